Source: an optimization exercise on an open RTL-to-GDS flow (aim: small area). Production flows keep margins and buffers that such runs may drop.
In this exercise RTL edits were held to simulation tests only and were not proved equivalent to the original.
Order is by start time. A run may have started before the one above it ended, and the first run may already hold edits.
Some runs may be left out. An edit can pass the tests and still lose a function that they never use.
Power and IR drop assume default switching activity.

## flow/config.mk

```make
export PLATFORM = sky130hd
export DESIGN_NAME = breakout_wall
export DESIGN_NICKNAME = breakout_wall
export VERILOG_FILES = /design/flow/design.v
export SDC_FILE = /design/flow/constraint.sdc
export NUM_CORES = 4
export LEC_CHECK = 0
export CAP_MARGIN = 20
export CORE_MARGIN = 2
export CORE_UTILIZATION = 45
export SLEW_MARGIN = 20
```

## flow/constraint.sdc

```tcl
create_clock -name core_clock -period 10.0 [get_ports {clk}]
set_input_delay 2.0000 -clock core_clock [delete_from_list [all_inputs] [get_ports {clk}]]
set_output_delay 2.0000 -clock core_clock [all_outputs]
set_load 0.01 [all_outputs]
```

## flow/design.v

```verilog
module block #(parameter xloc=120,
	      parameter	yloc=100,
	      parameter	xsize_div_2 = 20,
	      parameter	ysize_div_2 = 10)
   (
    input	     clk,  
    input	     pixpulse,  
    input	     rst,
    input [9:0]	     hcount,  
    input [9:0]	     vcount,  
    input	     empty,  
    input	     move,  
    input	     unbreak,   
    output	     draw_block,  
    output reg	     broken  
    );
   reg [ysize_div_2*2:0]			 occupied_lft;
   reg [ysize_div_2*2:0]			 occupied_rgt;
   reg [xsize_div_2*2:0]			 occupied_bot;
   reg [xsize_div_2*2:0]			 occupied_top;
   wire				 blk_lft, blk_rgt;
   wire				 blk_up, blk_dn;
   assign draw_block = (hcount <= xloc+xsize_div_2) & (hcount >= xloc-xsize_div_2) & 
			(vcount <= yloc+ysize_div_2) & (vcount >= yloc-ysize_div_2) ?  ~broken : 0;
   always @(posedge clk or posedge rst)
     begin
	if (rst) begin
	   occupied_lft <= 0;
	   occupied_rgt <= 0;
	   occupied_bot <= 0;
	   occupied_top <= 0;
	end else if (pixpulse) begin   
	   if (vcount >= yloc-(ysize_div_2+1) && vcount <= yloc+(ysize_div_2+1)) 
	     if (hcount == xloc+(xsize_div_2+1))
	       occupied_rgt[(yloc-vcount+(ysize_div_2+1))] <= ~empty;   
	     else if (hcount == xloc-(xsize_div_2+1))
	       occupied_lft[(yloc-vcount+(ysize_div_2+1))] <= ~empty;
	   if (hcount >= xloc-(xsize_div_2+1) && hcount <= xloc+(xsize_div_2+1)) 
	     if (vcount == yloc+(ysize_div_2+1))
	       occupied_bot[(xloc-hcount+(xsize_div_2+1))] <= ~empty;   
	     else if (vcount == yloc-(ysize_div_2+1))
	       occupied_top[(xloc-hcount+(xsize_div_2+1))] <= ~empty;
	end
     end	      
   assign blk_lft = |occupied_lft;   
   assign blk_rgt = |occupied_rgt;   
   assign blk_up = |occupied_top;   
   assign blk_dn = |occupied_bot;   
   always @(posedge clk or posedge rst)
     begin
	if (rst) begin
	   broken <= 0;
	end else if (pixpulse) begin
	   if (unbreak) begin
	      broken <= 0;
	   end
	   if (move) begin
	      if (blk_lft | blk_dn | blk_up | blk_rgt) begin
		 broken <= 1;
	      end
	   end 
	end 
     end
endmodule 
module paddle #(parameter xloc_start=320,
	      parameter	yloc_start=400,
	      parameter	xsize_div_2 = 5,
	      parameter	ysize_div_2 = 2)
   (
    input	     clk,  
    input	     pixpulse,  
    input	     rst,
    input [9:0]	     hcount,  
    input [9:0]	     vcount,  
    input	     empty,  
    input	     move,  
    input [3:0]	     move_dir,  
    output	     draw_paddle,  
    output reg [9:0] xloc,  
    output reg [9:0] yloc  
    );
   reg [ysize_div_2*2:0]			 occupied_lft;
   reg [ysize_div_2*2:0]			 occupied_rgt;
   reg [xsize_div_2*2:0]			 occupied_bot;
   reg [xsize_div_2*2:0]			 occupied_top;
   wire				 blk_lft, blk_rgt;
   wire				 blk_up, blk_dn;
   assign draw_paddle = (hcount <= xloc+xsize_div_2) & (hcount >= xloc-xsize_div_2) & 
			(vcount <= yloc+ysize_div_2) & (vcount >= yloc-ysize_div_2) ?  1 : 0;
   always @(posedge clk or posedge rst)
     begin
	if (rst) begin
	   occupied_lft <= 0;
	   occupied_rgt <= 0;
	   occupied_bot <= 0;
	   occupied_top <= 0;
	end else if (pixpulse) begin   
	   if (vcount >= yloc-(ysize_div_2+1) && vcount <= yloc+(ysize_div_2+1)) 
	     if (hcount == xloc+(xsize_div_2+1))
	       occupied_rgt[(yloc-vcount+(ysize_div_2+1))] <= ~empty;   
	     else if (hcount == xloc-(xsize_div_2+1))
	       occupied_lft[(yloc-vcount+(ysize_div_2+1))] <= ~empty;
	   if (hcount >= xloc-(xsize_div_2+1) && hcount <= xloc+(xsize_div_2+1)) 
	     if (vcount == yloc+(ysize_div_2+1))
	       occupied_bot[(xloc-hcount+(xsize_div_2+1))] <= ~empty;   
	     else if (vcount == yloc-(ysize_div_2+1))
	       occupied_top[(xloc-hcount+(xsize_div_2+1))] <= ~empty;
	end
     end	      
   assign blk_lft = |occupied_lft;   
   assign blk_rgt = |occupied_rgt;   
   assign blk_up = |occupied_top;   
   assign blk_dn = |occupied_bot;   
   always @(posedge clk or posedge rst)
     begin
	if (rst) begin
	   xloc <= xloc_start;
	   yloc <= yloc_start;
	end else if (pixpulse) begin
	   if (move) begin
	      case (move_dir)
		4'b0001: begin   
		   if (~blk_lft) begin
		      xloc <= xloc - 1;
		   end
		end
		4'b0010: begin   
		   if (~blk_dn) begin
		      yloc <= yloc + 1;
		   end
		end
		4'b0100: begin   
		   if (~blk_rgt) begin
		      xloc <= xloc + 1;
		   end
		end
		4'b1000: begin   
		   if (~blk_up) begin
		      yloc <= yloc - 1;
		   end
		end
	      endcase 
	   end 
	end 
     end
endmodule  
module breakout_wall
  (
   input	 clk,  
   input	 pixpulse,  
   input	 rst,
   input [9:0]	 hcount,  
   input [9:0]	 vcount,  
   input	 empty,  
   input	 move,  
   input [3:0]	 move_dir,  
   input	 unbreak,  
   output	 draw_paddle,  
   output [9:0]	 paddle_x,  
   output [9:0]	 paddle_y,
   output	 draw_blocks,  
   output [23:0] broken  
   );
   localparam NX = 6;
   localparam NY = 4;
   localparam X0 = 200;   
   localparam Y0 = 60;    
   localparam XP = 42;    
   localparam YP = 22;    
   wire [NX*NY-1:0] draw_b;
   genvar	    r, c;
   generate
      for (r = 0; r < NY; r = r + 1) begin : row
	 for (c = 0; c < NX; c = c + 1) begin : col
	    block #(.xloc(X0 + c*XP), .yloc(Y0 + r*YP)) ublk
	      (.clk(clk), .pixpulse(pixpulse), .rst(rst),
	       .hcount(hcount), .vcount(vcount), .empty(empty),
	       .move(move), .unbreak(unbreak),
	       .draw_block(draw_b[r*NX+c]), .broken(broken[r*NX+c]));
	 end
      end
   endgenerate
   assign draw_blocks = |draw_b;
   paddle upad
     (.clk(clk), .pixpulse(pixpulse), .rst(rst),
      .hcount(hcount), .vcount(vcount), .empty(empty),
      .move(move), .move_dir(move_dir),
      .draw_paddle(draw_paddle), .xloc(paddle_x), .yloc(paddle_y));
endmodule
```

## flow/run.sh

```bash
#!/bin/bash
# synth_recipe.tcl (not shown) runs the flow's synth.tcl, then flattens the netlist and writes it again
# the make line also repeats each setting of config.mk as NAME=value (left out here)
make -C /OpenROAD-flow-scripts/flow DESIGN_CONFIG=/design/flow/config.mk WORK_HOME=/design/flow/orfs CLKGATE_MAP_FILE= SYNTH_SCRIPT=/design/flow/synth_recipe.tcl finish
```

==> results of run 1 <==
## metrics by stage
step                std cells  utilization [%]  hold slack (ps)  worst slack [ps]  instance area, um2
floorplan               16220                -            448.7            -34470              153700
global placement        20140            47.07            460.6             744.0              159900
detailed placement      20140            47.08            465.9             714.0              160000
CTS                     20750            50.46            481.1              1357              171500
global route            20750            50.48            493.8              1020              171500
finish                  20770            50.49            476.0              1140              171600
## worst register-to-register path, stage by stage (launching register included)
cell	delay, ps
dfrtp_1	680
inv_1	340
fa_1	570
nor2b_1	130
o21ai_0	110
a21oi_1	500
nand4_1	410
nor4_1	800
nand3_1	170
ha_1	440
and3_1	180
nand3_1	120
nor3_1	230
nand3_1	110
o2bb2ai_1	460
nand4_1	220
nor4_1	300
o2111ai_1	240
a2111o_1	570
nor4_1	350
mux2i_1	230
## where the power goes
| part | switching [mW] | internal, mW |
|---|---|---|
| Clock | 5.39 | 7.56 |
| Combinational | 1.84 | 0.517 |
| Sequential | 0.0607 | 12.4 |
| Total | 7.29 | 20.4 |
## per-layer routing
layer	wire length [um]	global-route usage, %	share of wire, %	vias up
met5	123	0	0.022	-
met4	31440	16.00	5.7	16
met3	46540	6.103	8.4	1163
met2	238200	46.06	43	5164
met1	237600	44.05	43	63440
li1	-	-	-	57930
## cells in the final DEF (no fill, tap or decap), types with 50 or more instances in the layout
master	n
dfrtp_1	3047
o21ai_0	1787
nand2_1	1555
inv_1	1192
mux2i_1	1120
nor4_1	919
o31ai_1	898
nor2_1	756
nand3_1	412
buf_4	375
a21oi_1	362
nand4_1	353
clkbuf_16	344
nor3_1	299
xnor2_1	223
a21o_1	219
or3_1	218
ha_1	213
a31oi_1	163
nand2b_1	91
clkbuf_8	86
xor2_1	82
and3_1	81
nor4_2	75
or4_1	67
clkbuf_1	66
clkdlybuf4s50_1	63
nor3_2	62
clkinv_2	62
or2_2	59
and2_1	55
nor2b_1	50
## final timing paths
path | start | end | slack, ps | depth (start not counted)
min reg2reg | row[1].col[5].ublk.occupied_top[10] | row[1].col[5].ublk.occupied_top[10] | 480 | 1
max reg2reg | upad.yloc[1] | upad.occupied_lft[3] | 2800 | 20
max in group asynchronous | rst | row[2].col[2].ublk.occupied_bot[17] | 6140 | 4
min | row[1].col[5].ublk.occupied_top[10] | row[1].col[5].ublk.occupied_top[10] | 480 | 1
max | hcount[6] | draw_blocks | 1140 | 13
min in group asynchronous | rst | row[2].col[4].ublk.occupied_bot[20] | 1540 | 2
## cell families after synthesis
kind of cell	synth area share [%]
adders and majority gates	1.786
DFF	49.69
muxes	7.433
xor gates and xnor gates	1.872
and+or+nand+nor	17.70
AOI/OAI and AO/OA	15.72
buffers and inverters	5.799
## area by class of cell
class                           count  area [um2]  area share, %
Sequential cell                  3052       76380          44.52
Multi-Input combinational cell  10870       69280          40.38
Clock buffer                      496       10040          5.852
Tap cell                         4536        5675          3.308
Inverter                         1199        4504          2.626
Timing Repair Buffer              484        4195          2.445
Clock inverter                    115        1444         0.8416
Antenna cell                       15       37.54        0.02188
## registers in the layout (all words and copies together) (netlist names)
signal / flops
upad.occupied_top: 11
upad.xloc: 10
upad.occupied_bot: 11
upad.yloc: 10
row.col.ublk.occupied_rgt: 504
row.col.ublk.occupied_bot: 984
upad.occupied_lft: 5
row.col.ublk.occupied_top: 984
upad.occupied_rgt: 5
row.col.ublk.occupied_lft: 504
row.col.ublk.broken: 24
==> impl_metrics.env, run 1 <==
export IMPL_outcome="no timing/DRC/antenna violations"
export IMPL_endpoint_kind="output port"
export IMPL_cp_common_cell="nor2_1"
export IMPL_fin_crit_sh_pct=88.60
export IMPL_die_x_um=588.4
export IMPL_async_reset_ff_share_pct=100.0
export IMPL_num_rows=214
export IMPL_syn_to_final_growth_pct=11.61
export IMPL_io_pins=76
export IMPL_root_buffer="clkbuf_16"
export IMPL_clk_path_buf_depth=4
export IMPL_dp_hpwl_mm=383.5
export IMPL_syn_nets=16470
export IMPL_wire_per_inst_um=26.68
export IMPL_arrival_ps=6860
export IMPL_yosys_cell_count_top_type="dfrtp_1"
export IMPL_core_um2=339800
export IMPL_max_cap_viol_count=0
export IMPL_ir_drop_mv=0.1401
export IMPL_ys_dominant_reg_cell="dfrtp_1"
export IMPL_drc_errors=0
export IMPL_synth_edf_count=0
export IMPL_synthCells=16220
export IMPL_vias_per_cell=6.150
export IMPL_clk_pin_slew_ps=60
export IMPL_vias=127700
export IMPL_grt_pass1_vias=121300
export IMPL_critical_path_class="in -> out"
export IMPL_seq_area_frac_synth_pct=49.69
export IMPL_start_kind="input pin"
export IMPL_power_total_mw=27.73
export IMPL_setup_tns_final_ps=0
export IMPL_synth_area_leaders="dfrtp_1 (50%), mux2i_1 (7.3%), o21ai_0 (5.8%), o31ai_1 (4.4%), nor4_1 (3.9%)"
export IMPL_die_area_um2=346300
export IMPL_syn_avg_cell_area_um2=9.475
export IMPL_dr_pass1_iters=8
export IMPL_worst_path_max_fanout=20
export IMPL_max_slew_worst_pin_slew_ps=1307
export IMPL_cts_hold_buf=0
export IMPL_worst_path_max_delay_cell="clkdlybuf4s50_1"
export IMPL_gp_congestion=1.015
export IMPL_drv_slew=0
export IMPL_grtUsageTotal_pct=31.35
export IMPL_grt_start_max_net_pins=225
export IMPL_period_needed_ps=8860
export IMPL_setup_viol=0
export IMPL_rsz0062_at_grt="no"
export IMPL_ant_nets=0
export IMPL_power_density_nw_per_um2=161.6
export IMPL_h_tree_depth=5
export IMPL_path_cells="clkdlybuf4s50_1, buf_4, nor2_1, buf_4, o21ai_1, nor2_1, o21ai_0, o22ai_1, nor2_1, o221ai_1, o2111ai_1, nand3_1, clkdlybuf4s50_1"
export IMPL_relSlewSlack_pct=12.14
export IMPL_finalNetCount=16190
export IMPL_drtIter0Drc=15420
export IMPL_fmax_mhz=112.9
export IMPL_synth_ff_latch_count=3052
export IMPL_synth_top_area_share_pct=49.61
export IMPL_crit_buf_inv=4
export IMPL_crit_required_ps=8000
export IMPL_grt_pass1_wl_mm=822.4
export IMPL_syn_area_um2=153700
export IMPL_fin_skew_ps=66.23
export IMPL_path_delay_family="buffers and inverters"
export IMPL_cts_sink_count=3052
export IMPL_hp_class="reg -> reg"
export IMPL_initial_core_util_pct=45.24
export IMPL_placement_io_buffers=75
export IMPL_ys_types=117
export IMPL_post_cts_resized=0
export IMPL_antenna_found_initial=34
export IMPL_yosys_top_cells_count="dfrtp_1 (3047), o21ai_0 (1787), nand2_1 (1567)"
export IMPL_ys_warnings_count=25
export IMPL_cts_tree="built"
export IMPL_grt_ovfl_total=0
export IMPL_hold_violations=0
export IMPL_synth_top_area_cell="dfrtp_1"
export IMPL_clock_latency_ps=990
export IMPL_die_h_um=588.4
export IMPL_cts_setup_buffers=0
export IMPL_cts_made_buffers=338
export IMPL_drive_gt1_share_pct=8.350
export IMPL_fillCellCount=31320
export IMPL_cp_slowest_stage_delay_ps=780
export IMPL_p_leak_nw=77.50
export IMPL_routed_wl_mm=553.9
==> inputs of run 2 (changes only) <==
==> flow/design.v (replaced) <==
module block_wall
  (
   input	 clk,
   input	 pixpulse,
   input	 rst,
   input [9:0]	 hcount,
   input [9:0]	 vcount,
   input	 empty,
   input	 move,
   input	 unbreak,
   output	 draw_blocks,
   output reg [23:0] broken
   );
   wire [31:0]	 hlo, vlo, hhi, vhi;
   genvar	 k;
   generate
      for (k = 0; k < 32; k = k + 1) begin : pre
	 assign hlo[k] = (hcount[4:0] == k) | rst;
	 assign vlo[k] = (vcount[4:0] == k) | rst;
	 assign hhi[k] = (hcount[9:5] == k) | rst;
	 assign vhi[k] = (vcount[9:5] == k) | rst;
      end
   endgenerate
   wire		 go = pixpulse & ~rst;
   wire		 set = go & ~empty;
   wire [1229:0] H;
   wire [587:0]	 V;
   wire [29:0]	 orH;    
   wire [27:0]	 orV;    
   wire [5:0]	 hl_nb, hl_nc;    
   genvar	 h, c, i, r, l, j;
   generate
      for (h = 0; h < 5; h = h + 1) begin : hl
	 localparam Y = 49 + 22*h;
	 wire rs = vhi[Y/32] & vlo[Y%32];
	 assign hl_nb[h] = ~(rs & set);
	 assign hl_nc[h] = ~((rs & pixpulse) | rst);
      end
      for (c = 0; c < 6; c = c + 1) begin : hc
	 for (i = 0; i < 41; i = i + 1) begin : hb
	    localparam X = 181 + 42*c + i;
	    wire na = ~(hhi[X/32] & hlo[X%32]);
	    for (h = 0; h < 5; h = h + 1) begin : hl
	       ring_flag uf (.clk(clk), .na(na), .nb(hl_nb[h]), .nc(hl_nc[h]),
			     .q(H[(h*6+c)*41+i]));
	    end
	 end
      end
      for (h = 0; h < 5; h = h + 1) begin : ho
	 for (c = 0; c < 6; c = c + 1) begin : hc
	    assign orH[h*6+c] = |H[(h*6+c)*41 +: 41];
	 end
      end
      for (l = 0; l < 7; l = l + 1) begin : vl
	 localparam X = 179 + 42*l;
	 wire cs = hhi[X/32] & hlo[X%32];
	 wire nb = ~(cs & set);
	 wire nc = ~((cs & pixpulse) | rst);
	 for (r = 0; r < 4; r = r + 1) begin : vr
	    for (j = 0; j < 21; j = j + 1) begin : vb
	       localparam Y = 51 + 22*r + j;
	       if (l >= 1 && j == 20) begin : sh
		  assign V[(r*7+l)*21+j] = H[((r+1)*6+l-1)*41+40];
	       end else begin : st
		  wire na = ~(vhi[Y/32] & vlo[Y%32]);
		  ring_flag uf (.clk(clk), .na(na), .nb(nb), .nc(nc),
				.q(V[(r*7+l)*21+j]));
	       end
	    end
	    assign orV[r*7+l] = |V[(r*7+l)*21 +: 21];
	 end
      end
      for (r = 0; r < 4; r = r + 1) begin : br
	 for (c = 0; c < 6; c = c + 1) begin : bc
	    wire hit = orH[r*6+c] | orH[(r+1)*6+c] | orV[r*7+c] | orV[r*7+c+1];
	    always @(posedge clk or posedge rst)
	      if (rst)
		broken[r*6+c] <= 1'b0;
	      else if (pixpulse & ((move & hit) | unbreak))
		broken[r*6+c] <= move & hit;
	 end
      end
   endgenerate
   wire [5:0]	 incol;
   wire [3:0]	 inrow;
   generate
      for (c = 0; c < 6; c = c + 1) begin : dc
	 assign incol[c] = (hcount >= 180 + 42*c) & (hcount <= 220 + 42*c);
      end
      for (r = 0; r < 4; r = r + 1) begin : dr
	 assign inrow[r] = (vcount >= 50 + 22*r) & (vcount <= 70 + 22*r);
      end
   endgenerate
   wire [23:0]	 covered;
   generate
      for (r = 0; r < 4; r = r + 1) begin : cr
	 for (c = 0; c < 6; c = c + 1) begin : cc
	    assign covered[r*6+c] = inrow[r] & incol[c] & ~broken[r*6+c];
	 end
      end
   endgenerate
   assign draw_blocks = |covered;
endmodule
module ring_flag
  (
   input      clk,
   input      na,
   input      nb,
   input      nc,
   output reg q
   );
   always @(posedge clk)
     q <= ~((na | nb) & ~((na | nc) & q));
endmodule
module paddle #(parameter xloc_start=320,
		parameter yloc_start=400)
   (
    input	     clk,
    input	     pixpulse,
    input	     rst,
    input [9:0]	     hcount,
    input [9:0]	     vcount,
    input	     empty,
    input	     move,
    input [3:0]	     move_dir,  
    output	     draw_paddle,
    output reg [9:0] xloc,
    output reg [9:0] yloc
    );
   wire [4:0]	     occupied_lft;
   wire [4:0]	     occupied_rgt;
   wire [10:0]	     occupied_bot;
   wire [10:0]	     occupied_top;
   wire [10:0]	     dh = {1'b0, hcount} - {1'b0, xloc};
   wire [10:0]	     dv = {1'b0, vcount} - {1'b0, yloc};
   wire		     x_ge5 = (xloc >= 10'd5);
   wire		     x_ge6 = (xloc >= 10'd6);
   wire		     y_ge2 = (yloc >= 10'd2);
   wire		     y_ge3 = (yloc >= 10'd3);
   wire [10:0]	     dh_p5 = dh + 11'd5;
   wire [10:0]	     dv_p2 = dv + 11'd2;
   wire		     dh_in5 = (dh_p5 <= 11'd10);
   wire		     dv_in2 = (dv_p2 <= 11'd4);
   assign draw_paddle = x_ge5 & y_ge2 & dh_in5 & dv_in2;
   wire		     go = pixpulse & ~rst;
   wire		     set = go & ~empty;
   wire		     at_rgt = (dh == 11'd6);
   wire		     at_lft = (dh == 11'h7fa);   
   wire		     nb_rgt = ~(at_rgt & set);
   wire		     nc_rgt = ~((at_rgt & pixpulse) | rst);
   wire		     nb_lft = ~(at_lft & set);
   wire		     nc_lft = ~((at_lft & pixpulse) | rst);
   wire		     at_bot = (dv == 11'd3);
   wire		     at_top = (dv == 11'h7fd);   
   wire		     nb_bot = ~(at_bot & set);
   wire		     nc_bot = ~((at_bot & pixpulse) | rst);
   wire		     nb_top = ~(at_top & set);
   wire		     nc_top = ~((at_top & pixpulse) | rst);
   genvar	     n;
   generate
      for (n = 0; n < 5; n = n + 1) begin : sf
	 localparam [10:0] DV = 3 - n;
	 wire na = ~((y_ge3 & (dv == DV)) | rst);
	 ring_flag ur (.clk(clk), .na(na), .nb(nb_rgt), .nc(nc_rgt), .q(occupied_rgt[n]));
	 ring_flag ul (.clk(clk), .na(na), .nb(nb_lft), .nc(nc_lft), .q(occupied_lft[n]));
      end
      for (n = 0; n < 11; n = n + 1) begin : tf
	 localparam [10:0] DH = 6 - n;
	 wire na = ~((x_ge6 & (dh == DH)) | rst);
	 ring_flag ub (.clk(clk), .na(na), .nb(nb_bot), .nc(nc_bot), .q(occupied_bot[n]));
	 ring_flag ut (.clk(clk), .na(na), .nb(nb_top), .nc(nc_top), .q(occupied_top[n]));
      end
   endgenerate
   wire blk_lft = |occupied_lft;
   wire blk_rgt = |occupied_rgt;
   wire blk_up = |occupied_top;
   wire blk_dn = |occupied_bot;
   always @(posedge clk or posedge rst)
     begin
	if (rst) begin
	   xloc <= xloc_start;
	   yloc <= yloc_start;
	end else if (pixpulse & move) begin
	   case (move_dir)
	     4'b0001: if (~blk_lft) xloc <= xloc - 1'b1;
	     4'b0010: if (~blk_dn)  yloc <= yloc + 1'b1;
	     4'b0100: if (~blk_rgt) xloc <= xloc + 1'b1;
	     4'b1000: if (~blk_up)  yloc <= yloc - 1'b1;
	     default: ;
	   endcase
	end
     end
endmodule
module breakout_wall
  (
   input	 clk,  
   input	 pixpulse,  
   input	 rst,
   input [9:0]	 hcount,  
   input [9:0]	 vcount,  
   input	 empty,  
   input	 move,  
   input [3:0]	 move_dir,  
   input	 unbreak,  
   output	 draw_paddle,  
   output [9:0]	 paddle_x,  
   output [9:0]	 paddle_y,
   output	 draw_blocks,  
   output [23:0] broken  
   );
   block_wall uwall
     (.clk(clk), .pixpulse(pixpulse), .rst(rst),
      .hcount(hcount), .vcount(vcount), .empty(empty),
      .move(move), .unbreak(unbreak),
      .draw_blocks(draw_blocks), .broken(broken));
   paddle upad
     (.clk(clk), .pixpulse(pixpulse), .rst(rst),
      .hcount(hcount), .vcount(vcount), .empty(empty),
      .move(move), .move_dir(move_dir),
      .draw_paddle(draw_paddle), .xloc(paddle_x), .yloc(paddle_y));
endmodule
--- a/flow/config.mk
+++ b/flow/config.mk
@@ -8,4 +8,8 @@
 export CAP_MARGIN = 20
 export CORE_MARGIN = 2
 export CORE_UTILIZATION = 45
+export CTS_BUF_LIST = sky130_fd_sc_hd__clkbuf_4 sky130_fd_sc_hd__clkbuf_8
+export CTS_CLUSTER_SIZE = 20
 export SLEW_MARGIN = 20
+export SYNTH_HIERARCHICAL = 1
+export SYNTH_MINIMUM_KEEP_SIZE = 0
==> run 2 against run 1 <==
  * Still clean on timing, DRC and antenna
  * Worst setup slack improved by 250 ps
  * Register-to-register slack improved by 3400 ps
  * Area after synthesis fell by 57%
  * Clock power fell by 45%
  * Critical path type unchanged
  * Critical endpoint is now draw_paddle
  * Highest routed layer unchanged
==> impl_metrics.env, run 2 <==
export IMPL_holdPathStages=2
export IMPL_ys_warnings_count=9
export IMPL_critical_path_class="in -> out"
export IMPL_final_seq_area_um2=37660
export IMPL_design_area_um2=76820
export IMPL_hp_start="uwall.vl[2].vr[1].vb[2].st.uf.q"
export IMPL_swShare_pct=28.37
export IMPL_crit_required_ps=8000
export IMPL_reg2reg_to="upad.tf[2].ut.q"
export IMPL_pwr_share_seq_pct=45.8
export IMPL_syn_nets=7369
export IMPL_vias_per_cell=5.985
export IMPL_max_cap_viol_count=0
export IMPL_hp_class="reg -> reg"
export IMPL_clk_pin_slew_ps=60
export IMPL_place_ws_ps=1448
export IMPL_post_cts_resized=0
export IMPL_power_density_nw_per_um2=231.3
export IMPL_post_route_util_pct=52.77
export IMPL_worst_slack_ps=1394
export IMPL_ys_dominant_reg_cell="dfxtp_1"
export IMPL_synth_ff_latch_count=1870
export IMPL_grt_ovfl_total=0
export IMPL_grt_pass1_vias=54370
export IMPL_drv_slew=0
export IMPL_setup_tns_final_ps=0
export IMPL_multi_input_area_um2=28340
export IMPL_clock_latency_ps=1020
export IMPL_p_switching_mw=5.041
export IMPL_cts_sink_count=1870
export IMPL_syn_to_final_growth_pct=16.38
export IMPL_fin_crit_sh_pct=86.06
export IMPL_max_slew_worst_pin_slew_ps=1279
export IMPL_cts_made_buffers=318
export IMPL_combPwrFrac_pct=14.4
export IMPL_syn_avg_cell_area_um2=9.049
export IMPL_internal_power_mw=12.73
export IMPL_initial_core_util_pct=45.34
export IMPL_finalNetCount=7793
export IMPL_start_kind="input pin"
export IMPL_synthCells=7294
export IMPL_hold_violations=0
export IMPL_arrival_ps=6610
export IMPL_antenna_found_initial=12
export IMPL_gp_congestion=0.8712
export IMPL_seq_area_frac_synth_pct=57.06
export IMPL_setup_viol=0
export IMPL_die_area_um2=149800
export IMPL_rsz0062_at_grt="no"
export IMPL_worst_path_max_fanout=16
export IMPL_synth_area_leaders="dfxtp_1 (55%), o21ai_1 (28%), nor4_1 (3.9%), nand2_1 (2.4%), dfrtp_1 (1.5%)"
export IMPL_placement_io_buffers=75
export IMPL_drtIter0Drc=5401
export IMPL_outcome="no timing/DRC/antenna violations"
export IMPL_ant_nets=0
export IMPL_root_buffer="clkbuf_8"
export IMPL_relSlewSlack_pct=14.55
export IMPL_ys_types=90
export IMPL_dr_pass1_iters=6
export IMPL_syn_area_um2=66010
export IMPL_mostFrequentLayoutCells="o21ai_1 (3680), dfxtp_1 (1826), nand2_1 (418)"
export IMPL_cts_hold_buf=0
export IMPL_vias=58990
export IMPL_wire_per_inst_um=22.29
export IMPL_cts_setup_buffers=0
export IMPL_fillCellCount=13460
export IMPL_routed_wl_mm=219.7
export IMPL_clockPowerShare_pct=39.8
export IMPL_period_needed_ps=8606
export IMPL_placed_cell_area_um2=70100
export IMPL_h_tree_depth=5
export IMPL_grt_start_max_net_pins=198
export IMPL_final_common_cell="o21ai_1"
export IMPL_reg2reg_from="upad.yloc[0]"
export IMPL_ff2ff_path_depth=12
export IMPL_drive_gt1_share_pct=9.099
export IMPL_regMostFlops="uwall.hc.hb.hl.uf.q"
export IMPL_num_rows=140
export IMPL_yosys_top_cells_count="o21ai_1 (3689), dfxtp_1 (1826), nand2_1 (419)"
export IMPL_fmax_mhz=116.2
export IMPL_endpoint_kind="output port"
export IMPL_synth_top_area_cell="dfxtp_1"
export IMPL_clk_path_buf_depth=4
export IMPL_core_um2=145600
export IMPL_io_pins=76
export IMPL_die_h_um=387.0
export IMPL_grtUsageTotal_pct=28.66
export IMPL_synth_edf_count=0
export IMPL_min_to="uwall.vl[2].vr[1].vb[2].st.uf.q"
export IMPL_r2r_setup_slack_ps=6200
export IMPL_p_leak_nw=27.15
export IMPL_largest_reg_flops=1230
export IMPL_die_x_um=387.0
export IMPL_ir_drop_mv=0.1487
export IMPL_async_reset_ff_share_pct=2.353
export IMPL_drc_errors=0
export IMPL_dp_hpwl_mm=140.1
export IMPL_synth_top_area_share_pct=55.38
export IMPL_grt_pass1_wl_mm=334.4
export IMPL_yosys_cell_count_top_type="o21ai_1"
export IMPL_cts_tree="built"
export IMPL_fin_skew_ps=62.44
[run 2: cell count changes in the layout (fill, tap and decap cells not counted), moves of 895 or more]
cell     change
dfrtp_1   -3008
dfxtp_1   +1826
inv_1     -1150
mux2i_1   -1120
nand2_1   -1137
o21ai_0   -1749
o21ai_1   +3648
o31ai_1    -895
[run 2: worst max-delay path by stage]
stage                   start                      endpoint  cells after the start
global placement    hcount[0]                   draw_paddle                     13
global route        hcount[0]                   draw_paddle                     13
CTS                 hcount[0]                   draw_paddle                     13
finish              hcount[0]                   draw_paddle                     13
floorplan           vcount[2]  uwall.hc[0].hb[0].hl[3].uf.q                      7
detailed placement  hcount[0]                   draw_paddle                     13
[run 2: power groups by stage]
stage,combinational (mW),clock [mW],sequential (mW)
after floorplan,1.59,0,8.21
after global placement,2.48,0,8.28
after detailed placement,2.52,0,8.29
after CTS,2.53,7.18,8.14
after global routing,2.78,7.55,8.18
final,2.56,7.06,8.14
[run 2: critical path, stage by stage]
cell             delay (ps)
clkdlybuf4s50_1         830
inv_1                   180
ha_1                    270
fa_1                    430
nand2b_1                200
a21oi_1                 170
xnor2_1                 150
or3_1                   460
nor4_1                  380
mux2_1                  360
o21a_1                  170
nor4_1                  390
clkdlybuf4s50_1         630
[run 2: Yosys stat by module, one instance, submodules excluded, excerpt]
module,cell area (um2),flops+latches,cells inside
block_wall,7752,24,1371
paddle,3421,20,445
ring_flag,30.03,1,3
[run 2: final cells by class]
cell class | instances | share of cell area (%)
Timing Repair Buffer | 178 | 2.233
Antenna cell | 4 | 0.01303
Tap cell | 1917 | 3.122
Sequential cell | 1870 | 49.03
Multi-Input combinational cell | 5307 | 36.89
Clock inverter | 32 | 0.3600
Inverter | 43 | 0.2101
Clock buffer | 505 | 8.144
[run 2: logic make-up after synthesis]
kind of cell | synth area share (%)
AO/OA/AOI/OAI | 30.52
XOR/XNOR | 0.4739
buffers and inverters | 0.7222
multiplexers | 0.05686
adder cells (fa/ha/maj) | 0.9137
AND/OR/NAND/NOR | 10.25
flip-flops | 57.06
[run 2: per-stage QoR]
stage | total power, mW | cells | hold WS (ps)
finish | 17.77 | 9856 | 462.8
CTS | 17.85 | 9845 | 465.0
floorplan | 9.804 | 7294 | 433.6
global placement | 10.76 | 9308 | 444.4
detailed placement | 10.81 | 9308 | 451.7
global route | 18.51 | 9853 | 484.3
[run 2: routing by layer]
| layer | wire, um | vias to the layer above | GRT usage, % |
|---|---|---|---|
| li1 | - | 29000 | - |
| met4 | 7597 | 10 | 10.80 |
| met3 | 18340 | 407 | 6.410 |
| met5 | 64 | - | 0 |
| met1 | 98600 | 27640 | 39.75 |
| met2 | 95090 | 1925 | 43.48 |
==> inputs of run 3 (changes only) <==
--- a/flow/design.v
+++ b/flow/design.v
@@ -137,21 +137,25 @@
    wire		     x_ge6 = (xloc >= 10'd6);
    wire		     y_ge2 = (yloc >= 10'd2);
    wire		     y_ge3 = (yloc >= 10'd3);
-   wire [10:0]	     dh_p5 = dh + 11'd5;
-   wire [10:0]	     dv_p2 = dv + 11'd2;
-   wire		     dh_in5 = (dh_p5 <= 11'd10);
-   wire		     dv_in2 = (dv_p2 <= 11'd4);
+   wire		     hz = (dh[10:4] == 7'h00);    
+   wire		     ho = (dh[10:4] == 7'h7f);    
+   wire [3:0]	     dl = dh[3:0];
+   wire		     vz = (dv[10:2] == 9'h000);   
+   wire		     vo = (dv[10:2] == 9'h1ff);   
+   wire [1:0]	     vl = dv[1:0];
+   wire		     dh_in5 = (hz & (dl <= 4'd5)) | (ho & (dl >= 4'd11));
+   wire		     dv_in2 = (vz & (vl <= 2'd2)) | (vo & (vl >= 2'd2));
    assign draw_paddle = x_ge5 & y_ge2 & dh_in5 & dv_in2;
    wire		     go = pixpulse & ~rst;
    wire		     set = go & ~empty;
-   wire		     at_rgt = (dh == 11'd6);
-   wire		     at_lft = (dh == 11'h7fa);   
+   wire		     at_rgt = hz & (dl == 4'd6);
+   wire		     at_lft = ho & (dl == 4'd10);   
    wire		     nb_rgt = ~(at_rgt & set);
    wire		     nc_rgt = ~((at_rgt & pixpulse) | rst);
    wire		     nb_lft = ~(at_lft & set);
    wire		     nc_lft = ~((at_lft & pixpulse) | rst);
-   wire		     at_bot = (dv == 11'd3);
-   wire		     at_top = (dv == 11'h7fd);   
+   wire		     at_bot = vz & (vl == 2'd3);
+   wire		     at_top = vo & (vl == 2'd1);    
    wire		     nb_bot = ~(at_bot & set);
    wire		     nc_bot = ~((at_bot & pixpulse) | rst);
    wire		     nb_top = ~(at_top & set);
@@ -159,14 +163,14 @@
    genvar	     n;
    generate
       for (n = 0; n < 5; n = n + 1) begin : sf
-	 localparam [10:0] DV = 3 - n;
-	 wire na = ~((y_ge3 & (dv == DV)) | rst);
+	 wire at = (n <= 3) ? (vz & (vl == 3 - n)) : (vo & (vl == 2'd3));
+	 wire na = ~((y_ge3 & at) | rst);
 	 ring_flag ur (.clk(clk), .na(na), .nb(nb_rgt), .nc(nc_rgt), .q(occupied_rgt[n]));
 	 ring_flag ul (.clk(clk), .na(na), .nb(nb_lft), .nc(nc_lft), .q(occupied_lft[n]));
       end
       for (n = 0; n < 11; n = n + 1) begin : tf
-	 localparam [10:0] DH = 6 - n;
-	 wire na = ~((x_ge6 & (dh == DH)) | rst);
+	 wire at = (n <= 6) ? (hz & (dl == 6 - n)) : (ho & (dl == 22 - n));
+	 wire na = ~((x_ge6 & at) | rst);
 	 ring_flag ub (.clk(clk), .na(na), .nb(nb_bot), .nc(nc_bot), .q(occupied_bot[n]));
 	 ring_flag ut (.clk(clk), .na(na), .nb(nb_top), .nc(nc_top), .q(occupied_top[n]));
       end
@@ -175,19 +179,20 @@
    wire blk_rgt = |occupied_rgt;
    wire blk_up = |occupied_top;
    wire blk_dn = |occupied_bot;
+   wire		     go_lft = (move_dir == 4'b0001) & ~blk_lft;
+   wire		     go_dn  = (move_dir == 4'b0010) & ~blk_dn;
+   wire		     go_rgt = (move_dir == 4'b0100) & ~blk_rgt;
+   wire		     go_up  = (move_dir == 4'b1000) & ~blk_up;
+   wire [9:0]	     xnext = xloc + {{9{~move_dir[2]}}, 1'b1};
+   wire [9:0]	     ynext = yloc + {{9{move_dir[3]}}, 1'b1};
    always @(posedge clk or posedge rst)
      begin
 	if (rst) begin
 	   xloc <= xloc_start;
 	   yloc <= yloc_start;
 	end else if (pixpulse & move) begin
-	   case (move_dir)
-	     4'b0001: if (~blk_lft) xloc <= xloc - 1'b1;
-	     4'b0010: if (~blk_dn)  yloc <= yloc + 1'b1;
-	     4'b0100: if (~blk_rgt) xloc <= xloc + 1'b1;
-	     4'b1000: if (~blk_up)  yloc <= yloc - 1'b1;
-	     default: ;
-	   endcase
+	   if (go_lft | go_rgt) xloc <= xnext;
+	   if (go_dn | go_up) yloc <= ynext;
 	end
      end
 endmodule
--- a/flow/config.mk
+++ b/flow/config.mk
@@ -7,7 +7,7 @@
 export LEC_CHECK = 0
 export CAP_MARGIN = 20
 export CORE_MARGIN = 2
-export CORE_UTILIZATION = 45
+export CORE_UTILIZATION = 65
 export CTS_BUF_LIST = sky130_fd_sc_hd__clkbuf_4 sky130_fd_sc_hd__clkbuf_8
 export CTS_CLUSTER_SIZE = 20
 export SLEW_MARGIN = 20
==> run 3 against run 2 <==
  * Flip-flop and latch count unchanged
  * Hold slack about the same
  * Critical path depth decreased by 1
  * Fmax increased by 3.4%
  * Synthesized cell count decreased by 0.25%
  * Still clean on timing, DRC and antenna
==> impl_metrics.env, run 3 <==
export IMPL_syn_avg_cell_area_um2=9.063
export IMPL_die_x_um=322.5
export IMPL_yosys_top_cells_count="o21ai_1 (3666), dfxtp_1 (1826), nor4_1 (420)"
export IMPL_mostFrequentLayoutCells="o21ai_1 (3662), dfxtp_1 (1826), nor4_1 (418)"
export IMPL_relSlewSlack_pct=15.11
export IMPL_num_rows=116
export IMPL_post_cts_resized=0
export IMPL_regMostFlops="uwall.hc.hb.hl.uf.q"
export IMPL_clock_latency_ps=980
export IMPL_grt_ovfl_total=0
export IMPL_synth_top_area_share_pct=55.43
export IMPL_drive_gt1_share_pct=8.736
export IMPL_setup_viol=0
export IMPL_vias=60260
export IMPL_syn_to_final_growth_pct=14.40
export IMPL_root_buffer="clkbuf_8"
export IMPL_placement_io_buffers=75
export IMPL_fin_crit_sh_pct=83.24
export IMPL_final_common_cell="o21ai_1"
export IMPL_antenna_found_initial=5
export IMPL_finalNetCount=7735
export IMPL_io_pins=76
export IMPL_drv_slew=0
export IMPL_setup_tns_final_ps=0
export IMPL_clk_path_buf_depth=4
export IMPL_whs_ps=462.7
export IMPL_largest_reg_flops=1230
export IMPL_crit_buf_inv=3
export IMPL_arrival_ps=6320
export IMPL_grt_pass1_wl_mm=319.6
export IMPL_core_um2=100300
export IMPL_grt_start_max_net_pins=210
export IMPL_vias_per_cell=6.531
export IMPL_ys_dominant_reg_cell="dfxtp_1"
export IMPL_cts_setup_buffers=0
export IMPL_fmax_mhz=120.1
export IMPL_synth_ff_latch_count=1870
export IMPL_clk_pin_slew_ps=60
export IMPL_ir_drop_mv=0.1658
export IMPL_h_tree_depth=5
export IMPL_cts_hold_buf=0
export IMPL_period_needed_ps=8324
export IMPL_ys_warnings_count=9
export IMPL_drtIter0Drc=6453
export IMPL_cts_tree="built"
export IMPL_worst_path_max_delay_cell="clkdlybuf4s50_1"
export IMPL_gp_congestion=0.9230
export IMPL_outcome="no timing/DRC/antenna violations"
export IMPL_grtUsageTotal_pct=39.54
export IMPL_synth_area_leaders="dfxtp_1 (55%), o21ai_1 (28%), nor4_1 (4.0%), nand2_1 (2.2%), dfrtp_1 (1.5%)"
export IMPL_dp_hpwl_mm=131.8
export IMPL_hold_violations=0
export IMPL_async_reset_ff_share_pct=2.353
export IMPL_path_cells="clkdlybuf4s50_1, inv_1, ha_1, fa_1, nand2b_1, a2111oi_4, a311oi_2, nor4b_2, nand3_1, or4b_1, o2bb2a_4, clkdlybuf4s50_1"
export IMPL_fillCellCount=7483
export IMPL_synthCells=7276
export IMPL_seq_area_frac_synth_pct=57.11
export IMPL_rsz0062_at_grt="no"
export IMPL_hp_class="reg -> reg"
export IMPL_syn_area_um2=65950
export IMPL_routed_wl_mm=209.1
export IMPL_synth_edf_count=0
export IMPL_worst_path_max_fanout=18
export IMPL_cts_made_buffers=298
export IMPL_wire_per_inst_um=22.66
export IMPL_syn_nets=7346
export IMPL_endpoint_kind="output port"
export IMPL_grt_pass1_vias=55100
export IMPL_max_slew_worst_pin_slew_ps=1264
export IMPL_drc_errors=0
export IMPL_p_leak_nw=26.71
export IMPL_fin_skew_ps=69.77
export IMPL_power_density_nw_per_um2=230.0
export IMPL_ant_nets=0
export IMPL_max_cap_viol_count=0
export IMPL_cp_common_cell="clkdlybuf4s50_1"
export IMPL_cp_slowest_stage_delay_ps=980
export IMPL_die_h_um=322.5
export IMPL_synth_top_area_cell="dfxtp_1"
export IMPL_crit_required_ps=8000
export IMPL_yosys_cell_count_top_type="o21ai_1"
export IMPL_initial_core_util_pct=65.75
export IMPL_cts_sink_count=1870
export IMPL_ys_types=85
export IMPL_critical_path_class="in -> out"
export IMPL_die_area_um2=104000
export IMPL_dr_pass1_iters=6
export IMPL_path_delay_family="buffers and inverters"
export IMPL_start_kind="input pin"
==> run 3: final timing paths <==
path	start	depth (start not counted)	slack, ps	end
max in group asynchronous	rst	3	7760	uwall.broken[14]
max	hcount[0]	12	1680	draw_paddle
min	uwall.vl[2].vr[2].vb[4].st.uf.q	2	460	uwall.vl[2].vr[2].vb[4].st.uf.q
max reg2reg	uwall.hc[4].hb[8].hl[1].uf.q	6	6010	uwall.broken[4]
min reg2reg	uwall.vl[2].vr[2].vb[4].st.uf.q	2	460	uwall.vl[2].vr[2].vb[4].st.uf.q
min in group asynchronous	rst	2	1110	uwall.broken[17]
==> run 3: kinds of logic after synthesis <==
kind of cell,after synthesis,synth area share [%]
AOI/OAI and AO/OA,3927,30.55
xor gates and xnor gates,24,0.3188
adders and majority gates,40,0.8045
buffers and inverters,121,0.7532
DFF,1870,57.11
muxes,8,0.1385
and+or+nand+nor,1286,10.32
==> run 3: Yosys stat by module (local to each module, per instance), excerpt <==
module | times used | flip-flops and latches | cell area [um2]
ring_flag | 1826 | 1 | 30.03
block_wall | 1 | 24 | 7914
paddle | 1 | 20 | 3199
==> run 3: final cells by class <==
type | instances | area (um2) | share of cell area (%)
flip-flops and latches | 1870 | 37660 | 49.92
multi-input cells | 5285 | 28320 | 37.54
clock buffers | 465 | 5762 | 7.637
well taps | 1357 | 1698 | 2.251
repair buffers | 166 | 1550 | 2.055
clock inverters | 34 | 270.3 | 0.3582
inverters | 44 | 166.4 | 0.2206
diodes | 6 | 15.01 | 0.01990
==> run 3: per-layer routing <==
| metal | vias to the layer above | GRT usage, % | part of all wire, % |
|---|---|---|---|
| met5 | - | 0 | 0.0086 |
| li1 | 28870 | - | - |
| met2 | 2618 | 60.49 | 44 |
| met3 | 580 | 8.056 | 9.1 |
| met1 | 28200 | 52.10 | 41 |
| met4 | 2 | 23.06 | 5.7 |
==> run 3: through the flow <==
step / utilization (%) / power [mW] / std cells / setup slack, ps / instance area (um2)
after floorplan: - / 9.842 / 7276 / 1124 / 65970
after global placement: 69.12 / 10.76 / 8720 / 1681 / 69330
after detailed placement: 69.15 / 10.82 / 8721 / 1707 / 69350
after CTS: 75.17 / 17.31 / 9220 / 1702 / 75380
after global routing: 75.21 / 17.96 / 9223 / 1447 / 75430
final: 75.22 / 17.35 / 9227 / 1676 / 75440
==> run 3: worst reg2reg max path, cell delays in order (launching register included) <==
cell	delay, ps
dfxtp_1	310
nor4_1	530
nand4_1	300
nor3_1	1060
nand3_1	600
nor4_1	820
o21ai_0	190
==> run 3: where the power goes <==
part	total [mW]	internal [mW]	switching, mW	leakage [nW]
Combinational	2.59	0.849	1.75	8.17
Sequential	8.16	7.87	0.286	15.3
Clock	6.59	3.70	2.90	3.22
==> inputs of run 4 (changes only) <==
--- a/flow/config.mk
+++ b/flow/config.mk
@@ -8,7 +8,8 @@
 export CAP_MARGIN = 20
 export CORE_MARGIN = 2
 export CORE_UTILIZATION = 65
-export CTS_BUF_LIST = sky130_fd_sc_hd__clkbuf_4 sky130_fd_sc_hd__clkbuf_8
+export CTS_BUF_LIST = sky130_fd_sc_hd__clkbuf_8
+export CTS_CLUSTER_DIAMETER = 50
 export CTS_CLUSTER_SIZE = 20
 export SLEW_MARGIN = 20
 export SYNTH_HIERARCHICAL = 1
==> run 4 against run 3 <==
  * Still clean on timing, DRC and antenna
  * Critical path depth unchanged
  * Design area down 3.8%
  * Die area stayed put
  * Register-to-register slack worse by 170 ps
  * Total power fell by 12%
  * Utilization decreased by 2.8 points
  * Flip-flop and latch count stayed put
  * Area after synthesis did not move
  * Critical endpoint unchanged
  * Largest power group unchanged
==> impl_metrics.env, run 4 <==
export IMPL_outcome="no timing/DRC/antenna violations"
export IMPL_dp_hpwl_mm=131.8
export IMPL_wire_per_inst_um=22.76
export IMPL_drive_gt1_share_pct=5.610
export IMPL_start_kind="input pin"
export IMPL_routed_wl_mm=204.2
export IMPL_dr_pass1_iters=7
export IMPL_synth_ff_latch_count=1870
export IMPL_power_density_nw_per_um2=210.1
export IMPL_syn_area_um2=65950
export IMPL_synth_top_area_share_pct=55.43
export IMPL_worst_path_max_fanout=18
export IMPL_cts_hold_buf=0
export IMPL_relSlewSlack_pct=15.03
export IMPL_grt_ovfl_total=0
export IMPL_cp_common_cell="clkdlybuf4s50_1"
export IMPL_mostFrequentLayoutCells="o21ai_1 (3662), dfxtp_1 (1826), nor4_1 (419)"
export IMPL_die_h_um=322.5
export IMPL_clockPowerShare_pct=29.6
export IMPL_multi_input_area_um2=28320
export IMPL_synth_top_area_cell="dfxtp_1"
export IMPL_grtUsageTotal_pct=38.59
export IMPL_worst_path_max_delay_cell="clkdlybuf4s50_1"
export IMPL_rsz0062_at_grt="no"
export IMPL_clk_pin_slew_ps=80
export IMPL_cts_made_buffers=139
export IMPL_post_route_util_pct=72.39
export IMPL_finalNetCount=7576
export IMPL_drv_slew=0
export IMPL_period_needed_ps=8347
export IMPL_p_leak_nw=25.12
export IMPL_io_pins=76
export IMPL_antenna_found_initial=6
export IMPL_cts_sink_count=1870
export IMPL_worst_slack_ps=1653
export IMPL_ir_drop_mv=0.1598
export IMPL_vias_per_cell=6.561
export IMPL_final_common_cell="o21ai_1"
export IMPL_p_switching_mw=4.640
export IMPL_cts_tree="built"
export IMPL_drtIter0Drc=6232
export IMPL_drc_errors=0
export IMPL_die_x_um=322.5
export IMPL_yosys_top_cells_count="o21ai_1 (3666), dfxtp_1 (1826), nor4_1 (420)"
export IMPL_max_cap_viol_count=0
export IMPL_syn_nets=7346
export IMPL_setup_tns_final_ps=0
export IMPL_largest_reg_flops=1230
export IMPL_async_reset_ff_share_pct=2.353
export IMPL_pwr_share_seq_pct=53.4
export IMPL_clock_latency_ps=910
export IMPL_swShare_pct=30.43
export IMPL_post_cts_resized=0
export IMPL_regMostFlops="uwall.hc.hb.hl.uf.q"
export IMPL_root_buffer="clkbuf_8"
export IMPL_cts_setup_buffers=0
export IMPL_initial_core_util_pct=65.75
export IMPL_max_slew_worst_pin_slew_ps=1263
export IMPL_hold_violations=0
export IMPL_placement_io_buffers=75
export IMPL_final_seq_area_um2=37660
export IMPL_synth_area_leaders="dfxtp_1 (55%), o21ai_1 (28%), nor4_1 (4.0%), nand2_1 (2.2%), dfrtp_1 (1.5%)"
export IMPL_hp_class="reg -> reg"
export IMPL_endpoint_kind="output port"
export IMPL_syn_avg_cell_area_um2=9.063
export IMPL_seq_area_frac_synth_pct=57.11
export IMPL_place_ws_ps=1707
export IMPL_path_cells="clkdlybuf4s50_1, inv_1, ha_1, fa_1, nand2b_1, a2111oi_4, a311oi_2, nor4b_2, nand3_1, or4b_1, o2bb2a_4, clkdlybuf4s50_1"
export IMPL_grt_pass1_wl_mm=311.5
export IMPL_fillCellCount=7814
export IMPL_fmax_mhz=119.8
export IMPL_synth_edf_count=0
export IMPL_power_total_mw=15.25
export IMPL_core_um2=100300
export IMPL_gp_congestion=0.9230
export IMPL_clk_path_buf_depth=3
export IMPL_syn_to_final_growth_pct=10.09
export IMPL_setup_viol=0
export IMPL_crit_required_ps=8000
export IMPL_fin_skew_ps=43.04
export IMPL_combPwrFrac_pct=17.0
export IMPL_yosys_cell_count_top_type="o21ai_1"
export IMPL_num_rows=116
export IMPL_ys_dominant_reg_cell="dfxtp_1"
export IMPL_grt_start_max_net_pins=210
export IMPL_fin_crit_sh_pct=83.47
export IMPL_ys_types=85
export IMPL_grt_pass1_vias=53070
export IMPL_vias=58870
export IMPL_critical_path_class="in -> out"
export IMPL_ys_warnings_count=9
export IMPL_cp_slowest_stage_delay_ps=970
export IMPL_ant_nets=0
export IMPL_h_tree_depth=4
export IMPL_die_area_um2=104000
export IMPL_internal_power_mw=10.61
export IMPL_arrival_ps=6350
export IMPL_synthCells=7276
[run 4: worst max-delay path: cells and delay by family]
kind	cells	cell delay, ps
buf+inv	3	1650
simple gates	4	1220
compound gates	3	740
fa+ha+maj	2	720
[run 4: cell families after synthesis]
logic type	count (synthesis)	synth area share, %
multiplexers	8	0.1385
AO/OA/AOI/OAI	3927	30.55
flip-flops	1870	57.11
XOR/XNOR	24	0.3188
AND/OR/NAND/NOR	1286	10.32
adder cells (fa/ha/maj)	40	0.8045
buffers and inverters	121	0.7532
[run 4: worst paths after layout]
path                                                  startpoint                                to  slack [ps]  cells past startpoint
worst max-delay path                                   hcount[0]                       draw_paddle        1650                     12
worst min-delay path            uwall.vl[6].vr[2].vb[10].st.uf.q  uwall.vl[6].vr[2].vb[10].st.uf.q         470                      2
worst max register to register      uwall.hc[4].hb[8].hl[1].uf.q                   uwall.broken[4]        5840                      6
worst min register to register  uwall.vl[6].vr[2].vb[10].st.uf.q  uwall.vl[6].vr[2].vb[10].st.uf.q         470                      2
max in group asynchronous                                    rst                  uwall.broken[22]        7730                      3
min in group asynchronous                                    rst                  uwall.broken[17]        1200                      2
[run 4: per-stage QoR]
stage,hold slack (ps),cell area (um2),cells
global placement,442.7,69330,8720
global route,491.4,72590,8970
detailed placement,451.9,69350,8721
finish,473.2,72600,8972
CTS,475.2,72530,8967
floorplan,433.7,65970,7276
[run 4: power groups by stage]
stage          Clock, mW  Sequential (mW)  Combinational, mW
6_report            4.52             8.15               2.59
5_1_grt             4.82             8.19               2.79
4_1_cts             4.55             8.14               2.53
3_5_place_dp           0             8.31               2.52
3_3_place_gp           0             8.29               2.47
2_1_floorplan          0             8.24               1.61
[run 4: layout make-up]
type | count | area share (%)
antenna | 4 | 0.01379
clock buffer | 156 | 2.957
clock inverter | 90 | 1.425
inverter | 44 | 0.2292
timing repair buffer | 166 | 2.146
multi-input combinational | 5285 | 39.01
sequential | 1870 | 51.88
tap | 1357 | 2.339
[run 4: modules after synthesis (local to each module, per instance), a selection]
module      copies in the design  cells inside
block_wall                     1          1384
paddle                         1           414
ring_flag                   1826             3
[run 4: layer usage]
layer | up-vias | global-route usage (%) | wire (um)
li1 | 28450 | - | -
met1 | 27480 | 51.63 | 83640
met2 | 2400 | 59.44 | 90380
met3 | 528 | 7.183 | 18560
met4 | 6 | 20.80 | 11600
met5 | - | 0 | 31
==> inputs of run 5 (changes only) <==
--- a/flow/design.v
+++ b/flow/design.v
@@ -27,21 +27,24 @@
    wire [587:0]	 V;
    wire [29:0]	 orH;    
    wire [27:0]	 orV;    
-   wire [5:0]	 hl_nb, hl_nc;    
+   wire [79:0]	 hnb, hnc;    
+   wire [55:0]	 vnb, vnc;    
    genvar	 h, c, i, r, l, j;
    generate
       for (h = 0; h < 5; h = h + 1) begin : hl
 	 localparam Y = 49 + 22*h;
 	 wire rs = vhi[Y/32] & vlo[Y%32];
-	 assign hl_nb[h] = ~(rs & set);
-	 assign hl_nc[h] = ~((rs & pixpulse) | rst);
+	 for (k = 5; k <= 13; k = k + 1) begin : hk
+	    assign hnb[h*16+k] = ~(rs & hhi[k] & set);
+	    assign hnc[h*16+k] = ~((rs & hhi[k] & pixpulse) | rst);
+	 end
       end
       for (c = 0; c < 6; c = c + 1) begin : hc
 	 for (i = 0; i < 41; i = i + 1) begin : hb
 	    localparam X = 181 + 42*c + i;
-	    wire na = ~(hhi[X/32] & hlo[X%32]);
+	    wire na = ~hlo[X%32];
 	    for (h = 0; h < 5; h = h + 1) begin : hl
-	       ring_flag uf (.clk(clk), .na(na), .nb(hl_nb[h]), .nc(hl_nc[h]),
+	       ring_flag uf (.clk(clk), .na(na), .nb(hnb[h*16+X/32]), .nc(hnc[h*16+X/32]),
 			     .q(H[(h*6+c)*41+i]));
 	    end
 	 end
@@ -54,16 +57,18 @@
       for (l = 0; l < 7; l = l + 1) begin : vl
 	 localparam X = 179 + 42*l;
 	 wire cs = hhi[X/32] & hlo[X%32];
-	 wire nb = ~(cs & set);
-	 wire nc = ~((cs & pixpulse) | rst);
+	 for (k = 1; k <= 4; k = k + 1) begin : vk
+	    assign vnb[l*8+k] = ~(cs & vhi[k] & set);
+	    assign vnc[l*8+k] = ~((cs & vhi[k] & pixpulse) | rst);
+	 end
 	 for (r = 0; r < 4; r = r + 1) begin : vr
 	    for (j = 0; j < 21; j = j + 1) begin : vb
 	       localparam Y = 51 + 22*r + j;
 	       if (l >= 1 && j == 20) begin : sh
 		  assign V[(r*7+l)*21+j] = H[((r+1)*6+l-1)*41+40];
 	       end else begin : st
-		  wire na = ~(vhi[Y/32] & vlo[Y%32]);
-		  ring_flag uf (.clk(clk), .na(na), .nb(nb), .nc(nc),
+		  wire na = ~vlo[Y%32];
+		  ring_flag uf (.clk(clk), .na(na), .nb(vnb[l*8+Y/32]), .nc(vnc[l*8+Y/32]),
 				.q(V[(r*7+l)*21+j]));
 	       end
 	    end
==> flow/flow/run.sh (new file) <==
#!/bin/bash
# The standard layout (standard.sh), with two changes passed to ORFS:
# the clock tree is built from clkbuf_4 leaf clusters without dummy loads,
# and the ports are buffered with the smallest buffer, buf_1.
set -e
export CTS_ARGS="-sink_clustering_enable -repair_clock_nets -sink_clustering_size 10 -sink_clustering_max_diameter 35 -buf_list sky130_fd_sc_hd__clkbuf_4 -dont_use_dummy_load"
export BUFFER_PORTS_ARGS="-buffer_cell sky130_fd_sc_hd__buf_1"
bash standard.sh > standard.log 2>&1
==> flow/standard.sh (new file) <==
#!/bin/bash
# synth_recipe.tcl (not shown) runs the flow's synth.tcl, then flattens the netlist and writes it again
# the make line also repeats each setting of config.mk as NAME=value (left out here)
make -C /OpenROAD-flow-scripts/flow DESIGN_CONFIG=/design/flow/config.mk WORK_HOME=/design/flow/orfs CLKGATE_MAP_FILE= SYNTH_SCRIPT=/design/flow/synth_recipe.tcl "${@:-finish}"
--- a/flow/config.mk
+++ b/flow/config.mk
@@ -8,9 +8,9 @@
 export CAP_MARGIN = 20
 export CORE_MARGIN = 2
 export CORE_UTILIZATION = 65
-export CTS_BUF_LIST = sky130_fd_sc_hd__clkbuf_8
-export CTS_CLUSTER_DIAMETER = 50
-export CTS_CLUSTER_SIZE = 20
+export CTS_BUF_LIST = sky130_fd_sc_hd__clkbuf_4
+export CTS_CLUSTER_DIAMETER = 35
+export CTS_CLUSTER_SIZE = 10
 export SLEW_MARGIN = 20
 export SYNTH_HIERARCHICAL = 1
 export SYNTH_MINIMUM_KEEP_SIZE = 0
removed: flow/run.sh
==> run 5 against run 4 <==
  * Largest power group unchanged
  * Critical endpoint unchanged
  * Sequential power down 5.9%
  * Wire length up 3.5%
  * Synthesized cell count down 3.4%
  * Cell count down 2.6%
==> impl_metrics.env, run 5 <==
export IMPL_power_density_nw_per_um2=180.8
export IMPL_multi_input_area_um2=27910
export IMPL_synth_compound_area_share_pct=31.46
export IMPL_clk_path_buf_depth=3
export IMPL_mostFrequentLayoutCells="o21ai_1 (3663), dfxtp_1 (1826), nor4_1 (419)"
export IMPL_hold_violations=0
export IMPL_dp_hpwl_mm=126.7
export IMPL_dr_pass1_iters=6
export IMPL_critical_path_class="in -> out"
export IMPL_synth_ff_latch_count=1870
export IMPL_ys_dominant_reg_cell="dfxtp_1"
export IMPL_ff2ff_path_depth=11
export IMPL_largest_reg_flops=1230
export IMPL_die_h_um=320.4
export IMPL_drtIter0Drc=7184
export IMPL_grt_pass1_vias=53050
export IMPL_hp_class="reg -> reg"
export IMPL_endpoint_kind="output port"
export IMPL_wire_per_inst_um=24.18
export IMPL_cts_made_buffers=234
export IMPL_ant_nets=0
export IMPL_outcome="no timing/DRC/antenna violations"
export IMPL_num_rows=116
export IMPL_worst_slack_ps=2674
export IMPL_h_tree_depth=4
export IMPL_fmax_mhz=136.5
export IMPL_placement_io_buffers=75
export IMPL_post_cts_resized=0
export IMPL_syn_nets=7096
export IMPL_initial_core_util_pct=65.26
export IMPL_ys_warnings_count=9
export IMPL_syn_to_final_growth_pct=8.751
export IMPL_synthCells=7026
export IMPL_die_x_um=320.4
export IMPL_worst_path_max_fanout=16
export IMPL_synth_top_area_cell="dfxtp_1"
export IMPL_placed_cell_area_um2=68790
export IMPL_reg2reg_from="upad.xloc[0]"
export IMPL_regMostFlops="uwall.hc.hb.hl.uf.q"
export IMPL_cts_tree="built"
export IMPL_rsz0062_at_grt="no"
export IMPL_p_leak_nw=25.20
export IMPL_cts_setup_buffers=0
export IMPL_max_cap_viol_count=0
export IMPL_r2r_setup_slack_ps=6170
export IMPL_setup_viol=0
export IMPL_syn_avg_cell_area_um2=9.261
export IMPL_ys_types=91
export IMPL_grt_start_max_net_pins=77
export IMPL_ir_drop_mv=0.1558
export IMPL_fin_crit_sh_pct=73.26
export IMPL_fin_skew_ps=82.58
export IMPL_core_um2=99710
export IMPL_antenna_found_initial=8
export IMPL_period_needed_ps=7326
export IMPL_finalNetCount=7509
export IMPL_min_to="upad.sf[2].ur.q"
export IMPL_arrival_ps=5330
export IMPL_start_kind="input pin"
export IMPL_synth_area_mux_share_pct=0.1096
export IMPL_drv_slew=0
export IMPL_reg2reg_to="upad.sf[2].ul.q"
export IMPL_worst_path_max_delay_cell="buf_1"
export IMPL_vias=58800
export IMPL_whs_ps=470.6
export IMPL_cp_common_cell="buf_1"
export IMPL_synthAdderAreaFrac_pct=0.8153
export IMPL_crit_required_ps=8000
export IMPL_grt_pass1_wl_mm=318.9
export IMPL_synth_simple_gate_area_share_pct=8.599
export IMPL_fillCellCount=8131
export IMPL_gp_congestion=0.8952
export IMPL_io_pins=76
export IMPL_final_seq_area_um2=37660
export IMPL_drc_errors=0
export IMPL_yosys_cell_count_top_type="o21ai_1"
export IMPL_vias_per_cell=6.726
export IMPL_max_slew_worst_pin_slew_ps=1284
export IMPL_relSlewSlack_pct=13.96
export IMPL_root_buffer="clkbuf_4"
export IMPL_synth_area_leaders="dfxtp_1 (56%), o21ai_1 (28%), nor4_1 (4.0%), dfrtp_1 (1.5%), a21oi_1 (1.2%)"
export IMPL_routed_wl_mm=211.3
export IMPL_synth_top_family_by_area="compound AO/OA/AOI/OAI gates"
export IMPL_holdPathStages=2
export IMPL_cts_sink_count=1870
export IMPL_synth_top_area_share_pct=56.18
export IMPL_async_reset_ff_share_pct=2.353
export IMPL_synth_xor_area_share_pct=0.3903
export IMPL_design_area_um2=70770
export IMPL_seq_area_frac_synth_pct=57.88
export IMPL_setup_tns_final_ps=0
export IMPL_die_area_um2=102700
export IMPL_clock_latency_ps=1220
export IMPL_cp_slowest_stage_delay_ps=520
export IMPL_path_cells="buf_1, inv_1, fa_1, and2b_4, or4b_1, a211oi_2, a31oi_1, nor4_4, o211a_1, o221a_1, buf_1"
export IMPL_place_ws_ps=2697
export IMPL_final_common_cell="o21ai_1"
export IMPL_yosys_top_cells_count="o21ai_1 (3666), dfxtp_1 (1826), nor4_1 (419)"
export IMPL_grtUsageTotal_pct=40.29
export IMPL_grt_ovfl_total=0
export IMPL_hp_start="upad.sf[2].ur.q"
export IMPL_syn_area_um2=65070
export IMPL_synth_edf_count=0
export IMPL_clk_pin_slew_ps=80
export IMPL_cts_hold_buf=0
export IMPL_drive_gt1_share_pct=7.772
-- run 5: per-module statistics from Yosys, one instance, submodules excluded, excerpt --
module	cell area, um2	times used	flip-flops and latches
block_wall	7207	1	24
ring_flag	30.03	1826	1
paddle	3032	1	20
-- run 5: worst max path at each step --
| stage | from | endpoint |
|---|---|---|
| after floorplan | hcount[0] | uwall.vl[6].vr[3].vb[1].st.uf.q |
| after global placement | hcount[0] | draw_paddle |
| after global routing | hcount[1] | draw_paddle |
| after detailed placement | hcount[0] | draw_paddle |
| final | hcount[1] | draw_paddle |
| after CTS | hcount[0] | draw_paddle |
-- run 5: routing by layer --
metal	global-route usage, %	vias up	part of all wire (%)
met2	61.37	2692	44
met1	55.57	27560	42
met5	0	-	0.021
li1	-	28040	-
met3	7.760	492	9.7
met4	18.63	8	4.5
-- run 5: cell type report --
cell class | instances | area share, %
diodes | 6 | 0.02122
clock buffers | 234 | 2.482
flip-flops and latches | 1870 | 53.22
multi-input cells | 5048 | 39.44
inverters | 44 | 0.2334
repair buffers | 241 | 2.304
well taps | 1298 | 2.295
-- run 5: critical path: cells and delay by family --
kind | cells | cell delay, ps
compound gates | 4 | 750
fa+ha+maj | 1 | 510
buf+inv | 3 | 840
simple gates | 3 | 1230
-- run 5: power breakdown --
part	internal (mW)	switching (mW)	total [mW]	leakage [nW]
clock network	1.06	2.33	3.39	1.08
logic	0.466	1.27	1.73	8.87
registers	7.53	0.137	7.67	15.3
total	9.06	3.73	12.8	25.2
-- run 5: cells by family (layout without fill, tap and decap cells) --
logic type | count (synthesis) | after routing
flip-flops | 1870 | 1870
adder cells (fa/ha/maj) | 40 | 40
AND/OR/NAND/NOR | 963 | 963
XOR/XNOR | 29 | 29
other | 0 | 6
buffers and inverters | 108 | 519
multiplexers | 7 | 7
AO/OA/AOI/OAI | 4009 | 4009
-- run 5: stage by stage --
step	power, mW	std cells	util [%]
after floorplan	8.818	7026	-
after detailed placement	9.510	8495	68.99
after global routing	13.27	8737	70.96
after global placement	9.488	8494	68.94
after CTS	12.76	8729	70.75
final	12.79	8741	70.97
==> inputs of run 6 (changes only) <==
--- a/flow/design.v
+++ b/flow/design.v
@@ -15,37 +15,41 @@
    genvar	 k;
    generate
       for (k = 0; k < 32; k = k + 1) begin : pre
-	 assign hlo[k] = (hcount[4:0] == k) | rst;
-	 assign vlo[k] = (vcount[4:0] == k) | rst;
-	 assign hhi[k] = (hcount[9:5] == k) | rst;
-	 assign vhi[k] = (vcount[9:5] == k) | rst;
-      end
-   endgenerate
-   wire		 go = pixpulse & ~rst;
-   wire		 set = go & ~empty;
-   wire [1229:0] H;
+	 assign hlo[k] = (hcount[4:0] == k);
+	 assign vlo[k] = (vcount[4:0] == k);
+	 assign hhi[k] = (hcount[9:5] == k);
+	 assign vhi[k] = (vcount[9:5] == k);
+      end
+   endgenerate
+   wire		 set = pixpulse & ~empty;
+   reg [1229:0]	 H;
+   wire [1229:0] Hd;
+   wire [587:0]	 Vd;
+   reg [587:0]	 Vr;
    wire [587:0]	 V;
    wire [29:0]	 orH;    
    wire [27:0]	 orV;    
-   wire [79:0]	 hnb, hnc;    
-   wire [55:0]	 vnb, vnc;    
+   wire [5:0]	 hl_nb, hl_nc;    
    genvar	 h, c, i, r, l, j;
    generate
       for (h = 0; h < 5; h = h + 1) begin : hl
 	 localparam Y = 49 + 22*h;
 	 wire rs = vhi[Y/32] & vlo[Y%32];
-	 for (k = 5; k <= 13; k = k + 1) begin : hk
-	    assign hnb[h*16+k] = ~(rs & hhi[k] & set);
-	    assign hnc[h*16+k] = ~((rs & hhi[k] & pixpulse) | rst);
-	 end
+	 assign hl_nb[h] = ~(rs & set);
+	 assign hl_nc[h] = ~(rs & pixpulse);
       end
       for (c = 0; c < 6; c = c + 1) begin : hc
 	 for (i = 0; i < 41; i = i + 1) begin : hb
 	    localparam X = 181 + 42*c + i;
-	    wire na = ~hlo[X%32];
+	    wire na = ~(hhi[X/32] & hlo[X%32]);
 	    for (h = 0; h < 5; h = h + 1) begin : hl
-	       ring_flag uf (.clk(clk), .na(na), .nb(hnb[h*16+X/32]), .nc(hnc[h*16+X/32]),
-			     .q(H[(h*6+c)*41+i]));
+	       ring_next un (.na(na), .nb(hl_nb[h]), .nc(hl_nc[h]),
+			     .q(H[(h*6+c)*41+i]), .d(Hd[(h*6+c)*41+i]));
+	       always @(posedge clk or posedge rst)
+		 if (rst)
+		   H[(h*6+c)*41+i] <= 1'b0;
+		 else
+		   H[(h*6+c)*41+i] <= Hd[(h*6+c)*41+i];
 	    end
 	 end
       end
@@ -57,19 +61,23 @@
       for (l = 0; l < 7; l = l + 1) begin : vl
 	 localparam X = 179 + 42*l;
 	 wire cs = hhi[X/32] & hlo[X%32];
-	 for (k = 1; k <= 4; k = k + 1) begin : vk
-	    assign vnb[l*8+k] = ~(cs & vhi[k] & set);
-	    assign vnc[l*8+k] = ~((cs & vhi[k] & pixpulse) | rst);
-	 end
+	 wire nb = ~(cs & set);
+	 wire nc = ~(cs & pixpulse);
 	 for (r = 0; r < 4; r = r + 1) begin : vr
 	    for (j = 0; j < 21; j = j + 1) begin : vb
 	       localparam Y = 51 + 22*r + j;
 	       if (l >= 1 && j == 20) begin : sh
 		  assign V[(r*7+l)*21+j] = H[((r+1)*6+l-1)*41+40];
 	       end else begin : st
-		  wire na = ~vlo[Y%32];
-		  ring_flag uf (.clk(clk), .na(na), .nb(vnb[l*8+Y/32]), .nc(vnc[l*8+Y/32]),
-				.q(V[(r*7+l)*21+j]));
+		  wire na = ~(vhi[Y/32] & vlo[Y%32]);
+		  ring_next un (.na(na), .nb(nb), .nc(nc),
+				.q(Vr[(r*7+l)*21+j]), .d(Vd[(r*7+l)*21+j]));
+		  always @(posedge clk or posedge rst)
+		    if (rst)
+		      Vr[(r*7+l)*21+j] <= 1'b0;
+		    else
+		      Vr[(r*7+l)*21+j] <= Vd[(r*7+l)*21+j];
+		  assign V[(r*7+l)*21+j] = Vr[(r*7+l)*21+j];
 	       end
 	    end
 	    assign orV[r*7+l] = |V[(r*7+l)*21 +: 21];
@@ -106,16 +114,15 @@
    endgenerate
    assign draw_blocks = |covered;
 endmodule
-module ring_flag
+module ring_next
   (
-   input      clk,
-   input      na,
-   input      nb,
-   input      nc,
-   output reg q
+   input  na,
+   input  nb,
+   input  nc,
+   input  q,
+   output d
    );
-   always @(posedge clk)
-     q <= ~((na | nb) & ~((na | nc) & q));
+   assign d = ~((na | nb) & ~((na | nc) & q));
 endmodule
 module paddle #(parameter xloc_start=320,
 		parameter yloc_start=400)
@@ -132,10 +139,12 @@
     output reg [9:0] xloc,
     output reg [9:0] yloc
     );
-   wire [4:0]	     occupied_lft;
-   wire [4:0]	     occupied_rgt;
-   wire [10:0]	     occupied_bot;
-   wire [10:0]	     occupied_top;
+   reg [4:0]	     occupied_lft;
+   reg [4:0]	     occupied_rgt;
+   reg [10:0]	     occupied_bot;
+   reg [10:0]	     occupied_top;
+   wire [4:0]	     next_lft, next_rgt;
+   wire [10:0]	     next_bot, next_top;
    wire [10:0]	     dh = {1'b0, hcount} - {1'b0, xloc};
    wire [10:0]	     dv = {1'b0, vcount} - {1'b0, yloc};
    wire		     x_ge5 = (xloc >= 10'd5);
@@ -151,35 +160,46 @@
    wire		     dh_in5 = (hz & (dl <= 4'd5)) | (ho & (dl >= 4'd11));
    wire		     dv_in2 = (vz & (vl <= 2'd2)) | (vo & (vl >= 2'd2));
    assign draw_paddle = x_ge5 & y_ge2 & dh_in5 & dv_in2;
-   wire		     go = pixpulse & ~rst;
-   wire		     set = go & ~empty;
+   wire		     set = pixpulse & ~empty;
    wire		     at_rgt = hz & (dl == 4'd6);
    wire		     at_lft = ho & (dl == 4'd10);   
    wire		     nb_rgt = ~(at_rgt & set);
-   wire		     nc_rgt = ~((at_rgt & pixpulse) | rst);
+   wire		     nc_rgt = ~(at_rgt & pixpulse);
    wire		     nb_lft = ~(at_lft & set);
-   wire		     nc_lft = ~((at_lft & pixpulse) | rst);
+   wire		     nc_lft = ~(at_lft & pixpulse);
    wire		     at_bot = vz & (vl == 2'd3);
    wire		     at_top = vo & (vl == 2'd1);    
    wire		     nb_bot = ~(at_bot & set);
-   wire		     nc_bot = ~((at_bot & pixpulse) | rst);
+   wire		     nc_bot = ~(at_bot & pixpulse);
    wire		     nb_top = ~(at_top & set);
-   wire		     nc_top = ~((at_top & pixpulse) | rst);
+   wire		     nc_top = ~(at_top & pixpulse);
    genvar	     n;
    generate
       for (n = 0; n < 5; n = n + 1) begin : sf
 	 wire at = (n <= 3) ? (vz & (vl == 3 - n)) : (vo & (vl == 2'd3));
-	 wire na = ~((y_ge3 & at) | rst);
-	 ring_flag ur (.clk(clk), .na(na), .nb(nb_rgt), .nc(nc_rgt), .q(occupied_rgt[n]));
-	 ring_flag ul (.clk(clk), .na(na), .nb(nb_lft), .nc(nc_lft), .q(occupied_lft[n]));
+	 wire na = ~(y_ge3 & at);
+	 ring_next ur (.na(na), .nb(nb_rgt), .nc(nc_rgt), .q(occupied_rgt[n]), .d(next_rgt[n]));
+	 ring_next ul (.na(na), .nb(nb_lft), .nc(nc_lft), .q(occupied_lft[n]), .d(next_lft[n]));
       end
       for (n = 0; n < 11; n = n + 1) begin : tf
 	 wire at = (n <= 6) ? (hz & (dl == 6 - n)) : (ho & (dl == 22 - n));
-	 wire na = ~((x_ge6 & at) | rst);
-	 ring_flag ub (.clk(clk), .na(na), .nb(nb_bot), .nc(nc_bot), .q(occupied_bot[n]));
-	 ring_flag ut (.clk(clk), .na(na), .nb(nb_top), .nc(nc_top), .q(occupied_top[n]));
-      end
-   endgenerate
+	 wire na = ~(x_ge6 & at);
+	 ring_next ub (.na(na), .nb(nb_bot), .nc(nc_bot), .q(occupied_bot[n]), .d(next_bot[n]));
+	 ring_next ut (.na(na), .nb(nb_top), .nc(nc_top), .q(occupied_top[n]), .d(next_top[n]));
+      end
+   endgenerate
+   always @(posedge clk or posedge rst)
+     if (rst) begin
+	occupied_lft <= 0;
+	occupied_rgt <= 0;
+	occupied_bot <= 0;
+	occupied_top <= 0;
+     end else begin
+	occupied_lft <= next_lft;
+	occupied_rgt <= next_rgt;
+	occupied_bot <= next_bot;
+	occupied_top <= next_top;
+     end
    wire blk_lft = |occupied_lft;
    wire blk_rgt = |occupied_rgt;
    wire blk_up = |occupied_top;
==> run 6 against run 5 <==
  * Synthesized cell count increased by 2.6%
  * Design area increased by 13%
  * Area after synthesis increased by 15%
  * Via count increased by 5.8%
  * Wire length increased by 10%
  * Non-clock buffer count decreased by 71
  * Sequential share of layout area increased by 5.2 points
  * Clock power increased by 11%
  * Critical path depth increased by 1
  * Hold slack improved by 28 ps
  * Flip-flop and latch count unchanged
  * Global-route usage about the same
  * Critical endpoint unchanged
==> impl_metrics.env, run 6 <==
export IMPL_outcome="no timing/DRC/antenna violations"
export IMPL_cts_hold_buf=0
export IMPL_setup_tns_final_ps=0
export IMPL_syn_avg_cell_area_um2=10.35
export IMPL_crit_required_ps=8000
export IMPL_ant_nets=0
export IMPL_fin_skew_ps=123.9
export IMPL_rsz0062_at_grt="no"
export IMPL_relSlewSlack_pct=14.63
export IMPL_dp_cells=8810
export IMPL_combPwrFrac_pct=8.6
export IMPL_dr_pass1_iters=6
export IMPL_p_leak_nw=34.02
export IMPL_fillCellCount=8927
export IMPL_ir_drop_mv=0.1573
export IMPL_worst_path_max_fanout=15
export IMPL_cp_slowest_stage_delay_ps=650
export IMPL_cts_sink_count=1870
export IMPL_vias=62180
export IMPL_setup_viol=0
export IMPL_drtIter0Drc=7098
export IMPL_cts_tree="built"
export IMPL_synth_area_leaders="dfrtp_1 (63%), o21ai_1 (25%), nor4_1 (3.5%), nand2_1 (1.8%), nand4_1 (0.91%)"
export IMPL_initial_core_util_pct=65.40
export IMPL_grt_pass1_vias=58890
export IMPL_drc_errors=0
export IMPL_fmax_mhz=134.0
export IMPL_critical_path_class="in -> out"
export IMPL_period_needed_ps=7461
export IMPL_clk_path_buf_depth=4
export IMPL_ys_types=82
export IMPL_internal_power_mw=9.263
export IMPL_clockPowerShare_pct=30.0
export IMPL_hold_violations=0
export IMPL_clk_pin_slew_ps=70
export IMPL_seq_area_frac_synth_pct=62.76
export IMPL_finalNetCount=7662
export IMPL_cts_made_buffers=284
export IMPL_wire_per_inst_um=25.56
export IMPL_dp_hpwl_mm=147.3
export IMPL_placement_io_buffers=75
export IMPL_arrival_ps=5460
export IMPL_regMostFlops="uwall.H"
export IMPL_die_h_um=342.7
export IMPL_grtUsageTotal_pct=40.32
export IMPL_cp_common_cell="buf_1"
export IMPL_io_pins=76
export IMPL_syn_nets=7278
export IMPL_gp_congestion=0.9493
export IMPL_die_area_um2=117500
export IMPL_core_um2=114000
export IMPL_grt_ovfl_total=0
export IMPL_fin_crit_sh_pct=74.61
export IMPL_instances_no_fill=9112
export IMPL_whs_ps=498.2
export IMPL_cts_setup_buffers=0
export IMPL_h_tree_depth=5
export IMPL_swShare_pct=25.92
export IMPL_clock_latency_ps=1300
export IMPL_mostFrequentLayoutCells="o21ai_1 (3654), dfrtp_1 (1865), nor4_1 (417)"
export IMPL_yosys_top_cells_count="o21ai_1 (3654), dfrtp_1 (1865), nor4_1 (422)"
export IMPL_synth_top_area_cell="dfrtp_1"
export IMPL_syn_to_final_growth_pct=7.367
export IMPL_synthCells=7208
export IMPL_routed_wl_mm=232.9
export IMPL_async_reset_ff_share_pct=100.0
export IMPL_max_slew_worst_pin_slew_ps=1271
export IMPL_drive_gt1_share_pct=6.192
export IMPL_endpoint_kind="output port"
export IMPL_post_route_util_pct=70.22
export IMPL_final_common_cell="o21ai_1"
export IMPL_largest_reg_flops=1230
export IMPL_synth_edf_count=0
export IMPL_power_density_nw_per_um2=156.2
export IMPL_grt_pass1_wl_mm=359.1
export IMPL_root_buffer="clkbuf_4"
export IMPL_post_cts_resized=0
export IMPL_path_cells="buf_1, inv_1, ha_1, fa_1, nand2b_1, a211oi_1, o22ai_1, mux2i_1, nand4_1, or4_1, a221oi_2, buf_1"
export IMPL_synth_ff_latch_count=1870
export IMPL_antenna_found_initial=13
export IMPL_drv_slew=0
export IMPL_hp_class="reg -> reg"
export IMPL_ys_warnings_count=8
export IMPL_crit_buf_inv=3
export IMPL_vias_per_cell=6.824
export IMPL_path_delay_family="buffers and inverters"
export IMPL_grt_start_max_net_pins=202
export IMPL_pwr_share_seq_pct=61.4
export IMPL_start_kind="input pin"
export IMPL_synth_top_area_share_pct=62.58
export IMPL_p_switching_mw=3.241
export IMPL_power_total_mw=12.50
export IMPL_die_x_um=342.7
export IMPL_worst_path_max_delay_cell="buf_1"
export IMPL_yosys_cell_count_top_type="o21ai_1"
export IMPL_max_cap_viol_count=0
export IMPL_ys_dominant_reg_cell="dfrtp_1"
export IMPL_syn_area_um2=74580
export IMPL_num_rows=124
## run 6: changes by cell type after synthesis, sizes merged, moves of 18 or more
cell    before   now
dfxtp     1826     0
nand2      111   365
dfrtp       39  1865
nor2        81   111
buf         28    10
clkbuf      36    62
nand3       47   101
a21oi      161    29
o21ai     3712  3687
## run 6: cell type report
cell class	count	area [um2]	area share, %
multi-input combinational	5218	27780	34.69
timing repair buffer	170	1260	1.574
clock buffer	284	2132	2.663
antenna	10	25.02	0.03125
sequential	1870	46800	58.45
tap	1512	1892	2.363
inverter	48	183.9	0.2297
## run 6: path summary, 6_finish.rpt
check                              from          endpoint  slack, ps  depth (start not counted)
max                           hcount[0]       draw_paddle       2540                         12
min                         uwall.V[23]       uwall.V[23]        500                          2
max reg2reg                uwall.H[901]  uwall.broken[21]       6220                          6
min reg2reg                 uwall.V[23]       uwall.V[23]        500                          2
max in group asynchronous           rst      uwall.H[511]       6850                          4
min in group asynchronous           rst      upad.yloc[9]        710                          2
## run 6: kinds of logic after synthesis
logic type	after synthesis	synth area share, %
mux	5	0.06879
buf+inv	120	0.6359
fa+ha+maj	40	0.7114
compound gates	3829	26.17
xor+xnor	30	0.3523
flops	1870	62.76
simple gates	1314	9.305
## run 6: metal layers
metal	track usage, %	share of wire (%)
met1	57.34	41
met2	57.93	44
met3	10.41	10
met4	20.63	5.5
met5	0	0.023
## run 6: stage by stage
step / setup WS (ps) / cell area, um2
finish: 2539 / 80070
global route: 2308 / 80060
CTS: 2543 / 79840
detailed placement: 2555 / 77710
global placement: 2610 / 77690
floorplan: -17220 / 74580
## run 6: per-module statistics from Yosys (local to each module, per instance), a selection
module / cells inside / cell area (um2) / copies in the design / flops+latches
block_wall: 3138 / 52540 / 1 / 1818
ring_next: 2 / 10.01 / 1826 / 0
paddle: 418 / 3759 / 1 / 52
## run 6: worst reg2reg max path: cells and delay by family, from the launching register on
kind	cells	cell delay, ps
simple gates	5	2910
flops	1	580
compound gates	1	160
## run 6: power groups by stage
stage | Combinational, mW | Sequential, mW | Clock, mW
after CTS | 1.07 | 7.68 | 3.81
after floorplan | 0.763 | 7.85 | 0
after global routing | 1.20 | 7.68 | 4.13
final | 1.07 | 7.68 | 3.75
after detailed placement | 1.06 | 7.82 | 0
after global placement | 1.05 | 7.82 | 0
==> inputs of run 7 (changes only) <==
==> flow/design.v: back to that of run 5 <==
--- a/flow/config.mk
+++ b/flow/config.mk
@@ -7,10 +7,11 @@
 export LEC_CHECK = 0
 export CAP_MARGIN = 20
 export CORE_MARGIN = 2
-export CORE_UTILIZATION = 65
+export CORE_UTILIZATION = 70
 export CTS_BUF_LIST = sky130_fd_sc_hd__clkbuf_4
 export CTS_CLUSTER_DIAMETER = 35
 export CTS_CLUSTER_SIZE = 10
+export PLACE_DENSITY = 0.75
 export SLEW_MARGIN = 20
 export SYNTH_HIERARCHICAL = 1
 export SYNTH_MINIMUM_KEEP_SIZE = 0
==> run 7 against run 6 <==
  * Critical path depth unchanged
  * Critical path type unchanged
  * Highest routed layer unchanged
  * Combinational power up 63%
  * Non-clock buffer count grew 79
  * Largest cell class unchanged
  * Sequential power hardly changed
==> impl_metrics.env, run 7 <==
export IMPL_power_density_nw_per_um2=180.7
export IMPL_ys_types=91
export IMPL_setup_viol=0
export IMPL_ys_warnings_count=9
export IMPL_cp_common_cell="buf_1"
export IMPL_crit_cells=12
export IMPL_cts_tree="built"
export IMPL_holdPathStages=2
export IMPL_yosys_top_cells_count="o21ai_1 (3666), dfxtp_1 (1826), nor4_1 (419)"
export IMPL_rsz0062_at_grt="no"
export IMPL_max_cap_viol_count=0
export IMPL_critical_path_class="in -> out"
export IMPL_ant_nets=0
export IMPL_relSlewSlack_pct=14.82
export IMPL_drtIter0Drc=8251
export IMPL_clk_pin_slew_ps=80
export IMPL_yosys_cell_count_top_type="o21ai_1"
export IMPL_die_h_um=308.9
export IMPL_grt_ovfl_total=0
export IMPL_hp_class="reg -> reg"
export IMPL_placement_io_buffers=75
export IMPL_cts_hold_buf=0
export IMPL_synth_top_area_share_pct=56.18
export IMPL_synth_edf_count=0
export IMPL_regMostFlops="uwall.hc.hb.hl.uf.q"
export IMPL_post_cts_resized=0
export IMPL_whs_ps=468.8
export IMPL_seq_area_frac_synth_pct=57.88
export IMPL_arrival_ps=5380
export IMPL_h_tree_depth=4
export IMPL_die_x_um=308.9
export IMPL_mostFrequentLayoutCells="o21ai_1 (3667), dfxtp_1 (1826), nor4_1 (419)"
export IMPL_setup_tns_final_ps=0
export IMPL_crit_required_ps=8000
export IMPL_vias_per_cell=6.883
export IMPL_syn_to_final_growth_pct=8.518
export IMPL_ff2ff_path_depth=11
export IMPL_crit_buf_inv=3
export IMPL_fin_crit_sh_pct=73.79
export IMPL_routed_wl_mm=211.6
export IMPL_dr_pass1_iters=7
export IMPL_drive_gt1_share_pct=7.654
export IMPL_syn_nets=7096
export IMPL_clock_latency_ps=1280
export IMPL_path_delay_family="simple AND/OR/NAND/NOR gates"
export IMPL_synth_top_area_cell="dfxtp_1"
export IMPL_path_cells="buf_1, inv_1, ha_1, fa_1, and2b_4, or4b_1, a211oi_2, a31oi_1, nor4_4, o211a_1, o221a_1, buf_1"
export IMPL_initial_core_util_pct=70.78
export IMPL_synth_area_leaders="dfxtp_1 (56%), o21ai_1 (28%), nor4_1 (4.0%), dfrtp_1 (1.5%), a21oi_1 (1.2%)"
export IMPL_vias=59810
export IMPL_syn_avg_cell_area_um2=9.261
export IMPL_cts_sink_count=1870
export IMPL_grtUsageTotal_pct=43.54
export IMPL_worst_path_max_delay_cell="nor4_4"
export IMPL_syn_area_um2=65070
export IMPL_placed_cell_area_um2=68770
export IMPL_reg2reg_from="upad.xloc[0]"
export IMPL_crit_start="hcount[0]"
export IMPL_grt_pass1_wl_mm=317.6
export IMPL_synthCells=7026
export IMPL_async_reset_ff_share_pct=2.353
export IMPL_cts_setup_buffers=0
export IMPL_ir_drop_mv=0.1531
export IMPL_hold_violations=0
export IMPL_drc_errors=0
export IMPL_wire_per_inst_um=24.36
export IMPL_period_needed_ps=7379
export IMPL_io_pins=76
export IMPL_dp_hpwl_mm=129.7
export IMPL_finalNetCount=7506
export IMPL_final_common_cell="o21ai_1"
export IMPL_fmax_mhz=135.5
export IMPL_reg2reg_to="upad.sf[4].ul.q"
export IMPL_crit_path_end="draw_paddle"
export IMPL_r2r_setup_slack_ps=6170
export IMPL_worst_path_max_fanout=11
export IMPL_fin_skew_ps=165.5
export IMPL_clk_path_buf_depth=3
export IMPL_die_area_um2=95410
export IMPL_design_area_um2=70610
export IMPL_grt_start_max_net_pins=73
export IMPL_start_kind="input pin"
export IMPL_num_rows=111
export IMPL_outcome="no timing/DRC/antenna violations"
export IMPL_p_leak_nw=25.16
export IMPL_place_ws_ps=2668
export IMPL_core_um2=91940
export IMPL_synth_ff_latch_count=1870
export IMPL_cts_made_buffers=223
export IMPL_max_slew_worst_pin_slew_ps=1275
export IMPL_largest_reg_flops=1230
export IMPL_endpoint_kind="output port"
export IMPL_ys_dominant_reg_cell="dfxtp_1"
export IMPL_root_buffer="clkbuf_4"
export IMPL_drv_slew=0
export IMPL_grt_pass1_vias=54280
export IMPL_gp_congestion=0.9315
export IMPL_cp_slowest_stage_delay_ps=500
export IMPL_antenna_found_initial=6
export IMPL_worst_slack_ps=2621
run 7: cell type report:
cell class	instances	area, um2
well taps	1243	1555
diodes	13	32.53
fillers	6881	21330
repair buffers	249	1647
multi-input cells	5048	27880
flip-flops and latches	1870	37660
inverters	44	165.2
clock buffers	223	1674
run 7: worst min-delay path by stage:
stage	to	start
detailed placement	uwall.vl[5].vr[1].vb[2].st.uf.q	uwall.vl[5].vr[1].vb[2].st.uf.q
global placement	uwall.vl[1].vr[0].vb[7].st.uf.q	uwall.vl[1].vr[0].vb[7].st.uf.q
global route	upad.sf[4].ul.q	upad.sf[4].ul.q
finish	upad.sf[0].ur.q	upad.sf[0].ur.q
floorplan	upad.sf[4].ur.q	upad.sf[4].ur.q
CTS	upad.sf[0].ur.q	upad.sf[0].ur.q
run 7: worst reg2reg max path: stages (launching register included):
cell      delay [ps]
dfrtp_1          490
ha_1             260
fa_1             420
and2b_4          310
o221ai_1         210
a22oi_1          340
xor2_1           220
o21ai_0          140
nor3b_1          630
a41oi_1          370
o21ai_1          220
o21ai_1           80
run 7: where the power goes:
part | internal [mW] | switching [mW] | total [mW]
registers | 7.53 | 0.154 | 7.69
clock network | 1.02 | 2.31 | 3.33
logic | 0.467 | 1.28 | 1.74
run 7: modules after synthesis (local to each module, per instance), a selection:
module      copies in the design  flip-flops and latches  area [um2]  cells inside
paddle                         1                      20        3032           386
ring_flag                   1826                       1       30.03             3
block_wall                     1                      24        7207          1162
run 7: cell families after synthesis:
logic type | count (synthesis) | synth area share (%)
buffers and inverters | 108 | 0.7499
DFF | 1870 | 57.88
and+or+nand+nor | 963 | 8.599
adders and majority gates | 40 | 0.8153
muxes | 7 | 0.1096
AOI/OAI and AO/OA | 4009 | 31.46
xor gates and xnor gates | 29 | 0.3903
run 7: routing by layer:
layer	vias to the layer above	global-route usage [%]	wire, um
met4	4	23.70	12090
met1	27730	58.62	83060
met5	-	0	24
met2	3351	65.31	91010
met3	686	9.955	25470
li1	28040	-	-
run 7: through the flow:
step	power [mW]	std cells	utilization (%)
after floorplan	8.818	7026	-
after global placement	9.502	8448	74.73
after detailed placement	9.527	8451	74.80
after CTS	12.69	8674	76.62
after global routing	13.16	8685	76.79
final	12.76	8690	76.80
==> inputs of run 8 (changes only) <==
--- a/flow/design.v
+++ b/flow/design.v
@@ -27,24 +27,21 @@
    wire [587:0]	 V;
    wire [29:0]	 orH;    
    wire [27:0]	 orV;    
-   wire [79:0]	 hnb, hnc;    
-   wire [55:0]	 vnb, vnc;    
+   wire [5:0]	 hl_nb, hl_nc;    
    genvar	 h, c, i, r, l, j;
    generate
       for (h = 0; h < 5; h = h + 1) begin : hl
 	 localparam Y = 49 + 22*h;
 	 wire rs = vhi[Y/32] & vlo[Y%32];
-	 for (k = 5; k <= 13; k = k + 1) begin : hk
-	    assign hnb[h*16+k] = ~(rs & hhi[k] & set);
-	    assign hnc[h*16+k] = ~((rs & hhi[k] & pixpulse) | rst);
-	 end
+	 assign hl_nb[h] = ~(rs & set);
+	 assign hl_nc[h] = ~((rs & pixpulse) | rst);
       end
       for (c = 0; c < 6; c = c + 1) begin : hc
 	 for (i = 0; i < 41; i = i + 1) begin : hb
 	    localparam X = 181 + 42*c + i;
-	    wire na = ~hlo[X%32];
+	    wire na = ~(hhi[X/32] & hlo[X%32]);
 	    for (h = 0; h < 5; h = h + 1) begin : hl
-	       ring_flag uf (.clk(clk), .na(na), .nb(hnb[h*16+X/32]), .nc(hnc[h*16+X/32]),
+	       ring_flag uf (.clk(clk), .na(na), .nb(hl_nb[h]), .nc(hl_nc[h]),
 			     .q(H[(h*6+c)*41+i]));
 	    end
 	 end
@@ -57,18 +54,16 @@
       for (l = 0; l < 7; l = l + 1) begin : vl
 	 localparam X = 179 + 42*l;
 	 wire cs = hhi[X/32] & hlo[X%32];
-	 for (k = 1; k <= 4; k = k + 1) begin : vk
-	    assign vnb[l*8+k] = ~(cs & vhi[k] & set);
-	    assign vnc[l*8+k] = ~((cs & vhi[k] & pixpulse) | rst);
-	 end
+	 wire nb = ~(cs & set);
+	 wire nc = ~((cs & pixpulse) | rst);
 	 for (r = 0; r < 4; r = r + 1) begin : vr
 	    for (j = 0; j < 21; j = j + 1) begin : vb
 	       localparam Y = 51 + 22*r + j;
 	       if (l >= 1 && j == 20) begin : sh
 		  assign V[(r*7+l)*21+j] = H[((r+1)*6+l-1)*41+40];
 	       end else begin : st
-		  wire na = ~vlo[Y%32];
-		  ring_flag uf (.clk(clk), .na(na), .nb(vnb[l*8+Y/32]), .nc(vnc[l*8+Y/32]),
+		  wire na = ~(vhi[Y/32] & vlo[Y%32]);
+		  ring_flag uf (.clk(clk), .na(na), .nb(nb), .nc(nc),
 				.q(V[(r*7+l)*21+j]));
 	       end
 	    end
--- a/flow/config.mk
+++ b/flow/config.mk
@@ -7,11 +7,10 @@
 export LEC_CHECK = 0
 export CAP_MARGIN = 20
 export CORE_MARGIN = 2
-export CORE_UTILIZATION = 70
+export CORE_UTILIZATION = 65
 export CTS_BUF_LIST = sky130_fd_sc_hd__clkbuf_4
 export CTS_CLUSTER_DIAMETER = 35
 export CTS_CLUSTER_SIZE = 10
-export PLACE_DENSITY = 0.75
 export SLEW_MARGIN = 20
 export SYNTH_HIERARCHICAL = 1
 export SYNTH_MINIMUM_KEEP_SIZE = 0
==> run 8 against run 7 <==
  * Area after synthesis rose by 1.3%
  * First-iteration DRC count fell by 24%
  * Synthesized cell count rose by 3.6%
  * Cell count rose by 3.3%
  * Clock-buffer cell count rose by 13
  * Highest routed layer unchanged
  * Still clean on timing, DRC and antenna
  * Largest cell class unchanged
  * Utilization fell by 6.2 points
==> impl_metrics.env, run 8 <==
export IMPL_max_slew_worst_pin_slew_ps=1305
export IMPL_io_pins=76
export IMPL_synth_area_leaders="dfxtp_1 (55%), o21ai_1 (28%), nor4_1 (4.0%), nand2_1 (2.2%), dfrtp_1 (1.5%)"
export IMPL_die_area_um2=104000
export IMPL_mostFrequentLayoutCells="o21ai_1 (3662), dfxtp_1 (1826), nor4_1 (418)"
export IMPL_die_x_um=322.5
export IMPL_clk_path_buf_depth=3
export IMPL_relSlewSlack_pct=12.36
export IMPL_gp_congestion=0.9420
export IMPL_final_common_cell="o21ai_1"
export IMPL_clk_pin_slew_ps=90
export IMPL_ant_nets=0
export IMPL_cts_sink_count=1870
export IMPL_cts_tree="built"
export IMPL_core_um2=100300
export IMPL_power_density_nw_per_um2=198.7
export IMPL_yosys_cell_count_top_type="o21ai_1"
export IMPL_num_rows=116
export IMPL_final_seq_area_um2=37660
export IMPL_syn_to_final_growth_pct=7.329
export IMPL_drv_slew=0
export IMPL_whs_ps=471.0
export IMPL_multi_input_area_um2=28330
export IMPL_endpoint_kind="output port"
export IMPL_cts_hold_buf=0
export IMPL_die_h_um=322.5
export IMPL_synth_top_area_share_pct=55.43
export IMPL_setup_viol=0
export IMPL_async_reset_ff_share_pct=2.353
export IMPL_outcome="no timing/DRC/antenna violations"
export IMPL_ys_warnings_count=9
export IMPL_cts_made_buffers=236
export IMPL_finalNetCount=7679
export IMPL_grt_ovfl_total=0
export IMPL_antenna_found_initial=9
export IMPL_setup_tns_final_ps=0
export IMPL_post_cts_resized=0
export IMPL_power_total_mw=14.07
export IMPL_p_leak_nw=24.40
export IMPL_dp_hpwl_mm=131.6
export IMPL_wire_per_inst_um=22.75
export IMPL_arrival_ps=5560
export IMPL_largest_reg_flops=1230
export IMPL_hold_violations=0
export IMPL_grtUsageTotal_pct=38.53
export IMPL_drc_errors=0
export IMPL_placement_io_buffers=75
export IMPL_fmax_mhz=132.3
export IMPL_syn_nets=7346
export IMPL_initial_core_util_pct=65.75
export IMPL_synth_ff_latch_count=1870
export IMPL_cts_setup_buffers=0
export IMPL_root_buffer="clkbuf_4"
export IMPL_ir_drop_mv=0.1544
export IMPL_max_cap_viol_count=0
export IMPL_worst_path_max_fanout=18
export IMPL_grt_pass1_vias=52920
export IMPL_dr_pass1_iters=6
export IMPL_crit_required_ps=8000
export IMPL_fillCellCount=8228
export IMPL_drive_gt1_share_pct=5.640
export IMPL_h_tree_depth=4
export IMPL_hp_class="reg -> reg"
export IMPL_critical_path_class="in -> out"
export IMPL_rsz0062_at_grt="no"
export IMPL_drtIter0Drc=6262
export IMPL_clock_latency_ps=1250
export IMPL_grt_pass1_wl_mm=310.4
export IMPL_yosys_top_cells_count="o21ai_1 (3666), dfxtp_1 (1826), nor4_1 (420)"
export IMPL_synthCells=7276
export IMPL_seq_area_frac_synth_pct=57.11
export IMPL_syn_area_um2=65950
export IMPL_vias=59000
export IMPL_routed_wl_mm=204.2
export IMPL_fin_skew_ps=92.68
export IMPL_synth_edf_count=0
export IMPL_start_kind="input pin"
export IMPL_grt_start_max_net_pins=179
export IMPL_ys_types=85
export IMPL_period_needed_ps=7558
export IMPL_ys_dominant_reg_cell="dfxtp_1"
export IMPL_syn_avg_cell_area_um2=9.063
export IMPL_vias_per_cell=6.572
export IMPL_fin_crit_sh_pct=75.58
export IMPL_synth_top_area_cell="dfxtp_1"
export IMPL_regMostFlops="uwall.hc.hb.hl.uf.q"
run 8: routing by layer:
| metal | vias up | global-route usage [%] | share of wire (%) |
|---|---|---|---|
| li1 | 28650 | - | - |
| met1 | 27400 | 50.88 | 41 |
| met2 | 2416 | 59.26 | 44 |
| met3 | 532 | 8.439 | 9.1 |
| met4 | 4 | 20.53 | 5.4 |
| met5 | - | 0 | 0.011 |
run 8: per-module statistics from Yosys, one instance, submodules excluded, excerpt:
module / area (um2) / copies in the design
block_wall: 7914 / 1
paddle: 3199 / 1
ring_flag: 30.03 / 1826
run 8: final cells by class:
cell class / instances / area share (%)
sequential: 1870 / 53.21
clock buffer: 236 / 2.503
inverter: 44 / 0.2351
tap: 1357 / 2.399
antenna: 13 / 0.04596
timing repair buffer: 172 / 1.580
multi-input combinational: 5285 / 40.03
run 8: final timing paths:
check | cells after the start | to | slack (ps) | start
max reg2reg | 6 | uwall.broken[22] | 6030 | uwall.hc[4].hb[40].hl[3].uf.q
max in group asynchronous | 3 | uwall.broken[11] | 7730 | rst
min reg2reg | 2 | uwall.vl[6].vr[2].vb[9].st.uf.q | 470 | uwall.vl[6].vr[2].vb[9].st.uf.q
min in group asynchronous | 2 | uwall.broken[4] | 1240 | rst
min | 2 | uwall.vl[6].vr[2].vb[9].st.uf.q | 470 | uwall.vl[6].vr[2].vb[9].st.uf.q
max | 12 | draw_paddle | 2440 | hcount[0]
run 8: report_power, final:
part / internal, mW / leakage, nW / switching [mW]
Sequential: 7.86 / 15.3 / 0.276
Clock: 1.07 / 1.09 / 2.34
Combinational: 0.780 / 7.99 / 1.74
Total: 9.72 / 24.4 / 4.35
run 8: critical path, cell delays in order:
cell	delay [ps]
buf_1	720
inv_1	130
ha_1	270
fa_1	450
nand2b_1	250
a2111oi_4	330
a311oi_2	120
nor4b_2	310
nand3_1	100
or4b_1	500
o2bb2a_4	220
buf_1	150
run 8: cell families after synthesis:
kind of cell | count (synthesis) | synth area share (%)
compound gates | 3927 | 30.55
flops | 1870 | 57.11
simple gates | 1286 | 10.32
buf+inv | 121 | 0.7532
fa+ha+maj | 40 | 0.8045
xor+xnor | 24 | 0.3188
mux | 8 | 0.1385
run 8: per-stage QoR:
stage	cells	setup slack [ps]	area (um2)	util, %
detailed placement	8725	2481	68920	68.72
global route	8974	2219	70770	70.57
floorplan	7276	1124	65970	-
finish	8977	2442	70780	70.57
global placement	8725	2470	68920	68.72
CTS	8961	2473	70700	70.49
==> inputs of run 9 (changes only) <==
--- a/flow/design.v
+++ b/flow/design.v
@@ -27,21 +27,24 @@
    wire [587:0]	 V;
    wire [29:0]	 orH;    
    wire [27:0]	 orV;    
-   wire [5:0]	 hl_nb, hl_nc;    
+   wire [79:0]	 hnb, hnc;    
+   wire [55:0]	 vnb, vnc;    
    genvar	 h, c, i, r, l, j;
    generate
       for (h = 0; h < 5; h = h + 1) begin : hl
 	 localparam Y = 49 + 22*h;
 	 wire rs = vhi[Y/32] & vlo[Y%32];
-	 assign hl_nb[h] = ~(rs & set);
-	 assign hl_nc[h] = ~((rs & pixpulse) | rst);
+	 for (k = 5; k <= 13; k = k + 1) begin : hk
+	    assign hnb[h*16+k] = ~(rs & hhi[k] & set);
+	    assign hnc[h*16+k] = ~((rs & hhi[k] & pixpulse) | rst);
+	 end
       end
       for (c = 0; c < 6; c = c + 1) begin : hc
 	 for (i = 0; i < 41; i = i + 1) begin : hb
 	    localparam X = 181 + 42*c + i;
-	    wire na = ~(hhi[X/32] & hlo[X%32]);
+	    wire na = ~hlo[X%32];
 	    for (h = 0; h < 5; h = h + 1) begin : hl
-	       ring_flag uf (.clk(clk), .na(na), .nb(hl_nb[h]), .nc(hl_nc[h]),
+	       ring_flag uf (.clk(clk), .na(na), .nb(hnb[h*16+X/32]), .nc(hnc[h*16+X/32]),
 			     .q(H[(h*6+c)*41+i]));
 	    end
 	 end
@@ -54,16 +57,18 @@
       for (l = 0; l < 7; l = l + 1) begin : vl
 	 localparam X = 179 + 42*l;
 	 wire cs = hhi[X/32] & hlo[X%32];
-	 wire nb = ~(cs & set);
-	 wire nc = ~((cs & pixpulse) | rst);
+	 for (k = 1; k <= 4; k = k + 1) begin : vk
+	    assign vnb[l*8+k] = ~(cs & vhi[k] & set);
+	    assign vnc[l*8+k] = ~((cs & vhi[k] & pixpulse) | rst);
+	 end
 	 for (r = 0; r < 4; r = r + 1) begin : vr
 	    for (j = 0; j < 21; j = j + 1) begin : vb
 	       localparam Y = 51 + 22*r + j;
 	       if (l >= 1 && j == 20) begin : sh
 		  assign V[(r*7+l)*21+j] = H[((r+1)*6+l-1)*41+40];
 	       end else begin : st
-		  wire na = ~(vhi[Y/32] & vlo[Y%32]);
-		  ring_flag uf (.clk(clk), .na(na), .nb(nb), .nc(nc),
+		  wire na = ~vlo[Y%32];
+		  ring_flag uf (.clk(clk), .na(na), .nb(vnb[l*8+Y/32]), .nc(vnc[l*8+Y/32]),
 				.q(V[(r*7+l)*21+j]));
 	       end
 	    end
==> flow/flow/run.sh (replaced) <==
#!/bin/bash
# The standard layout (standard.sh), with two changes passed to ORFS:
# the clock tree is built from clkbuf_4 leaf clusters without dummy loads,
# and the ports are buffered with the smallest buffer, buf_1.
set -e
export CTS_ARGS="-sink_clustering_enable -repair_clock_nets -sink_clustering_size 6 -sink_clustering_max_diameter 28 -buf_list sky130_fd_sc_hd__clkbuf_2 -dont_use_dummy_load"
export BUFFER_PORTS_ARGS="-buffer_cell sky130_fd_sc_hd__buf_1"
bash standard.sh > standard.log 2>&1
--- a/flow/config.mk
+++ b/flow/config.mk
@@ -8,9 +8,9 @@
 export CAP_MARGIN = 20
 export CORE_MARGIN = 2
 export CORE_UTILIZATION = 65
-export CTS_BUF_LIST = sky130_fd_sc_hd__clkbuf_4
-export CTS_CLUSTER_DIAMETER = 35
-export CTS_CLUSTER_SIZE = 10
+export CTS_BUF_LIST = sky130_fd_sc_hd__clkbuf_2
+export CTS_CLUSTER_DIAMETER = 28
+export CTS_CLUSTER_SIZE = 6
 export SLEW_MARGIN = 20
 export SYNTH_HIERARCHICAL = 1
 export SYNTH_MINIMUM_KEEP_SIZE = 0
==> run 9 against run 8 <==
  * Register-to-register slack better by 140 ps
  * Area after synthesis down 1.3%
  * Clock power up 6.2%
  * First-iteration DRC count up 12%
  * Synthesized cell count down 3.4%
  * Largest cell class unchanged
  * Largest power group unchanged
  * Sequential power down 5.8%
  * Sequential share of layout area down 0.23 points
==> impl_metrics.env, run 9 <==
export IMPL_synth_top_area_share_pct=56.18
export IMPL_syn_area_um2=65070
export IMPL_regMostFlops="uwall.hc.hb.hl.uf.q"
export IMPL_max_slew_worst_pin_slew_ps=1210
export IMPL_io_pins=76
export IMPL_mostFrequentLayoutCells="o21ai_1 (3663), dfxtp_1 (1826), nor4_1 (419)"
export IMPL_drtIter0Drc=7021
export IMPL_cts_made_buffers=406
export IMPL_yosys_top_cells_count="o21ai_1 (3666), dfxtp_1 (1826), nor4_1 (419)"
export IMPL_worst_slack_ps=2662
export IMPL_syn_avg_cell_area_um2=9.261
export IMPL_power_total_mw=13.03
export IMPL_syn_nets=7096
export IMPL_fin_crit_sh_pct=73.38
export IMPL_relSlewSlack_pct=19.32
export IMPL_drv_slew=0
export IMPL_placement_io_buffers=75
export IMPL_syn_to_final_growth_pct=9.251
export IMPL_core_um2=99710
export IMPL_synth_ff_latch_count=1870
export IMPL_drive_gt1_share_pct=9.870
export IMPL_arrival_ps=5340
export IMPL_dp_cells=8495
export IMPL_p_leak_nw=25.82
export IMPL_synthCells=7026
export IMPL_place_ws_ps=2697
export IMPL_hp_class="reg -> reg"
export IMPL_fmax_mhz=136.3
export IMPL_ff2ff_path_depth=11
export IMPL_cp_common_cell="buf_1"
export IMPL_grt_start_max_net_pins=77
export IMPL_hold_violations=0
export IMPL_vias=59900
export IMPL_ys_warnings_count=9
export IMPL_period_needed_ps=7338
export IMPL_routed_wl_mm=213.4
export IMPL_path_cells="buf_1, inv_1, fa_1, and2b_4, or4b_1, a211oi_2, a31oi_1, nor4_4, o211a_1, o221a_1, buf_1"
export IMPL_final_common_cell="o21ai_1"
export IMPL_grt_pass1_vias=54550
export IMPL_critical_path_class="in -> out"
export IMPL_async_reset_ff_share_pct=2.353
export IMPL_yosys_cell_count_top_type="o21ai_1"
export IMPL_met1_usage_pct=55.06
export IMPL_clk_pin_slew_ps=50
export IMPL_grt_ovfl_total=0
export IMPL_worst_path_max_delay_cell="buf_1"
export IMPL_cts_setup_buffers=0
export IMPL_cts_tree="built"
export IMPL_post_cts_resized=0
export IMPL_ys_dominant_reg_cell="dfxtp_1"
export IMPL_grt_pass1_wl_mm=322.0
export IMPL_crit_required_ps=8000
export IMPL_initial_core_util_pct=65.26
export IMPL_placed_cell_area_um2=68790
export IMPL_vias_per_cell=6.713
export IMPL_grtUsageMet3_pct=8.543
export IMPL_rsz0062_at_grt="no"
export IMPL_finalNetCount=7681
export IMPL_synth_top_area_cell="dfxtp_1"
export IMPL_num_rows=116
export IMPL_instances_no_fill=8923
export IMPL_ys_types=91
export IMPL_fillCellCount=8140
export IMPL_setup_viol=0
export IMPL_grtUsageMet2_pct=62.09
export IMPL_drc_errors=0
export IMPL_fin_skew_ps=197.6
export IMPL_h_tree_depth=5
export IMPL_outcome="no timing/DRC/antenna violations"
export IMPL_dp_hpwl_mm=126.7
export IMPL_design_area_um2=71090
export IMPL_synth_area_leaders="dfxtp_1 (56%), o21ai_1 (28%), nor4_1 (4.0%), dfrtp_1 (1.5%), a21oi_1 (1.2%)"
export IMPL_start_kind="input pin"
export IMPL_ant_nets=0
export IMPL_largest_reg_flops=1230
export IMPL_reg2reg_from="upad.xloc[0]"
export IMPL_die_h_um=320.4
export IMPL_clock_latency_ps=1750
export IMPL_ir_drop_mv=0.1597
export IMPL_whs_ps=471.2
export IMPL_post_route_util_pct=71.30
export IMPL_setup_tns_final_ps=0
export IMPL_crit_start="hcount[1]"
export IMPL_endpoint_kind="output port"
export IMPL_power_density_nw_per_um2=183.2
export IMPL_wire_per_inst_um=23.91
export IMPL_cp_slowest_stage_delay_ps=530
export IMPL_worst_path_max_fanout=16
export IMPL_r2r_setup_slack_ps=6170
export IMPL_grtUsageTotal_pct=40.64
export IMPL_antenna_found_initial=9
export IMPL_gp_congestion=0.8952
export IMPL_die_x_um=320.4
export IMPL_die_area_um2=102700
export IMPL_max_cap_viol_count=0
export IMPL_cts_sink_count=1870
export IMPL_root_buffer="clkbuf_2"
export IMPL_cts_hold_buf=0
export IMPL_dr_pass1_iters=6
export IMPL_reg2reg_to="upad.sf[2].ul.q"
export IMPL_grt_busiest_layer="met2"
export IMPL_synth_edf_count=0
export IMPL_crit_path_end="draw_paddle"
export IMPL_clk_path_buf_depth=4
export IMPL_seq_area_frac_synth_pct=57.88
[run 9: modules after synthesis (local to each module, per instance), excerpt]
module | area [um2] | cells | flops+latches | times used
paddle | 3032 | 386 | 20 | 1
ring_flag | 30.03 | 3 | 1 | 1826
block_wall | 7207 | 1162 | 24 | 1
[run 9: critical path, delay by kind of cell]
kind | cells | cell delay (ps)
AO/OA/AOI/OAI | 4 | 750
adder cells (fa/ha/maj) | 1 | 510
buffers and inverters | 3 | 850
AND/OR/NAND/NOR | 3 | 1220
[run 9: how the worst min path moves through the flow]
stage	start	to	slack [ps]	cells after the start
detailed placement	upad.sf[2].ur.q	upad.sf[2].ur.q	450	2
global route	uwall.hc[4].hb[18].hl[4].uf.q	uwall.hc[4].hb[18].hl[4].uf.q	490	2
CTS	uwall.vl[2].vr[0].vb[17].st.uf.q	uwall.vl[2].vr[0].vb[17].st.uf.q	470	2
finish	uwall.vl[2].vr[0].vb[17].st.uf.q	uwall.vl[2].vr[0].vb[17].st.uf.q	470	2
floorplan	upad.sf[4].ur.q	upad.sf[4].ur.q	430	2
global placement	uwall.vl[3].vr[3].vb[7].st.uf.q	uwall.vl[3].vr[3].vb[7].st.uf.q	440	2
[run 9: where the power goes]
group          internal (mW)  switching (mW)  total (mW)
Combinational          0.466            1.27        1.74
Sequential              7.53           0.137        7.67
Clock                   1.05            2.56        3.62
Total                   9.05            3.97        13.0
[run 9: area by class of cell]
class | instances | area (um2) | share of cell area (%)
antenna | 16 | 40.04 | 0.05632
multi-input combinational | 5048 | 27930 | 39.29
inverter | 44 | 165.2 | 0.2323
sequential | 1870 | 37660 | 52.98
timing repair buffer | 241 | 1634 | 2.299
tap | 1298 | 1624 | 2.284
clock buffer | 406 | 2032 | 2.858
[run 9: logic make-up (layout without fill, tap and decap cells)]
group,after synthesis,count (layout),share of synthesized area [%]
flops,1870,1870,57.88
other cells,0,16,0
simple gates,963,963,8.599
fa+ha+maj,40,40,0.8153
mux,7,7,0.1096
buf+inv,108,691,0.7499
xor+xnor,29,29,0.3903
compound gates,4009,4009,31.46
[run 9: metal layers]
metal / vias up / part of all wire [%]
met4: 2 / 4.6
met3: 565 / 10
met5: - / 0.0033
met1: 27990 / 41
li1: 28480 / -
met2: 2869 / 44
==> inputs of run 10 (changes only) <==
--- a/flow/design.v
+++ b/flow/design.v
@@ -27,24 +27,21 @@
    wire [587:0]	 V;
    wire [29:0]	 orH;    
    wire [27:0]	 orV;    
-   wire [79:0]	 hnb, hnc;    
-   wire [55:0]	 vnb, vnc;    
+   wire [5:0]	 hl_nb, hl_nc;    
    genvar	 h, c, i, r, l, j;
    generate
       for (h = 0; h < 5; h = h + 1) begin : hl
 	 localparam Y = 49 + 22*h;
 	 wire rs = vhi[Y/32] & vlo[Y%32];
-	 for (k = 5; k <= 13; k = k + 1) begin : hk
-	    assign hnb[h*16+k] = ~(rs & hhi[k] & set);
-	    assign hnc[h*16+k] = ~((rs & hhi[k] & pixpulse) | rst);
-	 end
+	 assign hl_nb[h] = ~(rs & set);
+	 assign hl_nc[h] = ~((rs & pixpulse) | rst);
       end
       for (c = 0; c < 6; c = c + 1) begin : hc
 	 for (i = 0; i < 41; i = i + 1) begin : hb
 	    localparam X = 181 + 42*c + i;
-	    wire na = ~hlo[X%32];
+	    wire na = ~(hhi[X/32] & hlo[X%32]);
 	    for (h = 0; h < 5; h = h + 1) begin : hl
-	       ring_flag uf (.clk(clk), .na(na), .nb(hnb[h*16+X/32]), .nc(hnc[h*16+X/32]),
+	       ring_flag uf (.clk(clk), .na(na), .nb(hl_nb[h]), .nc(hl_nc[h]),
 			     .q(H[(h*6+c)*41+i]));
 	    end
 	 end
@@ -57,18 +54,16 @@
       for (l = 0; l < 7; l = l + 1) begin : vl
 	 localparam X = 179 + 42*l;
 	 wire cs = hhi[X/32] & hlo[X%32];
-	 for (k = 1; k <= 4; k = k + 1) begin : vk
-	    assign vnb[l*8+k] = ~(cs & vhi[k] & set);
-	    assign vnc[l*8+k] = ~((cs & vhi[k] & pixpulse) | rst);
-	 end
+	 wire nb = ~(cs & set);
+	 wire nc = ~((cs & pixpulse) | rst);
 	 for (r = 0; r < 4; r = r + 1) begin : vr
 	    for (j = 0; j < 21; j = j + 1) begin : vb
 	       localparam Y = 51 + 22*r + j;
 	       if (l >= 1 && j == 20) begin : sh
 		  assign V[(r*7+l)*21+j] = H[((r+1)*6+l-1)*41+40];
 	       end else begin : st
-		  wire na = ~vlo[Y%32];
-		  ring_flag uf (.clk(clk), .na(na), .nb(vnb[l*8+Y/32]), .nc(vnc[l*8+Y/32]),
+		  wire na = ~(vhi[Y/32] & vlo[Y%32]);
+		  ring_flag uf (.clk(clk), .na(na), .nb(nb), .nc(nc),
 				.q(V[(r*7+l)*21+j]));
 	       end
 	    end
==> flow/flow/run.sh (replaced) <==
#!/bin/bash
# The standard layout (standard.sh), with two changes passed to ORFS:
# the clock tree is built from clkbuf_4 leaf clusters without dummy loads,
# and the ports are buffered with the smallest buffer, buf_1.
set -e
export CTS_ARGS="-sink_clustering_enable -repair_clock_nets -sink_clustering_size 10 -sink_clustering_max_diameter 35 -buf_list sky130_fd_sc_hd__clkbuf_4 -dont_use_dummy_load"
export BUFFER_PORTS_ARGS="-buffer_cell sky130_fd_sc_hd__buf_1"
bash standard.sh > standard.log 2>&1
==> flow/config.mk (replaced) <==
export PLATFORM = sky130hd
export DESIGN_NAME = breakout_wall
export DESIGN_NICKNAME = breakout_wall
export VERILOG_FILES = /design/flow/design.v
export SDC_FILE = /design/flow/constraint.sdc
export NUM_CORES = 4
export LEC_CHECK = 0
export CAP_MARGIN = 20
export CORE_MARGIN = 2
export CORE_UTILIZATION = 70
export CTS_BUF_LIST = sky130_fd_sc_hd__clkbuf_4
export CTS_CLUSTER_DIAMETER = 35
export CTS_CLUSTER_SIZE = 10
export GPL_TIMING_DRIVEN = 0
export PLACE_DENSITY = 0.75
export SLEW_MARGIN = 20
export SYNTH_HIERARCHICAL = 1
export SYNTH_MINIMUM_KEEP_SIZE = 0
==> run 10 against run 9 <==
  * First-iteration DRC count rose by 0.73%
  * Utilization increased by 7.2 points
  * Cell count up 0.58%
  * Global-route usage grew 1.1 points
  * Worst setup slack improved by 170 ps
  * Sequential share of layout area down 1.6 points
  * Total power up 8.6%
  * Hold slack lost 1.4 ps
  * Critical endpoint unchanged
==> impl_metrics.env, run 10 <==
export IMPL_outcome="no timing/DRC/antenna violations"
export IMPL_final_common_cell="o21ai_1"
export IMPL_synth_top_area_share_pct=55.43
export IMPL_seq_area_frac_synth_pct=57.11
export IMPL_place_ws_ps=2934
export IMPL_design_area_um2=73260
export IMPL_clk_path_buf_depth=3
export IMPL_power_density_nw_per_um2=193.1
export IMPL_critical_path_class="in -> out"
export IMPL_fillCellCount=6662
export IMPL_fin_crit_sh_pct=71.66
export IMPL_core_um2=93330
export IMPL_cts_made_buffers=229
export IMPL_ys_types=85
export IMPL_period_needed_ps=7166
export IMPL_ir_drop_mv=0.1429
export IMPL_setup_tns_final_ps=0
export IMPL_placement_io_buffers=75
export IMPL_relSlewSlack_pct=14.13
export IMPL_syn_area_um2=65950
export IMPL_crit_buf_inv=3
export IMPL_hp_class="reg -> reg"
export IMPL_initial_core_util_pct=70.66
export IMPL_start_kind="input pin"
export IMPL_async_reset_ff_share_pct=2.353
export IMPL_cts_sink_count=1870
export IMPL_vias=61000
export IMPL_arrival_ps=5170
export IMPL_root_buffer="clkbuf_4"
export IMPL_dr_pass1_iters=9
export IMPL_path_cells="buf_1, inv_1, ha_1, fa_1, nand2b_1, a21o_1, a211oi_1, o2111ai_1, a211oi_1, nor4b_1, o2bb2a_4, buf_1"
export IMPL_drtIter0Drc=7072
export IMPL_finalNetCount=7781
export IMPL_syn_avg_cell_area_um2=9.063
export IMPL_num_rows=112
export IMPL_die_area_um2=96680
export IMPL_drc_errors=0
export IMPL_syn_nets=7346
export IMPL_die_x_um=310.9
export IMPL_synth_edf_count=0
export IMPL_p_leak_nw=25.47
export IMPL_max_slew_worst_pin_slew_ps=1278
export IMPL_gp_congestion=0.9555
export IMPL_ys_dominant_reg_cell="dfxtp_1"
export IMPL_synthCells=7276
export IMPL_mostFrequentLayoutCells="o21ai_1 (3660), dfxtp_1 (1826), nor4_1 (412)"
export IMPL_ant_nets=0
export IMPL_h_tree_depth=4
export IMPL_synth_top_area_cell="dfxtp_1"
export IMPL_dp_hpwl_mm=145.6
export IMPL_crit_required_ps=8000
export IMPL_syn_to_final_growth_pct=11.09
export IMPL_placed_cell_area_um2=71440
export IMPL_yosys_cell_count_top_type="o21ai_1"
export IMPL_synth_ff_latch_count=1870
export IMPL_grt_pass1_vias=56670
export IMPL_fmax_mhz=139.5
export IMPL_drive_gt1_share_pct=6.434
export IMPL_io_pins=76
export IMPL_synth_area_leaders="dfxtp_1 (55%), o21ai_1 (28%), nor4_1 (4.0%), nand2_1 (2.2%), dfrtp_1 (1.5%)"
export IMPL_grt_ovfl_total=0
export IMPL_wire_per_inst_um=23.05
export IMPL_antenna_found_initial=7
export IMPL_grt_pass1_wl_mm=319.3
export IMPL_cts_tree="built"
export IMPL_max_cap_viol_count=0
export IMPL_routed_wl_mm=206.9
export IMPL_clk_pin_slew_ps=60
export IMPL_regMostFlops="uwall.hc.hb.hl.uf.q"
export IMPL_die_h_um=310.9
export IMPL_grtUsageTotal_pct=41.75
export IMPL_setup_viol=0
export IMPL_worst_path_max_delay_cell="nor4b_1"
export IMPL_largest_reg_flops=1230
export IMPL_worst_slack_ps=2834
export IMPL_fin_skew_ps=114.5
export IMPL_path_delay_family="compound AO/OA/AOI/OAI gates"
export IMPL_cts_hold_buf=0
export IMPL_post_cts_resized=0
export IMPL_hold_violations=0
export IMPL_grt_start_max_net_pins=64
export IMPL_clock_latency_ps=1250
export IMPL_cts_setup_buffers=0
export IMPL_worst_path_max_fanout=9
export IMPL_rsz0062_at_grt="no"
export IMPL_ys_warnings_count=9
export IMPL_drv_slew=0
export IMPL_yosys_top_cells_count="o21ai_1 (3666), dfxtp_1 (1826), nor4_1 (420)"
export IMPL_cp_slowest_stage_delay_ps=440
export IMPL_endpoint_kind="output port"
export IMPL_vias_per_cell=6.797
[run 10: changes by cell type in the layout (fill, tap and decap cells not counted), sizes merged, moves of 13 or more]
| cell | previous run | this run |
|---|---|---|
| buf | 240 | 222 |
| a21oi | 161 | 51 |
| o31ai | 3 | 16 |
| nand2 | 111 | 394 |
| clkbuf | 407 | 288 |
| a31oi | 20 | 36 |
| nand3 | 47 | 75 |
[run 10: worst register-to-register path, cell delays in order, from the launching register on]
cell and delay (ps):
dfxtp_1 330, nor4_1 480, nand4_1 280, nor3_1 1040, nand3_1 390, nor4_1 930, o21ai_0 160
[run 10: Yosys stat by module (local to each module, per instance), excerpt]
module      cell area [um2]  cells  times used  flip-flops and latches
ring_flag             30.03      3        1826                       1
block_wall             7914   1384           1                      24
paddle                 3199    414           1                      20
[run 10: cells by family (layout without fill, tap and decap cells)]
logic type,after synthesis,after routing,synth area share [%]
adders and majority gates,40,40,0.8045
muxes,8,8,0.1385
and+or+nand+nor,1286,1286,10.32
xor gates and xnor gates,24,24,0.3188
buffers and inverters,121,554,0.7532
other,0,12,0
AOI/OAI and AO/OA,3927,3927,30.55
DFF,1870,1870,57.11
[run 10: stage by stage]
stage	util, %	hold WS [ps]	std cells	power [mW]
after floorplan	-	433.7	7276	9.842
after global placement	72.67	443.3	8605	10.63
after detailed placement	76.55	451.6	8733	10.86
after CTS	78.39	465.1	8962	14.07
after global routing	78.49	486.9	8972	14.70
final	78.49	469.9	8975	14.15
[run 10: layout make-up]
cell class | count | area, um2 | share of cell area [%]
sequential | 1870 | 37660 | 51.41
buffer | 77 | 336.6 | 0.4594
clock buffer | 229 | 1719 | 2.347
tap | 1254 | 1569 | 2.142
timing repair buffer | 204 | 3323 | 4.536
inverter | 44 | 165.2 | 0.2254
multi-input combinational | 5285 | 28450 | 38.84
antenna | 12 | 30.03 | 0.04099
[run 10: where the power goes]
group	switching (mW)	internal, mW	total (mW)
clock	2.30	1.04	3.34
sequential	0.273	7.86	8.14
combinational	1.79	0.882	2.67
[run 10: final timing paths]
path	endpoint	slack (ps)	cells past startpoint	from
worst max-delay path	draw_paddle	2830	12	vcount[0]
worst min-delay path	uwall.vl[2].vr[2].vb[7].st.uf.q	470	2	uwall.vl[2].vr[2].vb[7].st.uf.q
worst max register to register	uwall.broken[21]	6120	6	uwall.hc[3].hb[33].hl[3].uf.q
worst min register to register	uwall.vl[2].vr[2].vb[7].st.uf.q	470	2	uwall.vl[2].vr[2].vb[7].st.uf.q
max in group asynchronous	uwall.broken[3]	7110	5	rst
min in group asynchronous	upad.xloc[4]	1640	3	rst
[run 10: metal layers]
metal / part of all wire [%] / up-vias / GRT usage, %
li1: - / 28870 / -
met4: 7.0 / 12 / 26.33
met1: 39 / 28370 / 53.13
met3: 11 / 788 / 11.47
met5: 0.039 / - / 0
met2: 43 / 2960 / 63.05

## re-timing with driven ports
In the flow no input, the clock included, has a driving cell. The finished layouts below were timed again as built, in two steps. Step 1 sets driving cells, clkbuf_16 on the clock port and buf_2 on the other inputs (assumed; they add their load-dependent delay and slew). Step 2 times the ports against the registers' clock, not the clock port: input delays grow and output delays shrink by t, the midpoint of the rising clock arrivals with the driver on. Slacks: ideal ports / drivers / drivers and shift; pairs: ideal ports / drivers.
run	t (ns)	setup WS [ns]	worst setup path after step 2	slew at the worst register clock pin (ns)	pins driven straight from the clock port
run 1	1.062	1.140 / 1.115 / 0.407	input to register	0.07 / 0.07	1
run 2	1.061	1.394 / 1.313 / 1.313	input to output	0.07 / 0.07	1
run 3	1.020	1.676 / 1.635 / 1.635	input to output	0.07 / 0.07	1
run 4	0.957	1.653 / 1.617 / 1.617	input to output	0.12 / 0.12	1
run 5	1.242	2.674 / 2.650 / 2.650	input to output	0.11 / 0.11	1
run 6	1.317	2.539 / 2.513 / 2.513	input to output	0.11 / 0.11	1
run 7	1.262	2.621 / 2.592 / 2.592	input to output	0.11 / 0.11	1
run 8	1.291	2.442 / 2.408 / 2.408	input to output	0.11 / 0.11	1
run 9	1.705	2.662 / 2.638 / 2.638	input to output	0.12 / 0.12	1
run 10	1.261	2.834 / 2.784 / 2.784	input to output	0.12 / 0.12	1
After both steps setup and hold are still met in every run listed. For run 1, which loses most, drivers alone change the setup slack by -0.025 ns; drivers and shift together by -0.733 ns.
